This design comes from an exercise in tuning for small area on the open sky130 flow, not from production work.
Only simulation tests tie the RTL to the original design; equivalence was not proved.
Order is by start time. A run may have started before the one above it ended, and the first run may already hold edits.
The series may have gaps, and a smaller design here may also do less where the tests do not look.
The clock port is modelled as an ideal driver; clocking choices that lean on that would not hold on a real chip.
No activity file was given, so power comes from the tool's default toggle rates.

File: flow/constraint.sdc
create_clock -name core_clock -period 12.5 [get_ports {clk}]
set_input_delay 2.5000 -clock core_clock [delete_from_list [all_inputs] [get_ports {clk}]]
set_output_delay 2.5000 -clock core_clock [all_outputs]
set_load 0.01 [all_outputs]
File: flow/config.mk
export PLATFORM = sky130hd
export DESIGN_NAME = DCalles_Lab7_7Segments
export DESIGN_NICKNAME = DCalles_Lab7_7Segments
export VERILOG_FILES = /design/flow/design.v
export SDC_FILE = /design/flow/constraint.sdc
export NUM_CORES = 4
export LEC_CHECK = 0
export CAP_MARGIN = 20
export CORE_MARGIN = 2
export CORE_UTILIZATION = 40
export SLEW_MARGIN = 20
File: flow/run.sh
#!/bin/bash
# synth_recipe.tcl (not shown) runs the flow's synth.tcl, then flattens the netlist and writes it again
# the make line also repeats each setting of config.mk as NAME=value (left out here)
make -C /OpenROAD-flow-scripts/flow DESIGN_CONFIG=/design/flow/config.mk WORK_HOME=/design/flow/orfs CLKGATE_MAP_FILE= SYNTH_SCRIPT=/design/flow/synth_recipe.tcl finish
File: flow/design.v
module SevenSegments(input [3:0] ones,
                     output reg[6:0] segments);
always@(ones)
begin
    case(ones)
        4'b0000 : segments = 7'b1000000;  
        4'b0001 : segments = 7'b1111001;  
        4'b0010 : segments = 7'b0100100;  
        4'b0011 : segments = 7'b0110000;  
        4'b0100 : segments = 7'b0011001;  
        4'b0101 : segments = 7'b0010010;  
        4'b0110 : segments = 7'b0000010;  
        4'b0111 : segments = 7'b1111000;  
        4'b1000 : segments = 7'b0000000;  
        4'b1001 : segments = 7'b0011000;  
        4'b1010 : segments = 7'b0001000;  
        4'b1011 : segments = 7'b0000011;  
        4'b1100 : segments = 7'b1000110;  
        4'b1101 : segments = 7'b0100001;  
        4'b1110 : segments = 7'b0000110;  
        4'b1111 : segments = 7'b0001110;  
        default : segments = 7'b0111111;  
    endcase
end
endmodule
module ModuleDivision( 
        input [15:0] number,
		  input [15:0] divider,
		  input [15:0] mod,
        output [3:0] result
    );
	assign result = (number / divider) % mod;
endmodule
module Counter16Bits(
		input clk,
		input reset,
		input enable,
		output [15:0] count
	);
	reg [15:0] countSignal;
	always@(posedge clk)
	begin
		if (!reset) 
			countSignal <= 16'h0000;
		else if (enable)
			countSignal <= countSignal + 16'h0001;	
	end
	assign count = countSignal;
endmodule
module FreqDivider(
		input clk,
		input reset,
		input [9:0] factor,
		output reg clk_out,
		output tick
);
	reg [31:0] countSignal;
	wire [31:0] clkFactorSignal;
	assign clkFactorSignal = {4'd0, factor, 18'd0};
	always@(posedge clk)
	begin
		if (!reset) begin
			countSignal <= 32'd0;
			clk_out <= 1'b0;
		end
		else begin
			if (countSignal < clkFactorSignal) begin 
				countSignal <= countSignal + 32'd1;
			end
			else begin
				countSignal <= 32'd0;
				clk_out <= ~clk_out;
			end
		end
	end
	assign tick = reset & ~(countSignal < clkFactorSignal) & ~clk_out;
endmodule
module DCalles_Lab7_7Segments(
		input clk,
		input reset,
		input [9:0] clkFactor,
		output [6:0] segment0,
		output [6:0] segment1,	
		output [6:0] segment2,
		output [6:0] segment3,	
		output [6:0] segment4
	);
	wire [6:0] segment0Signal;
	wire [6:0] segment1Signal;
	wire [6:0] segment2Signal;
	wire [6:0] segment3Signal;
	wire [6:0] segment4Signal;
	wire [3:0] digit0Signal;
	wire [3:0] digit1Signal;
	wire [3:0] digit2Signal;
	wire [3:0] digit3Signal;
	wire [3:0] digit4Signal;
	wire [15:0] countSignal;
	wire dividedclkSignal;
	wire tickSignal;
	SevenSegments SevenSegments0(
		digit0Signal, segment0Signal);
	SevenSegments SevenSegments1(
		digit1Signal, segment1Signal);
	SevenSegments SevenSegments2(
		digit2Signal, segment2Signal);
	SevenSegments SevenSegments3(
		digit3Signal, segment3Signal);
	SevenSegments SevenSegments4(
		digit4Signal, segment4Signal);
	Counter16Bits Counter16Bits0(
		clk, reset, tickSignal, countSignal);
	FreqDivider FreqDivider0(
		clk, reset, clkFactor, dividedclkSignal, tickSignal);
	ModuleDivision ModuleDivision0(
		countSignal, 16'h0001, 16'h000A, digit0Signal);
	ModuleDivision ModuleDivision1(
		countSignal, 16'h000A, 16'h000A, digit1Signal);
	ModuleDivision ModuleDivision2(
		countSignal, 16'h0064, 16'h000A, digit2Signal);
	ModuleDivision ModuleDivision3(
		countSignal, 16'h03E8, 16'h000A, digit3Signal);
	ModuleDivision ModuleDivision4(
		countSignal, 16'h2710, 16'h000A, digit4Signal);
	assign segment0 = segment0Signal;
	assign segment1 = segment1Signal;
	assign segment2 = segment2Signal;
	assign segment3 = segment3Signal;
	assign segment4 = segment4Signal;
endmodule
==> flow_metrics.env, run 1 <==
export IMPL_syn_avg_cell_area_um2=7.216
export IMPL_area_delta_synth_final_pct=9.853
export IMPL_synth_top_family_by_area="compound AO/OA/AOI/OAI gates"
export IMPL_h_tree_depth=2
export IMPL_worstSetupPathType="register to primary output"
export IMPL_grt_overflow_total=0
export IMPL_ys_flop_type="dfxtp_1"
export IMPL_syn_area_um2=9359
export IMPL_antennaDiodeCount=0
export IMPL_cts_tree="built"
export IMPL_coreArea_um2=22780
export IMPL_slew_headroom_pct=37.37
export IMPL_antenna_left=0
export IMPL_max_stage_delay_ns=0.57
export IMPL_die_area_um2=24640
export IMPL_arrival_ns=9.35
export IMPL_crit_slowest_cell="clkdlybuf4s50_1"
export IMPL_multiInputGateArea_um2=7820
export IMPL_required_ns=10.00
export IMPL_grt_max_degree=47
export IMPL_end_kind="primary output"
export IMPL_synth_cells=1297
export IMPL_layout_drive_gt1_share_pct=10.56
export IMPL_grt_antenna_before_repair=0
export IMPL_vias=9459
export IMPL_fmax_mhz=84.40
export IMPL_synth_top_area_share_pct=10.48
export IMPL_crit_path_start_kind="register"
export IMPL_final_seq_area_um2=993.5
export IMPL_layout_commonest_cell="nor2_1"
export IMPL_cts_buffer_depth=2
export IMPL_ys_seq_area_share_pct=10.48
export IMPL_dp_hpwl_um=18480
export IMPL_port_buffers=46
export IMPL_fillCellCount=2351
export IMPL_synth_area_leaders="dfxtp_1 10%, ha_1 7.2%, xnor2_1 6.0%, nor2_1 5.9%, nand2_1 4.1%"
export IMPL_power_density_nw_per_um2=33.36
export IMPL_track_usage_pct=19.76
export IMPL_die_y_um=157.0
export IMPL_cts_sinks=49
export IMPL_wl_per_cell_um=15.35
export IMPL_cts_root_buffer="clkbuf_16"
export IMPL_gp_congestion=0.8472
export IMPL_grt_pass1_vias=8616
export IMPL_synth_distinct_cells=122
export IMPL_skew_ns=0.007332
export IMPL_drv_cap=0
export IMPL_synthAdderAreaFrac_pct=8.610
export IMPL_hold_viol_final=0
export IMPL_status="finished clean"
export IMPL_hold_path_class="register to register"
export IMPL_drtIter0Drc=771
export IMPL_firstDrtPassIters=8
export IMPL_tightest_slew_ns=0.9372
export IMPL_synth_compound_area_share_pct=33.84
export IMPL_clk_pin_slew_worst_paths_ns=0.07
export IMPL_p_total_w=0.0003430
export IMPL_rows=55
export IMPL_synthMuxAreaShare_pct=5.374
export IMPL_initial_core_util_pct=41.09
export IMPL_clock_latency_ns=0.29
export IMPL_synthArstFlopShare_pct=0
export IMPL_postPlaceCellArea_um2=9966
export IMPL_io_pin_count=47
export IMPL_crit_fanout=25
export IMPL_routed_via_density=5.875
export IMPL_vdd_drop_max_mv=0.09302
export IMPL_totalWireLength_um=24720
export IMPL_total_leakage_power_nw=3.850
export IMPL_ys_warn_count=3
export IMPL_synth_edf_count=0
export IMPL_drv_slew=0
export IMPL_period_needed_ns=11.85
export IMPL_numCtsBuffers=5
export IMPL_drc=0
export IMPL_final_area_um2=10280
export IMPL_finalCritPeriodShare_pct=94.79
export IMPL_fin_nets=1362
export IMPL_synth_xor_area_share_pct=8.877
export IMPL_grt_pass1_wl_um=41500
export IMPL_synth_seq_cells=49
export IMPL_setup_violations=0
export IMPL_die_w_um=157.0
export IMPL_final_cell_mix="146 x nor2_1, 102 x nand2_1, 67 x a21oi_1, 62 x xnor2_1, 55 x inv_1"
export IMPL_synth_simple_area_share_pct=25.75
export IMPL_synth_top_cell_by_area="dfxtp_1"
[worst paths after layout]
path / start / to / slack (ns) / cells past startpoint
setup reg to reg: FreqDivider0.countSignal[19] / Counter16Bits0.countSignal[15] / 8.96 / 18
setup / recovery: Counter16Bits0.countSignal[15] / segment3[3] / 0.65 / 36
hold reg to reg: FreqDivider0.countSignal[0] / FreqDivider0.countSignal[0] / 0.46 / 1
hold / removal: FreqDivider0.countSignal[0] / FreqDivider0.countSignal[0] / 0.46 / 1
[through the flow]
stage / setup WS [ns] / setup TNS [ns] / util, % / hold WS, ns / instances
2_1_floorplan: 2.212 / 0 / - / 0.4281 / 1299
3_3_place_gp: 0.6901 / 0 / 43.75 / 0.4460 / 1593
3_5_place_dp: 0.4195 / 0 / 43.75 / 0.4500 / 1593
4_1_cts: 0.09192 / 0 / 44.38 / 0.4656 / 1601
5_1_grt: -0.02955 / -0.02955 / 45.14 / 0.4912 / 1610
6_report: 0.6514 / 0 / 45.14 / 0.4634 / 1610
[power by group]
part,leakage (nW),switching (W),internal [W]
registers,0.400,0.00000319,0.000158
logic,3.38,0.0000222,0.0000245
clock network,0.0712,0.0000607,0.0000748
[sequential cells by signal (all words and copies together) (netlist names)]
signal	count
Counter16Bits0.countSignal	16
FreqDivider0.clk_out	1
FreqDivider0.countSignal	32
[worst max-delay path, delay by kind of cell, from the launching register on]
| family | cells | cell delay (ns) |
|---|---|---|
| XOR/XNOR | 3 | 0.53 |
| multiplexers | 3 | 0.95 |
| AO/OA/AOI/OAI | 10 | 2.79 |
| AND/OR/NAND/NOR | 12 | 2.44 |
| adder cells (fa/ha/maj) | 2 | 0.54 |
| flip-flops | 1 | 0.39 |
| buffers and inverters | 6 | 1.35 |
[metal layers]
layer | wire length, µm | GRT usage [%] | part of all wire (%) | vias to the layer above
met5 | 0 | 0 | 0 | -
met4 | 348 | 4.063 | 1.4 | 0
met3 | 890 | 1.184 | 3.6 | 23
met2 | 11880 | 34.86 | 48 | 203
met1 | 11610 | 26.56 | 47 | 4462
li1 | - | - | - | 4771
[layout make-up]
class / instances / area share, %
Clock buffer: 6 / 1.254
Clock inverter: 2 / 0.1339
Inverter: 64 / 2.337
Multi-Input combinational cell: 1099 / 76.06
Sequential cell: 49 / 9.663
Tap cell: 313 / 3.809
Timing Repair Buffer: 77 / 6.742
[logic make-up (layout without fill, tap and decap cells)]
family                   after synthesis  in the layout
buffers and inverters                151            149
XOR/XNOR                              91             91
multiplexers                          47             47
flip-flops                            49             49
other                                  1              3
AO/OA/AOI/OAI                        406            406
adder cells (fa/ha/maj)               67             67
AND/OR/NAND/NOR                      485            485
[synth_stat cells (12+ instances only)]
master      n
nand4_1    13
o21ai_0    54
o22ai_1    15
a211oi_1   27
dfxtp_1    49
and2_1     35
a31oi_1    17
a21o_1     14
nor4_1     12
buf_2      28
and3_1     16
maj3_1     13
nand2b_1   21
nor2b_1    15
xor2_1     24
mux2i_1    33
inv_1      55
clkbuf_1   42
nor3_1     34
nand2_1   102
or3_1      15
nand3_1    37
o211ai_1   15
a21oi_1    67
xnor2_1    64
nor2_1    147
ha_1       54
[repair_timing]
| item | 4_1_cts | 5_1_grt |
|---|---|---|
| buffers inserted | 0 | 9 |
| endpoints found under the setup margin | 0 | 17 |
| resized for setup | 0 | 28 |
| hold buffers | 0 | 0 |
==> run 2, diff against run 1 <==
==> flow/design.v (replaced) <==
module SevenSegments(input [3:0] ones,
                     output [6:0] segments);
    assign segments =
        (ones == 4'd0) ? 7'b1000000 :
        (ones == 4'd1) ? 7'b1111001 :
        (ones == 4'd2) ? 7'b0100100 :
        (ones == 4'd3) ? 7'b0110000 :
        (ones == 4'd4) ? 7'b0011001 :
        (ones == 4'd5) ? 7'b0010010 :
        (ones == 4'd6) ? 7'b0000010 :
        (ones == 4'd7) ? 7'b1111000 :
        (ones == 4'd8) ? 7'b0000000 :
                         7'b0011000;
endmodule
module Counter16Bits(
		input clk,
		input reset,
		input enable,
		output reg [3:0] digit0,
		output reg [3:0] digit1,
		output reg [3:0] digit2,
		output reg [3:0] digit3,
		output reg [2:0] digit4
	);
	wire top = digit4[2] & digit4[1] & digit3[2] & digit3[0] & digit2[2] &
	           digit2[0] & digit1[1] & digit1[0] & digit0[2] & digit0[0];
	wire nine0 = digit0[3] & digit0[0];
	wire nine1 = digit1[3] & digit1[0];
	wire nine2 = digit2[3] & digit2[0];
	wire nine3 = digit3[3] & digit3[0];
	wire en1 = enable & nine0;
	wire en2 = en1 & nine1;
	wire en3 = en2 & nine2;
	wire en4 = en3 & nine3;
	always @(posedge clk) begin
		if (!reset || (enable && top)) begin
			digit0 <= 4'd0;
			digit1 <= 4'd0;
			digit2 <= 4'd0;
			digit3 <= 4'd0;
			digit4 <= 3'd0;
		end else begin
			if (enable) digit0 <= nine0 ? 4'd0 : digit0 + 4'd1;
			if (en1) digit1 <= nine1 ? 4'd0 : digit1 + 4'd1;
			if (en2) digit2 <= nine2 ? 4'd0 : digit2 + 4'd1;
			if (en3) digit3 <= nine3 ? 4'd0 : digit3 + 4'd1;
			if (en4) digit4 <= digit4 + 3'd1;
		end
	end
endmodule
module FreqDivider(
		input clk,
		input reset,
		input [9:0] factor,
		output tick
);
	localparam [18:0] LO_LAST = 19'h18544;
	localparam [18:0] LO_MASK = 19'h7dff3;
	reg [18:0] lo;
	reg [9:0] hi;
	reg clk_out;
	wire hit = ~(hi < factor);
	wire clr = ~reset | hit;
	wire lo_last = ((lo ^ LO_LAST) & LO_MASK) == 19'd0;
	always @(posedge clk) begin
		if (clr) begin
			lo <= 19'd0;
			hi <= 10'd0;
		end else if (lo_last) begin
			lo <= 19'd0;
			hi <= hi + 10'd1;
		end else
			lo <= {lo[17:0], ~(lo[18] ^ lo[5])};
		if (!reset)
			clk_out <= 1'b0;
		else if (hit)
			clk_out <= ~clk_out;
	end
	assign tick = reset & hit & ~clk_out;
endmodule
module DCalles_Lab7_7Segments(
		input clk,
		input reset,
		input [9:0] clkFactor,
		output [6:0] segment0,
		output [6:0] segment1,
		output [6:0] segment2,
		output [6:0] segment3,
		output [6:0] segment4
	);
	wire tickSignal;
	wire [3:0] digit0Signal, digit1Signal, digit2Signal, digit3Signal;
	wire [2:0] digit4Signal;
	FreqDivider FreqDivider0(
		.clk(clk), .reset(reset), .factor(clkFactor), .tick(tickSignal));
	Counter16Bits Counter16Bits0(
		.clk(clk), .reset(reset), .enable(tickSignal),
		.digit0(digit0Signal), .digit1(digit1Signal), .digit2(digit2Signal),
		.digit3(digit3Signal), .digit4(digit4Signal));
	SevenSegments SevenSegments0(digit0Signal, segment0);
	SevenSegments SevenSegments1(digit1Signal, segment1);
	SevenSegments SevenSegments2(digit2Signal, segment2);
	SevenSegments SevenSegments3(digit3Signal, segment3);
	SevenSegments SevenSegments4({1'b0, digit4Signal}, segment4);
endmodule
==> run 2 against run 1 <==
  * Via count fell by 72%
  * Synthesized area fell by 67%
  * Largest power group unchanged
  * Still clean on timing, DRC and antenna
  * Synthesized cell count fell by 70%
==> flow_metrics.env, run 2 <==
export IMPL_status="finished clean"
export IMPL_rows=32
export IMPL_synthArstFlopShare_pct=0
export IMPL_grt_overflow_total=0
export IMPL_synth_distinct_cells=50
export IMPL_setup_ws_ns=7.670
export IMPL_synth_area_leaders="dfxtp_1 31%, ha_1 13%, nor2_1 5.1%, a21oi_1 4.8%, and2_1 4.4%"
export IMPL_crit_fanout=10
export IMPL_synth_cells=392
export IMPL_numCtsBuffers=5
export IMPL_clkPwrFrac_pct=37.2
export IMPL_synthMostInstantiatedCell="dfxtp_1"
export IMPL_cts_sinks=49
export IMPL_reg_largest_list="FreqDivider0.lo: 19 flops, FreqDivider0.hi: 10 flops"
export IMPL_power_internal_w=0.0002033
export IMPL_finalCritPeriodShare_pct=38.64
export IMPL_p_comb_share_pct=3.6
export IMPL_drtIter0Drc=161
export IMPL_tightest_slew_ns=0.7580
export IMPL_vias=2687
export IMPL_top_register="FreqDivider0.lo"
export IMPL_syn_avg_cell_area_um2=7.954
export IMPL_end_kind="primary output"
export IMPL_hold_path_class="register to register"
export IMPL_antennaDiodeCount=0
export IMPL_rsz0062_at_grt="no"
export IMPL_totalWireLength_um=6002
export IMPL_required_ns=10.00
export IMPL_p_switching_w=0.00006187
export IMPL_die_w_um=92.29
export IMPL_synth_top_area_share_pct=31.46
export IMPL_wl_per_cell_um=11.41
export IMPL_crit_path_start_kind="register"
export IMPL_die_y_um=92.29
export IMPL_antenna_left=0
export IMPL_syn_area_um2=3118
export IMPL_area_delta_synth_final_pct=18.30
export IMPL_setup_tns_ns=0
export IMPL_grt_antenna_before_repair=0
export IMPL_cts_resized=0
export IMPL_fin_nets=467
export IMPL_cts_buffer_depth=2
export IMPL_slew_headroom_pct=49.46
export IMPL_power_density_nw_per_um2=71.89
export IMPL_grt_pass1_vias=2402
export IMPL_yosys_top_cells_count="49 x dfxtp_1, 42 x nor2_1, 32 x ha_1"
export IMPL_arrival_ns=2.33
export IMPL_total_leakage_power_nw=1.348
export IMPL_vdd_drop_max_mv=0.06160
export IMPL_largest_register_ffs=19
export IMPL_layout_drive_gt1_share_pct=4.245
export IMPL_cts_root_buffer="clkbuf_8"
export IMPL_r2r_cells=7
export IMPL_grt_max_degree=20
export IMPL_synth_seq_cells=49
export IMPL_skew_ns=0.004960
export IMPL_gp_congestion=0.8364
export IMPL_clock_latency_ns=0.30
export IMPL_worstSetupPathType="register to primary output"
export IMPL_dp_hpwl_um=4457
export IMPL_cts_setup_buffers=0
export IMPL_ys_flop_type="dfxtp_1"
export IMPL_track_usage_pct=14.29
export IMPL_synth_top_cell_by_area="dfxtp_1"
export IMPL_hold_viol_final=0
export IMPL_clk_pin_slew_worst_paths_ns=0.10
export IMPL_drv_slew=0
export IMPL_final_cell_mix="49 x dfxtp_1, 46 x clkdlybuf4s50_1, 42 x nor2_1, 32 x ha_1, 30 x a21oi_1"
export IMPL_initial_core_util_pct=40.77
export IMPL_p_total_w=0.0002652
export IMPL_drc=0
export IMPL_layout_commonest_cell="dfxtp_1"
export IMPL_whs_path_depth=1
export IMPL_ys_warn_count=2
export IMPL_grt_pass1_wl_um=10320
export IMPL_h_tree_depth=2
export IMPL_cts_tree="built"
export IMPL_coreArea_um2=7647
export IMPL_port_buffers=46
export IMPL_fmax_mhz=207.0
export IMPL_seqPwrFrac_pct=59.2
export IMPL_routed_via_density=5.108
export IMPL_drv_cap=0
export IMPL_cts_hold_buffers=0
export IMPL_setup_violations=0
export IMPL_die_area_um2=8517
export IMPL_firstDrtPassIters=4
export IMPL_ys_seq_area_share_pct=31.46
export IMPL_synth_edf_count=0
export IMPL_preCtsSetupSlack_ns=7.419
export IMPL_switching_share_pct=23.33
export IMPL_io_pin_count=47
export IMPL_period_needed_ns=4.830
-- run 2: changes by cell type in the layout (fill, tap and decap cells not counted), moves of 22 or more --
cell	previous run	this run
o21ai_0	53	23
ha_1	54	32
nor2_1	146	42
buf_4	31	0
a21oi_1	67	30
nand2_1	102	25
xnor2_1	62	9
inv_1	55	27
nand3_1	37	13
nor3_1	33	9
mux2i_1	32	2
-- run 2: final timing paths --
path	to	slack, ns	from
min reg2reg	FreqDivider0.lo[4]	0.44	FreqDivider0.lo[3]
min	FreqDivider0.lo[4]	0.44	FreqDivider0.lo[3]
max reg2reg	FreqDivider0.lo[1]	10.10	FreqDivider0.hi[7]
max	segment2[6]	7.67	Counter16Bits0.digit2[0]
-- run 2: kinds of logic (layout without fill, tap and decap cells) --
logic type | count (synthesis) | count (layout) | synth area share (%)
AO/OA/AOI/OAI | 81 | 81 | 15.33
XOR/XNOR | 14 | 14 | 3.933
adder cells (fa/ha/maj) | 32 | 32 | 12.84
buffers and inverters | 49 | 81 | 6.942
flip-flops | 49 | 49 | 31.46
multiplexers | 2 | 2 | 0.6421
AND/OR/NAND/NOR | 165 | 165 | 28.85
-- run 2: per-layer routing --
metal,GRT usage (%),part of all wire (%),up-vias
met4,3.856,0.87,0
li1,-,-,1420
met1,18.45,49,1217
met5,0,0,-
met2,24.88,47,46
met3,2.197,3.3,4
-- run 2: stage by stage --
stage	area, µm²	hold slack, ns	utilization (%)	cells
floorplan	3118	0.4057	-	392
global placement	3591	0.4104	46.96	518
detailed placement	3591	0.4144	46.96	518
CTS	3689	0.4394	48.23	526
global route	3689	0.4443	48.23	526
finish	3689	0.4356	48.23	526
-- run 2: layout make-up --
class                      instances  area [µm²]
fill                             758        3959
multi-input combinational        294        1921
sequential                        49       980.9
timing repair buffer              46       460.4
tap                              102       127.6
inverter                          27       101.3
clock buffer                       5       68.82
clock inverter                     3       28.78
-- run 2: power groups by stage --
stage	Combinational, W	Sequential, W	Clock [W]
finish	0.00000959	0.000157	0.0000986
global route	0.0000109	0.000157	0.000109
CTS	0.00000968	0.000157	0.000104
detailed placement	0.00000956	0.000161	0
global placement	0.00000944	0.000161	0
floorplan	0.00000569	0.000161	0
-- run 2: critical path, cell delays in order (launching register included) --
cell and delay, ns:
dfxtp_1 0.49, inv_1 0.13, ha_1 0.33, nor2_1 0.16, nand3_1 0.09, o22a_1 0.19, nor2_1 0.09, clkdlybuf4s50_1 0.54
==> run 3, diff against run 2 <==
--- a/flow/config.mk
+++ b/flow/config.mk
@@ -7,5 +7,5 @@
 export LEC_CHECK = 0
 export CAP_MARGIN = 20
 export CORE_MARGIN = 2
-export CORE_UTILIZATION = 40
+export CORE_UTILIZATION = 70
 export SLEW_MARGIN = 20
==> run 3 against run 2 <==
  * Via count grew 2.8%
  * Setup slack lost 0.038 ns
  * Clock power grew 4%
  * Critical endpoint unchanged
  * Highest routed layer unchanged
  * Sequential power is essentially flat
  * Final area shrank 1.7%
  * Fmax shrank 0.78%
  * Still clean
  * Cell count shrank 9.5%
  * Register-to-register slack lost 0.07 ns
  * Total power grew 1.7%
==> flow_metrics.env, run 3 <==
export IMPL_status="finished clean"
export IMPL_slew_headroom_pct=51.43
export IMPL_tightest_slew_ns=0.7284
export IMPL_dp_hpwl_um=4656
export IMPL_hold_path_class="register to register"
export IMPL_die_y_um=70.74
export IMPL_fin_nets=467
export IMPL_firstDrtPassIters=4
export IMPL_cts_resized=0
export IMPL_rrSetupSlack_ns=10.03
export IMPL_grt_pass1_vias=2636
export IMPL_cts_setup_buffers=0
export IMPL_crit_chain="inv_1, ha_1, nor2_1, nand3_1, o22a_1, nor2_1, clkdlybuf4s50_1"
export IMPL_rsz0062_at_grt="no"
export IMPL_rows=24
export IMPL_syn_avg_cell_area_um2=7.954
export IMPL_setup_tns_ns=0
export IMPL_crit_slowest_cell="clkdlybuf4s50_1"
export IMPL_reg_largest_list="FreqDivider0.lo: 19 flops, FreqDivider0.hi: 10 flops"
export IMPL_drv_slew=0
export IMPL_skew_ns=0.009032
export IMPL_top_register="FreqDivider0.lo"
export IMPL_period_needed_ns=4.868
export IMPL_synthMostInstantiatedCell="dfxtp_1"
export IMPL_ys_seq_area_share_pct=31.46
export IMPL_antenna_left=0
export IMPL_preCtsSetupSlack_ns=7.392
export IMPL_end_kind="primary output"
export IMPL_cp_common_cell="nor2_1"
export IMPL_required_ns=10.00
export IMPL_ys_warn_count=2
export IMPL_synth_cells=392
export IMPL_crit_family="buffers and inverters"
export IMPL_die_w_um=70.74
export IMPL_cts_root_buffer="clkbuf_8"
export IMPL_whs_path_depth=1
export IMPL_max_stage_delay_ns=0.53
export IMPL_clk_pin_slew_worst_paths_ns=0.10
export IMPL_drv_cap=0
export IMPL_synthArstFlopShare_pct=0
export IMPL_cts_buffer_depth=2
export IMPL_synth_distinct_cells=50
export IMPL_fmax_mhz=205.4
export IMPL_clock_latency_ns=0.32
export IMPL_ys_flop_type="dfxtp_1"
export IMPL_syn_area_um2=3118
export IMPL_routed_via_density=5.805
export IMPL_setup_ws_ns=7.632
export IMPL_layout_commonest_cell="dfxtp_1"
export IMPL_track_usage_pct=27.44
export IMPL_numCtsBuffers=5
export IMPL_grt_overflow_total=0
export IMPL_finalCritPeriodShare_pct=38.94
export IMPL_vias=2763
export IMPL_power_density_nw_per_um2=74.39
export IMPL_synth_top_cell_by_area="dfxtp_1"
export IMPL_wl_per_cell_um=13.51
export IMPL_critPathBufInv=2
export IMPL_area_delta_synth_final_pct=16.29
export IMPL_drc=0
export IMPL_setup_violations=0
export IMPL_port_buffers=46
export IMPL_total_leakage_power_nw=1.348
export IMPL_cts_sinks=49
export IMPL_grt_antenna_before_repair=0
export IMPL_p_total_w=0.0002697
export IMPL_cp_depth=7
export IMPL_worstSetupPathType="register to primary output"
export IMPL_hold_viol_final=0
export IMPL_grt_max_degree=20
export IMPL_gp_congestion=0.8238
export IMPL_arrival_ns=2.37
export IMPL_largest_register_ffs=19
export IMPL_synth_area_leaders="dfxtp_1 31%, ha_1 13%, nor2_1 5.1%, a21oi_1 4.8%, and2_1 4.4%"
export IMPL_cts_hold_buffers=0
export IMPL_final_cell_mix="49 x dfxtp_1, 46 x clkdlybuf4s50_1, 42 x nor2_1, 32 x ha_1, 30 x a21oi_1"
export IMPL_layout_drive_gt1_share_pct=4.245
export IMPL_grt_pass1_wl_um=11320
export IMPL_r2r_cells=7
export IMPL_cts_tree="built"
export IMPL_coreArea_um2=4324
export IMPL_io_pin_count=47
export IMPL_drtIter0Drc=151
export IMPL_whs_ns=0.4508
export IMPL_totalWireLength_um=6430
export IMPL_synth_top_area_share_pct=31.46
export IMPL_vdd_drop_max_mv=0.09361
export IMPL_antennaDiodeCount=0
export IMPL_crit_fanout=10
export IMPL_yosys_top_cells_count="49 x dfxtp_1, 42 x nor2_1, 32 x ha_1"
export IMPL_initial_core_util_pct=72.11
export IMPL_h_tree_depth=2
export IMPL_die_area_um2=5004
export IMPL_crit_path_start_kind="register"
export IMPL_synth_seq_cells=49
export IMPL_synth_edf_count=0
## run 3: routing by layer
metal,vias to the layer above,wire [µm],part of all wire (%),global-route usage (%)
li1,1424,-,-,-
met1,1271,2795,43,32.40
met2,51,3310,51,48.70
met3,17,168,2.6,5.271
met4,0,156,2.4,11.32
met5,-,0,0,0
## run 3: cell families after synthesis
group	Yosys count	synth area share (%)
compound gates	81	15.33
xor+xnor	14	3.933
fa+ha+maj	32	12.84
buf+inv	49	6.942
flops	49	31.46
mux	2	0.6421
simple gates	165	28.85
## run 3: worst reg2reg max path: cells and delay by family, from the launching register on
family | cells | cell delay (ns)
compound gates | 1 | 0.26
simple gates | 5 | 1.50
flops | 1 | 0.39
fa+ha+maj | 1 | 0.27
## run 3: path summary, 6_finish.rpt
| check | start | to |
|---|---|---|
| worst max register to register | FreqDivider0.hi[7] | FreqDivider0.lo[4] |
| worst max-delay path | Counter16Bits0.digit2[0] | segment2[6] |
| worst min register to register | FreqDivider0.lo[13] | FreqDivider0.lo[14] |
| worst min-delay path | FreqDivider0.lo[13] | FreqDivider0.lo[14] |
## run 3: power by group
part | internal, W | leakage [nW] | switching (W)
clock network | 0.0000419 | 0.0506 | 0.0000607
logic | 0.00000482 | 0.902 | 0.00000520
registers | 0.000157 | 0.395 | 0.000000396
## run 3: metrics by stage
stage	util [%]	cell area, µm²	std cells
after floorplan	-	3118	392
after global placement	81.60	3528	468
after detailed placement	81.60	3528	468
after CTS	83.85	3626	476
after global routing	83.85	3626	476
final	83.85	3626	476
## run 3: area by class of cell
type / count / area [µm²]
Multi-Input combinational cell: 294 / 1921
Sequential cell: 49 / 980.9
Fill cell: 276 / 698.2
Timing Repair Buffer: 46 / 460.4
Inverter: 27 / 101.3
Clock buffer: 5 / 68.82
Tap cell: 52 / 65.06
Clock inverter: 3 / 28.78
==> run 4, diff against run 3 <==
==> flow/design.v (replaced) <==
module SevenSegments(input [3:0] code,
                     output [6:0] segments);
	function lut4(input [15:0] t, input [3:0] i);
		lut4 = t[i];
	endfunction
	function lut3(input [7:0] t, input [2:0] i);
		lut3 = t[i];
	endfunction
	assign segments = {lut4(16'h8083, code),
		lut4(16'h888e, code),
		lut4(16'hbaba, code),
		lut4(16'hfa92, code),
		lut4(16'h0404, code),
		lut4(16'h6060, code),
		lut4(16'h0012, code)};
endmodule
module SevenSegments3(input [2:0] code,
                      output [6:0] segments);
	function lut4(input [15:0] t, input [3:0] i);
		lut4 = t[i];
	endfunction
	function lut3(input [7:0] t, input [2:0] i);
		lut3 = t[i];
	endfunction
	assign segments = {lut3(8'h03, code),
		lut3(8'h0e, code),
		lut3(8'h3a, code),
		lut3(8'h12, code),
		lut3(8'h04, code),
		lut3(8'he0, code),
		lut3(8'h12, code)};
endmodule
module Counter16Bits(
		input clk,
		input reset,
		input enable,
		output reg [3:0] digit0,
		output reg [3:0] digit1,
		output reg [3:0] digit2,
		output reg [3:0] digit3,
		output reg [2:0] digit4
	);
	function lut4(input [15:0] t, input [3:0] i);
		lut4 = t[i];
	endfunction
	function lut3(input [7:0] t, input [2:0] i);
		lut3 = t[i];
	endfunction
	function [3:0] step(input [3:0] d);
		step = {lut4(16'hd580, d), lut4(16'h7878, d), lut4(16'h0066, d), lut4(16'h5555, d)};
	endfunction
	function [2:0] step4(input [2:0] d);
		step4 = {lut3(8'hf8, d), lut3(8'h66, d), lut3(8'h55, d)};
	endfunction
	wire nine0 = lut4(16'h0a00, digit0);
	wire nine1 = lut4(16'h0a00, digit1);
	wire nine2 = lut4(16'h0a00, digit2);
	wire nine3 = lut4(16'h0a00, digit3);
	wire top = lut3(8'h40, digit4) & lut4(16'h00a0, digit3) & lut4(16'h00a0, digit2) &
	           lut4(16'h0088, digit1) & lut4(16'h00a0, digit0);
	wire en1 = enable & nine0;
	wire en2 = en1 & nine1;
	wire en3 = en2 & nine2;
	wire en4 = en3 & nine3;
	wire clr = ~reset | (enable & top);
	always @(posedge clk) begin
		if (clr) begin
			digit0 <= 4'd0;
			digit1 <= 4'd0;
			digit2 <= 4'd0;
			digit3 <= 4'd0;
			digit4 <= 3'd0;
		end else begin
			if (enable) digit0 <= step(digit0);
			if (en1) digit1 <= step(digit1);
			if (en2) digit2 <= step(digit2);
			if (en3) digit3 <= step(digit3);
			if (en4) digit4 <= step4(digit4);
		end
	end
endmodule
module FreqDivider(
		input clk,
		input reset,
		input [9:0] factor,
		output tick
);
	localparam [18:0] LO_LAST = 19'h18544;
	localparam [18:0] LO_MASK = 19'h7dff3;
	localparam [18:0] LO_INV  = 19'h2aaaa;
	reg [18:0] lo_q;
	reg [9:0] hi;
	reg clk_out;
	wire [18:0] lo = lo_q ^ LO_INV;
	wire [10:0] ge;
	assign ge[0] = 1'b1;
	genvar j;
	generate
		for (j = 0; j < 10; j = j + 1) begin : cmp
			assign ge[j+1] = (hi[j] & ~factor[j]) | ((hi[j] | ~factor[j]) & ge[j]);
		end
	endgenerate
	wire hit = ge[10];
	wire lo_last = ((lo ^ LO_LAST) & LO_MASK) == 19'd0;
	wire run_hi = reset & ~hit;
	wire run_lo = run_hi & ~lo_last;
	wire [10:0] c;
	assign c[0] = lo_last;
	generate
		for (j = 0; j < 10; j = j + 1) begin : inc
			assign c[j+1] = c[j] & hi[j];
		end
	endgenerate
	wire [18:0] lo_next = {19{run_lo}} & {lo[17:0], ~(lo[18] ^ lo[5])};
	always @(posedge clk) begin
		lo_q <= lo_next ^ LO_INV;
		hi <= {10{run_hi}} & (hi ^ c[9:0]);
		clk_out <= reset & (clk_out ^ hit);
	end
	assign tick = reset & hit & ~clk_out;
endmodule
module DCalles_Lab7_7Segments(
		input clk,
		input reset,
		input [9:0] clkFactor,
		output [6:0] segment0,
		output [6:0] segment1,
		output [6:0] segment2,
		output [6:0] segment3,
		output [6:0] segment4
	);
	wire tickSignal;
	wire [3:0] digit0Signal, digit1Signal, digit2Signal, digit3Signal;
	wire [2:0] digit4Signal;
	FreqDivider FreqDivider0(
		.clk(clk), .reset(reset), .factor(clkFactor), .tick(tickSignal));
	Counter16Bits Counter16Bits0(
		.clk(clk), .reset(reset), .enable(tickSignal),
		.digit0(digit0Signal), .digit1(digit1Signal), .digit2(digit2Signal),
		.digit3(digit3Signal), .digit4(digit4Signal));
	SevenSegments SevenSegments0(digit0Signal, segment0);
	SevenSegments SevenSegments1(digit1Signal, segment1);
	SevenSegments SevenSegments2(digit2Signal, segment2);
	SevenSegments SevenSegments3(digit3Signal, segment3);
	SevenSegments3 SevenSegments4(digit4Signal, segment4);
endmodule
==> flow/flow/run.sh (new file) <==
#!/bin/bash
# Layout flow: standard.sh (ORFS) with
# - synthesis through flow/synth.tcl (area-oriented abc script, no adder cells);
# - port buffers of the smallest buffer cell, sky130_fd_sc_hd__buf_1.
# Each tool's full output is in the ORFS logs under orfs/logs; make's
# output is in flow.log.
set -euo pipefail
here=$(pwd)
export FLOW_SYNTH_TCL=$here/synth_recipe.tcl
export FLOW_ABC_SCRIPT=$here/flow/area.abc
bash standard.sh SYNTH_SCRIPT=$here/flow/synth.tcl \
  "BUFFER_PORTS_ARGS=-buffer_cell sky130_fd_sc_hd__buf_1" finish > flow.log 2>&1
==> flow/flow/area.abc (new file) <==
strash; dch -f; amap; topo
==> flow/flow/synth.tcl (new file) <==
# The standard flow's synthesis (synth_recipe.tcl, which runs ORFS's synth.tcl) with
# two changes that affect only the combinational logic:
# - no extraction of half and full adder cells (ADDER_MAP_FILE unset);
# - abc maps with the area script in flow/area.abc, without the clock
#   period, instead of ORFS's speed script.
# The flip-flops are mapped by dfflibmap before abc, as in the standard flow's run.
if { [info exists ::env(ADDER_MAP_FILE)] } { unset ::env(ADDER_MAP_FILE) }
proc abc {args} {
  set i [lsearch $args -script]
  if {$i >= 0} { set args [lreplace $args $i [expr {$i+1}] -script $::env(FLOW_ABC_SCRIPT)] }
  set i [lsearch $args -D]
  if {$i >= 0} { set args [lreplace $args $i [expr {$i+1}]] }
  yosys abc {*}$args
}
source $::env(FLOW_SYNTH_TCL)
==> flow/standard.sh (new file) <==
#!/bin/bash
# synth_recipe.tcl (not shown) runs the flow's synth.tcl, then flattens the netlist and writes it again
# the make line also repeats each setting of config.mk as NAME=value (left out here)
make -C /OpenROAD-flow-scripts/flow DESIGN_CONFIG=/design/flow/config.mk WORK_HOME=/design/flow/orfs CLKGATE_MAP_FILE= SYNTH_SCRIPT=/design/flow/synth_recipe.tcl "${@:-finish}"
--- a/flow/config.mk
+++ b/flow/config.mk
@@ -7,5 +7,5 @@
 export LEC_CHECK = 0
 export CAP_MARGIN = 20
 export CORE_MARGIN = 2
-export CORE_UTILIZATION = 70
+export CORE_UTILIZATION = 40
 export SLEW_MARGIN = 20
removed: flow/run.sh
==> run 4 against run 3 <==
  * Count of clock-buffer cells in the layout is 1 higher
  * Critical path depth up 15
  * Setup slack got worse by 1.5 ns
  * Clock power rose by 13%
  * Flip-flop and latch count unchanged
  * Combinational power fell by 45%
  * Global-route usage fell by 14 points
  * Synthesized cell count decreased by 19%
  * Cell count fell by 14%
  * Fmax fell by 23%
  * Largest power group unchanged
==> flow_metrics.env, run 4 <==
export IMPL_initial_core_util_pct=41.73
export IMPL_ys_flop_type="dfxtp_1"
export IMPL_cts_root_buffer="clkbuf_8"
export IMPL_synth_seq_cells=49
export IMPL_final_cell_mix="73 x nor2_1, 49 x dfxtp_1, 46 x buf_1, 37 x clkinv_1, 29 x nand2_1"
export IMPL_total_leakage_power_nw=0.8130
export IMPL_fmax_mhz=157.8
export IMPL_synthArstFlopShare_pct=0
export IMPL_synth_edf_count=0
export IMPL_yosys_top_cells_count="73 x nor2_1, 49 x dfxtp_1, 37 x clkinv_1"
export IMPL_p_switching_w=0.00005474
export IMPL_dp_hpwl_um=3193
export IMPL_io_pin_count=47
export IMPL_fin_nets=350
export IMPL_cts_buffer_depth=2
export IMPL_cts_resized=0
export IMPL_port_buffers=46
export IMPL_cts_hold_buffers=0
export IMPL_syn_avg_cell_area_um2=7.291
export IMPL_gp_congestion=0.8099
export IMPL_crit_fanout=6
export IMPL_cts_sinks=49
export IMPL_ys_warn_count=4
export IMPL_worstSetupPathType="input pin to register"
export IMPL_grt_overflow_total=0
export IMPL_coreArea_um2=5574
export IMPL_totalWireLength_um=4165
export IMPL_cts_tree="built"
export IMPL_dp_cells=403
export IMPL_drv_slew=0
export IMPL_area_delta_synth_final_pct=5.810
export IMPL_synth_area_leaders="dfxtp_1 42%, nor2_1 12%, buf_4 11%, clkinv_1 6.0%, nand2_1 4.7%"
export IMPL_p_comb_share_pct=2.0
export IMPL_status="finished clean"
export IMPL_skew_ns=0.008759
export IMPL_drc=0
export IMPL_arrival_ns=6.55
export IMPL_crit_chain="buf_1, or2_0, a32oi_1, o21ai_0, a222oi_1, o21ai_0, o221ai_1, a21oi_1, a221oi_1, nor2_1, a21o_1, o21ai_0, nand3_1, nor2_1, nand3_1, nor2_1, nand3_1, clkinv_1, nand4_1, nor4_1, clkinv_1, a221oi_1"
export IMPL_largest_register_ffs=19
export IMPL_ys_seq_area_share_pct=42.17
export IMPL_synth_top_area_share_pct=42.17
export IMPL_numCtsBuffers=5
export IMPL_slew_headroom_pct=56.65
export IMPL_fillCellCount=575
export IMPL_die_w_um=80.26
export IMPL_final_seq_area_um2=980.9
export IMPL_vias=2004
export IMPL_rsz0062_at_grt="no"
export IMPL_firstDrtPassIters=5
export IMPL_cts_setup_buffers=0
export IMPL_clock_latency_ns=0.30
export IMPL_crit_path_start_kind="input pin"
export IMPL_synth_distinct_cells=24
export IMPL_setup_violations=0
export IMPL_grt_antenna_before_repair=0
export IMPL_layout_drive_gt1_share_pct=2.950
export IMPL_antennaDiodeCount=0
export IMPL_layout_commonest_cell="nor2_1"
export IMPL_multiInputGateArea_um2=950.9
export IMPL_p_total_w=0.0002782
export IMPL_r2r_cells=22
export IMPL_drtIter0Drc=115
export IMPL_h_tree_depth=2
export IMPL_finalCritPeriodShare_pct=50.69
export IMPL_required_ns=12.71
export IMPL_grt_max_degree=17
export IMPL_layout_cells_non_filler=411
export IMPL_end_kind="register"
export IMPL_top_register="FreqDivider0.lo_q"
export IMPL_final_area_um2=2461
export IMPL_synthMostInstantiatedCell="nor2_1"
export IMPL_die_area_um2=6441
export IMPL_postPlaceCellArea_um2=2341
export IMPL_setup_tns_ns=0
export IMPL_hold_path_class="register to register"
export IMPL_die_y_um=80.26
export IMPL_power_internal_w=0.0002235
export IMPL_syn_area_um2=2326
export IMPL_clkPwrFrac_pct=41.6
export IMPL_final_util_pct=44.15
export IMPL_whs_path_depth=1
export IMPL_crit_slowest_cell="nor4_1"
export IMPL_tightest_slew_ns=0.6479
export IMPL_switching_share_pct=19.68
export IMPL_seqPwrFrac_pct=56.4
export IMPL_period_needed_ns=6.336
export IMPL_power_density_nw_per_um2=113.0
export IMPL_rows=27
export IMPL_hold_viol_final=0
export IMPL_track_usage_pct=13.80
export IMPL_drv_cap=0
export IMPL_vdd_drop_max_mv=0.05421
export IMPL_max_stage_delay_ns=0.53
export IMPL_synth_top_cell_by_area="dfxtp_1"
export IMPL_grt_pass1_wl_um=7155
export IMPL_grt_pass1_vias=1685
export IMPL_reg_largest_list="FreqDivider0.lo_q: 19 flops, FreqDivider0.hi: 10 flops"
export IMPL_synth_cells=319
export IMPL_antenna_left=0
export IMPL_clk_pin_slew_worst_paths_ns=0.09
export IMPL_wl_per_cell_um=10.13
export IMPL_routed_via_density=4.876
## run 4: cell types whose count changed in the layout (fill, tap and decap cells not counted), moves of 7 or more
cell / previous run / this run
inv_1: 27 / 0
and2_1: 22 / 0
ha_1: 32 / 0
clkdlybuf4s50_1: 46 / 0
xnor2_1: 9 / 0
nor2_1: 42 / 73
o21ai_0: 23 / 16
clkinv_1: 0 / 37
nor4_1: 10 / 1
a21oi_1: 30 / 20
nor3_1: 9 / 20
buf_1: 0 / 46
## run 4: per-stage QoR
step / hold slack [ns] / worst slack, ns
after CTS: 0.3849 / 6.166
final: 0.3851 / 6.164
after detailed placement: 0.3555 / 5.840
after global routing: 0.4008 / 5.631
after floorplan: 0.3434 / 6.395
after global placement: 0.3618 / 5.989
## run 4: worst paths after layout
path,end,startpoint,slack (ns)
worst max-delay path,Counter16Bits0.digit4[0],clkFactor[1],6.16
worst min-delay path,FreqDivider0.lo_q[17],FreqDivider0.lo_q[16],0.39
worst max register to register,Counter16Bits0.digit4[0],FreqDivider0.hi[1],8.03
worst min register to register,FreqDivider0.lo_q[17],FreqDivider0.lo_q[16],0.39
## run 4: worst max-delay path, delay by kind of cell
family          cells  cell delay [ns]
simple gates        9             2.08
buf+inv             3             0.40
compound gates     10             1.57
## run 4: layout make-up
class                      instances  share of cell area (%)
clock buffer                       6                   3.355
clock inverter                     2                   1.525
inverter                          37                   5.643
multi-input combinational        198                   38.64
sequential                        49                   39.86
tap                               72                   3.660
timing repair buffer              47                   7.321
## run 4: routing by layer
metal	GRT usage, %	vias up	wire, µm
met4	4.068	0	23
li1	-	1078	-
met1	18.32	862	2080
met3	3.708	2	239
met5	0	-	0
met2	21.92	62	1821
## run 4: power groups by stage
stage           logic [W]  registers [W]  clock network (W)
4_1_cts        0.00000566       0.000157           0.000119
3_3_place_gp   0.00000557       0.000161                  0
2_1_floorplan  0.00000272       0.000161                  0
3_5_place_dp   0.00000569       0.000161                  0
5_1_grt        0.00000628       0.000157           0.000126
6_report       0.00000555       0.000157           0.000116
## run 4: cell families after synthesis
| family | Yosys count | share of synthesized area, % |
|---|---|---|
| flops | 49 | 42.17 |
| compound gates | 61 | 16.03 |
| buf+inv | 72 | 17.27 |
| simple gates | 137 | 24.53 |
==> run 5, diff against run 4 <==
==> flow/flow/run.sh (replaced) <==
#!/bin/bash
# Layout flow: standard.sh (ORFS) with
# - synthesis through flow/synth.tcl (area-oriented abc script, no adder cells);
# - port buffers of the smallest buffer cell, sky130_fd_sc_hd__buf_1;
# - clock tree synthesis with the arguments below: one level of clock
#   buffers from flow/cts_buf, and no dummy loads.
# Each tool's full output is in the ORFS logs under orfs/logs; make's
# output is in flow.log.
set -euo pipefail
here=$(pwd)
export FLOW_SYNTH_TCL=$here/synth_recipe.tcl
export FLOW_ABC_SCRIPT=$here/flow/area.abc
bash standard.sh SYNTH_SCRIPT=$here/flow/synth.tcl \
  "BUFFER_PORTS_ARGS=-buffer_cell sky130_fd_sc_hd__buf_1" \
  "CTS_ARGS=$(cat $here/flow/cts_args)" finish > flow.log 2>&1
==> flow/flow/cts_args (new file) <==
-sink_clustering_enable -repair_clock_nets -dont_use_dummy_load -sink_clustering_size 50 -sink_clustering_max_diameter 500 -buf_list sky130_fd_sc_hd__clkbuf_8
==> run 5 against run 4 <==
  * Critical path depth unchanged
  * Combinational power barely moved
  * Die area is the same
  * Setup slack worse by 0.0028 ns
  * Via count down 0.45%
  * Sequential share of layout area up 0.85 points
  * Largest cell class unchanged
  * Highest routed layer unchanged
==> flow_metrics.env, run 5 <==
export IMPL_rows=27
export IMPL_status="finished clean"
export IMPL_dp_hpwl_um=3193
export IMPL_synth_simple_area_share_pct=24.53
export IMPL_fmax_mhz=157.8
export IMPL_required_ns=12.71
export IMPL_layout_cells_non_filler=408
export IMPL_cts_hold_buffers=0
export IMPL_h_tree_depth=2
export IMPL_hold_viol_final=0
export IMPL_reg_largest_list="FreqDivider0.lo_q: 19 flops, FreqDivider0.hi: 10 flops"
export IMPL_cts_root_buffer="clkbuf_8"
export IMPL_p_total_w=0.0002440
export IMPL_setup_violations=0
export IMPL_clk_pin_slew_worst_paths_ns=0.09
export IMPL_area_delta_synth_final_pct=3.604
export IMPL_hold_path_class="register to register"
export IMPL_cts_sinks=49
export IMPL_synth_xor_area_share_pct=0
export IMPL_synth_seq_cells=49
export IMPL_gp_congestion=0.8099
export IMPL_synthArstFlopShare_pct=0
export IMPL_antenna_left=0
export IMPL_cts_buffer_depth=2
export IMPL_synth_compound_area_share_pct=16.03
export IMPL_syn_avg_cell_area_um2=7.291
export IMPL_dp_cells=403
export IMPL_top_register="FreqDivider0.lo_q"
export IMPL_cts_setup_buffers=0
export IMPL_drv_slew=0
export IMPL_crit_path_start_kind="input pin"
export IMPL_end_kind="register"
export IMPL_yosys_top_cells_count="73 x nor2_1, 49 x dfxtp_1, 37 x clkinv_1"
export IMPL_skew_ns=0.02031
export IMPL_drv_cap=0
export IMPL_tightest_slew_ns=0.6495
export IMPL_fin_nets=350
export IMPL_synth_area_leaders="dfxtp_1 42%, nor2_1 12%, buf_4 11%, clkinv_1 6.0%, nand2_1 4.7%"
export IMPL_synthAdderAreaFrac_pct=0
export IMPL_drtIter0Drc=119
export IMPL_io_pin_count=47
export IMPL_total_leakage_power_nw=0.7915
export IMPL_firstDrtPassIters=4
export IMPL_setup_tns_ns=0
export IMPL_grt_pass1_vias=1675
export IMPL_clock_latency_ns=0.30
export IMPL_rsz0062_at_grt="no"
export IMPL_antennaDiodeCount=0
export IMPL_synth_cells=319
export IMPL_synthMuxAreaShare_pct=0
export IMPL_synth_top_area_share_pct=42.17
export IMPL_cts_resized=0
export IMPL_ys_seq_area_share_pct=42.17
export IMPL_synth_top_family_by_area="simple AND/OR/NAND/NOR gates"
export IMPL_grt_max_degree=17
export IMPL_ys_warn_count=4
export IMPL_finalCritPeriodShare_pct=50.71
export IMPL_synth_edf_count=0
export IMPL_port_buffers=46
export IMPL_routed_via_density=4.890
export IMPL_crit_chain="buf_1, or2_0, a32oi_1, o21ai_0, a222oi_1, o21ai_0, o221ai_1, a21oi_1, a221oi_1, nor2_1, a21o_1, o21ai_0, nand3_1, nor2_1, nand3_1, nor2_1, nand3_1, clkinv_1, nand4_1, nor4_1, clkinv_1, a221oi_1"
export IMPL_crit_fanout=6
export IMPL_wl_per_cell_um=10.10
export IMPL_die_area_um2=6441
export IMPL_drc=0
export IMPL_worstSetupPathType="input pin to register"
export IMPL_numCtsBuffers=5
export IMPL_initial_core_util_pct=41.73
export IMPL_layout_commonest_cell="nor2_1"
export IMPL_track_usage_pct=13.73
export IMPL_vias=1995
export IMPL_max_stage_delay_ns=0.53
export IMPL_coreArea_um2=5574
export IMPL_ys_flop_type="dfxtp_1"
export IMPL_grt_pass1_wl_um=7100
export IMPL_crit_slowest_cell="nor4_1"
export IMPL_synth_top_cell_by_area="dfxtp_1"
export IMPL_die_y_um=80.26
export IMPL_totalWireLength_um=4120
export IMPL_cts_tree="built"
export IMPL_final_util_pct=43.23
export IMPL_largest_register_ffs=19
export IMPL_synthMostInstantiatedCell="nor2_1"
export IMPL_slew_headroom_pct=56.54
export IMPL_final_cell_mix="73 x nor2_1, 49 x dfxtp_1, 46 x buf_1, 37 x clkinv_1, 29 x nand2_1"
export IMPL_vdd_drop_max_mv=0.05234
export IMPL_layout_drive_gt1_share_pct=2.083
export IMPL_grt_antenna_before_repair=0
export IMPL_synth_distinct_cells=24
export IMPL_period_needed_ns=6.339
export IMPL_grt_overflow_total=0
export IMPL_syn_area_um2=2326
export IMPL_power_density_nw_per_um2=101.2
export IMPL_die_w_um=80.26
export IMPL_arrival_ns=6.55
## run 5: cell families after synthesis
| logic type | count (synthesis) |
|---|---|
| flops | 49 |
| compound gates | 61 |
| simple gates | 137 |
| buf+inv | 72 |
## run 5: routing by layer
layer	vias up	global-route usage (%)	wire (µm)
met2	50	21.83	1775
met3	6	3.708	220
li1	1080	-	-
met4	0	4.068	50
met1	859	18.17	2074
met5	-	0	0
## run 5: cell type report
type	instances	area (µm²)
clock buffers	5	68.82
fillers	582	3164
inverters	37	138.9
multi-input cells	198	950.9
flip-flops and latches	49	980.9
well taps	72	90.09
repair buffers	47	180.2
## run 5: report_power, final
part | total, W | internal (W) | leakage (nW) | switching, W
clock network | 0.0000814 | 0.0000361 | 0.0359 | 0.0000453
registers | 0.000157 | 0.000157 | 0.396 | 0.000000325
logic | 0.00000556 | 0.00000178 | 0.360 | 0.00000379
## run 5: critical path, delay by kind of cell
kind	cells	cell delay, ns
and+or+nand+nor	9	2.08
buffers and inverters	3	0.40
AOI/OAI and AO/OA	10	1.57
## run 5: through the flow
stage          setup slack, ns  instance area (µm²)  hold slack (ns)
6_report                 6.161                 2410           0.3810
5_1_grt                  5.632                 2410           0.3955
4_1_cts                  6.167                 2410           0.3763
3_5_place_dp             5.840                 2341           0.3555
3_3_place_gp             5.989                 2341           0.3618
2_1_floorplan            6.395                 2326           0.3434
## run 5: final timing paths
check | slack, ns | end | cells after the start | startpoint
worst max-delay path | 6.16 | Counter16Bits0.digit4[0] | 22 | clkFactor[1]
worst min register to register | 0.38 | FreqDivider0.lo_q[17] | 1 | FreqDivider0.lo_q[16]
worst max register to register | 8.04 | Counter16Bits0.digit4[0] | 22 | FreqDivider0.hi[1]
worst min-delay path | 0.38 | FreqDivider0.lo_q[17] | 1 | FreqDivider0.lo_q[16]
==> run 6, diff against run 5 <==
==> flow/flow/cts_args (replaced) <==
-sink_clustering_enable -repair_clock_nets -dont_use_dummy_load -sink_clustering_size 50 -sink_clustering_max_diameter 500 -buf_list sky130_fd_sc_hd__clkbuf_16
==> run 6 against run 5 <==
  * Critical endpoint unchanged
  * Fmax shrank 0.20%
  * Clock skew decreased by 0.0077 ns
  * Die area unchanged
  * Still clean on timing, DRC and antenna
==> flow_metrics.env, run 6 <==
export IMPL_status="finished clean"
export IMPL_crit_chain="buf_1, or2_0, a32oi_1, o21ai_0, a222oi_1, o21ai_0, o221ai_1, a21oi_1, a221oi_1, nor2_1, a21o_1, o21ai_0, nand3_1, nor2_1, nand3_1, nor2_1, nand3_1, clkinv_1, nand4_1, nor4_1, clkinv_1, a221oi_1"
export IMPL_syn_avg_cell_area_um2=7.291
export IMPL_firstDrtPassIters=5
export IMPL_end_kind="register"
export IMPL_crit_slowest_cell="nor4_1"
export IMPL_grt_antenna_before_repair=0
export IMPL_dp_hpwl_um=3193
export IMPL_hold_viol_final=0
export IMPL_period_needed_ns=6.352
export IMPL_cts_resized=0
export IMPL_hold_path_class="register to register"
export IMPL_synthArstFlopShare_pct=0
export IMPL_setup_tns_ns=0
export IMPL_max_stage_delay_ns=0.53
export IMPL_cts_buffer_depth=2
export IMPL_cts_setup_buffers=0
export IMPL_fillCellCount=572
export IMPL_crit_fanout=6
export IMPL_power_density_nw_per_um2=114.9
export IMPL_setup_violations=0
export IMPL_drv_cap=0
export IMPL_worstSetupPathType="input pin to register"
export IMPL_rows=27
export IMPL_numCtsBuffers=5
export IMPL_reg_largest_list="FreqDivider0.lo_q: 19 flops, FreqDivider0.hi: 10 flops"
export IMPL_cts_sinks=49
export IMPL_synth_seq_cells=49
export IMPL_slew_headroom_pct=56.59
export IMPL_busiest_layer="met2"
export IMPL_antennaDiodeCount=0
export IMPL_setup_ws_ns=6.148
export IMPL_grt_max_degree=17
export IMPL_largest_register_ffs=19
export IMPL_die_area_um2=6441
export IMPL_final_seq_area_um2=980.9
export IMPL_synth_area_leaders="dfxtp_1 42%, nor2_1 12%, buf_4 11%, clkinv_1 6.0%, nand2_1 4.7%"
export IMPL_synth_top_cell_by_area="dfxtp_1"
export IMPL_crit_path_start_kind="input pin"
export IMPL_cts_hold_buffers=0
export IMPL_preCtsSetupSlack_ns=5.840
export IMPL_io_pin_count=47
export IMPL_vdd_drop_max_mv=0.05847
export IMPL_gp_congestion=0.8099
export IMPL_area_delta_synth_final_pct=6.025
export IMPL_total_leakage_power_nw=0.8172
export IMPL_grt_pass1_wl_um=7162
export IMPL_fmax_mhz=157.4
export IMPL_required_ns=12.69
export IMPL_grt_overflow_total=0
export IMPL_drc=0
export IMPL_vias=2007
export IMPL_antenna_left=0
export IMPL_cts_root_buffer="clkbuf_16"
export IMPL_initial_core_util_pct=41.73
export IMPL_synthMostInstantiatedCell="nor2_1"
export IMPL_port_buffers=46
export IMPL_final_cell_mix="73 x nor2_1, 49 x dfxtp_1, 46 x buf_1, 37 x clkinv_1, 29 x nand2_1"
export IMPL_fin_nets=350
export IMPL_synth_distinct_cells=24
export IMPL_ys_warn_count=4
export IMPL_synth_top_area_share_pct=42.17
export IMPL_skew_ns=0.01258
export IMPL_arrival_ns=6.54
export IMPL_rsz0062_at_grt="no"
export IMPL_use_met3_pct=3.708
export IMPL_h_tree_depth=2
export IMPL_die_w_um=80.26
export IMPL_top_register="FreqDivider0.lo_q"
export IMPL_clk_pin_slew_worst_paths_ns=0.06
export IMPL_synth_edf_count=0
export IMPL_layout_drive_gt1_share_pct=2.083
export IMPL_clock_latency_ns=0.28
export IMPL_finalCritPeriodShare_pct=50.82
export IMPL_drtIter0Drc=97
export IMPL_wl_per_cell_um=10.23
export IMPL_track_usage_pct=13.90
export IMPL_grt_use_met1_pct=18.40
export IMPL_cts_tree="built"
export IMPL_synth_cells=319
export IMPL_drv_slew=0
export IMPL_routed_via_density=4.919
export IMPL_die_y_um=80.26
export IMPL_layout_commonest_cell="nor2_1"
export IMPL_tightest_slew_ns=0.6488
export IMPL_syn_area_um2=2326
export IMPL_totalWireLength_um=4175
export IMPL_ys_seq_area_share_pct=42.17
export IMPL_multiInputGateArea_um2=950.9
export IMPL_coreArea_um2=5574
export IMPL_ys_flop_type="dfxtp_1"
export IMPL_grt_pass1_vias=1676
export IMPL_use_met2_pct=22.17
export IMPL_yosys_top_cells_count="73 x nor2_1, 49 x dfxtp_1, 37 x clkinv_1"
==> run 6: cell counts after synthesis <==
Identical to the previous run, type by type.
==> run 6: per-layer routing <==
layer,vias up,share of wire [%]
li1,1076,-
met1,862,49
met2,62,43
met3,7,6.1
met4,0,1.2
met5,-,0
==> run 6: final timing paths <==
| check | startpoint | endpoint | slack, ns | depth (start not counted) |
|---|---|---|---|---|
| setup reg to reg | FreqDivider0.hi[1] | Counter16Bits0.digit4[0] | 8.05 | 22 |
| hold / removal | FreqDivider0.lo_q[16] | FreqDivider0.lo_q[17] | 0.37 | 1 |
| hold reg to reg | FreqDivider0.lo_q[16] | FreqDivider0.lo_q[17] | 0.37 | 1 |
| setup / recovery | clkFactor[1] | Counter16Bits0.digit4[0] | 6.15 | 22 |
==> run 6: final cells by class <==
| cell class | count | area share, % |
|---|---|---|
| sequential | 49 | 39.78 |
| clock buffer | 5 | 5.074 |
| timing repair buffer | 47 | 7.306 |
| multi-input combinational | 198 | 38.56 |
| inverter | 37 | 5.632 |
| tap | 72 | 3.653 |
==> run 6: where the power goes <==
part	switching, W	total [W]	internal, W
Sequential	0.000000325	0.000157	0.000157
Clock	0.0000498	0.000121	0.0000707
Combinational	0.00000380	0.00000558	0.00000178
Total	0.0000540	0.000283	0.000229
==> run 6: logic make-up (layout without fill, tap and decap cells) <==
kind of cell | count (synthesis) | after routing | synth area share [%]
AND/OR/NAND/NOR | 137 | 137 | 24.53
buffers and inverters | 72 | 89 | 17.27
flip-flops | 49 | 49 | 42.17
AO/OA/AOI/OAI | 61 | 61 | 16.03
==> run 6: through the flow <==
stage	instances	hold slack, ns	power [W]	utilization (%)	area (µm²)
after floorplan	319	0.3434	0.0001633	-	2326
after global placement	403	0.3618	0.0001662	42.00	2341
after detailed placement	403	0.3555	0.0001663	42.00	2341
after CTS	408	0.3752	0.0002867	44.24	2466
after global routing	408	0.3908	0.0002943	44.24	2466
final	408	0.3745	0.0002833	44.24	2466
==> run 6: critical path, delay by kind of cell <==
family / cells / cell delay [ns]
buffers and inverters: 3 / 0.40
AOI/OAI and AO/OA: 10 / 1.57
and+or+nand+nor: 9 / 2.08
==> run 7, diff against run 6 <==
==> flow/flow/cts_args (replaced) <==
-repair_clock_nets -dont_use_dummy_load -buf_list sky130_fd_sc_hd__clkbuf_8 -sink_buffer_max_cap_derate 1.0
==> run 7 against run 6 <==
  * Highest routed layer unchanged
  * First-iteration DRC count rose by 23%
  * Flip-flop and latch count did not move
  * Fmax increased by 0.20%
  * Still clean on timing, DRC and antenna
  * Via count down 0.60%
  * Largest cell class unchanged
==> flow_metrics.env, run 7 <==
export IMPL_area_delta_synth_final_pct=3.604
export IMPL_die_y_um=80.26
export IMPL_hold_path_class="register to register"
export IMPL_synth_cells=319
export IMPL_largest_register_ffs=19
export IMPL_cts_sinks=49
export IMPL_die_area_um2=6441
export IMPL_fin_nets=350
export IMPL_wl_per_cell_um=10.10
export IMPL_port_buffers=46
export IMPL_coreArea_um2=5574
export IMPL_antennaDiodeCount=0
export IMPL_synth_compound_area_share_pct=16.03
export IMPL_synth_xor_area_share_pct=0
export IMPL_top_register="FreqDivider0.lo_q"
export IMPL_finalCritPeriodShare_pct=50.71
export IMPL_vdd_drop_max_mv=0.05234
export IMPL_switching_share_pct=20.23
export IMPL_tightest_slew_ns=0.6495
export IMPL_dp_hpwl_um=3193
export IMPL_skew_ns=0.02031
export IMPL_syn_avg_cell_area_um2=7.291
export IMPL_rows=27
export IMPL_fmax_mhz=157.8
export IMPL_layout_drive_gt1_share_pct=2.083
export IMPL_yosys_top_cells_count="73 x nor2_1, 49 x dfxtp_1, 37 x clkinv_1"
export IMPL_vias=1995
export IMPL_critPathBufInv=3
export IMPL_fillCellCount=582
export IMPL_synthArstFlopShare_pct=0
export IMPL_p_switching_w=0.00004937
export IMPL_ys_flop_type="dfxtp_1"
export IMPL_synth_top_area_share_pct=42.17
export IMPL_h_tree_depth=2
export IMPL_synth_seq_cells=49
export IMPL_total_leakage_power_nw=0.7915
export IMPL_synth_simple_area_share_pct=24.53
export IMPL_grt_overflow_total=0
export IMPL_cts_root_buffer="clkbuf_8"
export IMPL_power_density_nw_per_um2=101.2
export IMPL_totalWireLength_um=4120
export IMPL_grt_max_degree=17
export IMPL_setup_violations=0
export IMPL_synthAdderAreaFrac_pct=0
export IMPL_synth_edf_count=0
export IMPL_grt_pass1_vias=1675
export IMPL_synth_top_family_by_area="simple AND/OR/NAND/NOR gates"
export IMPL_layout_cells_non_filler=408
export IMPL_seqPwrFrac_pct=64.4
export IMPL_clk_pin_slew_worst_paths_ns=0.09
export IMPL_setup_tns_ns=0
export IMPL_routed_via_density=4.890
export IMPL_layout_commonest_cell="nor2_1"
export IMPL_crit_slowest_cell="nor4_1"
export IMPL_period_needed_ns=6.339
export IMPL_synth_distinct_cells=24
export IMPL_grt_antenna_before_repair=0
export IMPL_synth_top_cell_by_area="dfxtp_1"
export IMPL_end_kind="register"
export IMPL_rsz0062_at_grt="no"
export IMPL_drv_slew=0
export IMPL_crit_path_start_kind="input pin"
export IMPL_synth_area_leaders="dfxtp_1 42%, nor2_1 12%, buf_4 11%, clkinv_1 6.0%, nand2_1 4.7%"
export IMPL_ys_warn_count=4
export IMPL_synthMostInstantiatedCell="nor2_1"
export IMPL_cts_hold_buffers=0
export IMPL_status="finished clean"
export IMPL_cts_setup_buffers=0
export IMPL_initial_core_util_pct=41.73
export IMPL_reg_largest_list="FreqDivider0.lo_q: 19 flops, FreqDivider0.hi: 10 flops"
export IMPL_drv_cap=0
export IMPL_grt_pass1_wl_um=7100
export IMPL_cts_resized=0
export IMPL_gp_congestion=0.8099
export IMPL_crit_family="simple AND/OR/NAND/NOR gates"
export IMPL_numCtsBuffers=5
export IMPL_slew_headroom_pct=56.54
export IMPL_final_util_pct=43.23
export IMPL_io_pin_count=47
export IMPL_final_cell_mix="73 x nor2_1, 49 x dfxtp_1, 46 x buf_1, 37 x clkinv_1, 29 x nand2_1"
export IMPL_arrival_ns=6.55
export IMPL_required_ns=12.71
export IMPL_power_internal_w=0.0001946
export IMPL_cts_tree="built"
export IMPL_antenna_left=0
export IMPL_clkPwrFrac_pct=33.4
export IMPL_ys_seq_area_share_pct=42.17
export IMPL_max_stage_delay_ns=0.53
export IMPL_dp_cells=403
export IMPL_die_w_um=80.26
export IMPL_track_usage_pct=13.73
export IMPL_cts_buffer_depth=2
export IMPL_p_comb_share_pct=2.3
export IMPL_drc=0
export IMPL_worstSetupPathType="input pin to register"
export IMPL_syn_area_um2=2326
export IMPL_hold_viol_final=0
export IMPL_synthMuxAreaShare_pct=0
export IMPL_clock_latency_ns=0.30
export IMPL_crit_chain="buf_1, or2_0, a32oi_1, o21ai_0, a222oi_1, o21ai_0, o221ai_1, a21oi_1, a221oi_1, nor2_1, a21o_1, o21ai_0, nand3_1, nor2_1, nand3_1, nor2_1, nand3_1, clkinv_1, nand4_1, nor4_1, clkinv_1, a221oi_1"
export IMPL_drtIter0Drc=119
export IMPL_firstDrtPassIters=4
export IMPL_crit_fanout=6
[run 7: cell counts after synthesis]
Identical to the previous run, type by type.
[run 7: per-stage QoR]
| step | total power, W | hold slack (ns) | setup slack [ns] | cell area [µm²] |
|---|---|---|---|---|
| final | 0.0002440 | 0.3810 | 6.161 | 2410 |
| after global routing | 0.0002548 | 0.3955 | 5.632 | 2410 |
| after CTS | 0.0002480 | 0.3763 | 6.167 | 2410 |
| after detailed placement | 0.0001663 | 0.3555 | 5.840 | 2341 |
| after global placement | 0.0001662 | 0.3618 | 5.989 | 2341 |
| after floorplan | 0.0001633 | 0.3434 | 6.395 | 2326 |
[run 7: kinds of logic after synthesis]
| group | count (synthesis) |
|---|---|
| buf+inv | 72 |
| simple gates | 137 |
| flops | 49 |
| compound gates | 61 |
[run 7: final cells by class]
| type | count | area [µm²] | area share, % |
|---|---|---|---|
| clock buffers | 5 | 68.82 | 2.856 |
| well taps | 72 | 90.09 | 3.738 |
| flip-flops and latches | 49 | 980.9 | 40.71 |
| multi-input cells | 198 | 950.9 | 39.46 |
| inverters | 37 | 138.9 | 5.763 |
| repair buffers | 47 | 180.2 | 7.477 |
[run 7: worst paths after layout]
| path | to | from | slack (ns) | depth (start not counted) |
|---|---|---|---|---|
| setup / recovery | Counter16Bits0.digit4[0] | clkFactor[1] | 6.16 | 22 |
| setup reg to reg | Counter16Bits0.digit4[0] | FreqDivider0.hi[1] | 8.04 | 22 |
| hold / removal | FreqDivider0.lo_q[17] | FreqDivider0.lo_q[16] | 0.38 | 1 |
| hold reg to reg | FreqDivider0.lo_q[17] | FreqDivider0.lo_q[16] | 0.38 | 1 |
[run 7: power by group through the flow]
stage          Clock [W]  Combinational (W)  Sequential (W)
2_1_floorplan          0         0.00000272        0.000161
3_3_place_gp           0         0.00000557        0.000161
3_5_place_dp           0         0.00000569        0.000161
4_1_cts        0.0000853         0.00000566        0.000157
5_1_grt        0.0000914         0.00000629        0.000157
6_report       0.0000814         0.00000556        0.000157
[run 7: per-layer routing]
layer / share of wire (%) / up-vias / wire (µm) / global-route usage, %
met1: 50 / 859 / 2074 / 18.17
met5: 0 / - / 0 / 0
li1: - / 1080 / - / -
met4: 1.2 / 0 / 50 / 4.068
met2: 43 / 50 / 1775 / 21.83
met3: 5.3 / 6 / 220 / 3.708
==> run 8, diff against run 7 <==
==> flow/design.v (replaced) <==
module SevenSegments(input [3:0] code,
                     output [6:0] segments);
	localparam [15:0] T4_0012 = 16'h0012;
	localparam [15:0] T4_0404 = 16'h0404;
	localparam [15:0] T4_6060 = 16'h6060;
	localparam [15:0] T4_8083 = 16'h8083;
	localparam [15:0] T4_888E = 16'h888e;
	localparam [15:0] T4_BABA = 16'hbaba;
	localparam [15:0] T4_FA92 = 16'hfa92;
	assign segments = {T4_8083[code],
		T4_888E[code],
		T4_BABA[code],
		T4_FA92[code],
		T4_0404[code],
		T4_6060[code],
		T4_0012[code]};
endmodule
module SevenSegments3(input [2:0] code,
                      output [6:0] segments);
	localparam [7:0] T3_03 = 8'h03;
	localparam [7:0] T3_04 = 8'h04;
	localparam [7:0] T3_0E = 8'h0e;
	localparam [7:0] T3_12 = 8'h12;
	localparam [7:0] T3_3A = 8'h3a;
	localparam [7:0] T3_E0 = 8'he0;
	assign segments = {T3_03[code],
		T3_0E[code],
		T3_3A[code],
		T3_12[code],
		T3_04[code],
		T3_E0[code],
		T3_12[code]};
endmodule
module Counter16Bits(
		input clk,
		input reset,
		input enable,
		output reg [3:0] digit0,
		output reg [3:0] digit1,
		output reg [3:0] digit2,
		output reg [3:0] digit3,
		output reg [2:0] digit4
	);
	localparam [7:0] T3_40 = 8'h40;
	localparam [7:0] T3_55 = 8'h55;
	localparam [7:0] T3_66 = 8'h66;
	localparam [7:0] T3_F8 = 8'hf8;
	localparam [15:0] T4_0066 = 16'h0066;
	localparam [15:0] T4_0088 = 16'h0088;
	localparam [15:0] T4_00A0 = 16'h00a0;
	localparam [15:0] T4_0A00 = 16'h0a00;
	localparam [15:0] T4_5555 = 16'h5555;
	localparam [15:0] T4_7878 = 16'h7878;
	localparam [15:0] T4_D580 = 16'hd580;
	wire [3:0] next0 = {T4_D580[digit0], T4_7878[digit0], T4_0066[digit0], T4_5555[digit0]};
	wire [3:0] next1 = {T4_D580[digit1], T4_7878[digit1], T4_0066[digit1], T4_5555[digit1]};
	wire [3:0] next2 = {T4_D580[digit2], T4_7878[digit2], T4_0066[digit2], T4_5555[digit2]};
	wire [3:0] next3 = {T4_D580[digit3], T4_7878[digit3], T4_0066[digit3], T4_5555[digit3]};
	wire [2:0] next4 = {T3_F8[digit4], T3_66[digit4], T3_55[digit4]};
	wire nine0 = T4_0A00[digit0];
	wire nine1 = T4_0A00[digit1];
	wire nine2 = T4_0A00[digit2];
	wire nine3 = T4_0A00[digit3];
	wire top = T3_40[digit4] & T4_00A0[digit3] & T4_00A0[digit2] &
	           T4_0088[digit1] & T4_00A0[digit0];
	wire en1 = enable & nine0;
	wire en2 = en1 & nine1;
	wire en3 = en2 & nine2;
	wire en4 = en3 & nine3;
	wire clr = ~reset | (enable & top);
	always @(posedge clk) begin
		if (clr) begin
			digit0 <= 4'd0;
			digit1 <= 4'd0;
			digit2 <= 4'd0;
			digit3 <= 4'd0;
			digit4 <= 3'd0;
		end else begin
			if (enable) digit0 <= next0;
			if (en1) digit1 <= next1;
			if (en2) digit2 <= next2;
			if (en3) digit3 <= next3;
			if (en4) digit4 <= next4;
		end
	end
endmodule
module FreqDivider(
		input clk,
		input reset,
		input [9:0] factor,
		output tick
);
	localparam [18:0] LO_LAST = 19'h18544;
	localparam [18:0] LO_MASK = 19'h7dff3;
	localparam [18:0] LO_INV  = 19'h2aaaa;
	localparam [9:0] HI_INV = 10'h1fd;
	reg [18:0] lo_q;
	reg [9:0] hi_q;
	wire [9:0] hi = hi_q ^ HI_INV;
	reg clk_out;
	wire [18:0] lo = lo_q ^ LO_INV;
	wire [10:0] ge;
	assign ge[0] = 1'b1;
	genvar j;
	generate
		for (j = 0; j < 10; j = j + 1) begin : cmp
			assign ge[j+1] = (hi[j] & ~factor[j]) | ((hi[j] | ~factor[j]) & ge[j]);
		end
	endgenerate
	wire hit = ge[10];
	wire lo_last = ((lo ^ LO_LAST) & LO_MASK) == 19'd0;
	wire run_hi = reset & ~hit;
	wire run_lo = run_hi & ~lo_last;
	wire [10:0] c;
	assign c[0] = lo_last;
	generate
		for (j = 0; j < 10; j = j + 1) begin : inc
			assign c[j+1] = c[j] & hi[j];
		end
	endgenerate
	wire [18:0] lo_next = {19{run_lo}} & {lo[17:0], ~(lo[18] ^ lo[5])};
	always @(posedge clk) begin
		lo_q <= lo_next ^ LO_INV;
		hi_q <= ({10{run_hi}} & (hi ^ c[9:0])) ^ HI_INV;
		clk_out <= reset & (clk_out ^ hit);
	end
	assign tick = reset & hit & ~clk_out;
endmodule
module DCalles_Lab7_7Segments(
		input clk,
		input reset,
		input [9:0] clkFactor,
		output [6:0] segment0,
		output [6:0] segment1,
		output [6:0] segment2,
		output [6:0] segment3,
		output [6:0] segment4
	);
	wire tickSignal;
	wire [3:0] digit0Signal, digit1Signal, digit2Signal, digit3Signal;
	wire [2:0] digit4Signal;
	FreqDivider FreqDivider0(
		.clk(clk), .reset(reset), .factor(clkFactor), .tick(tickSignal));
	Counter16Bits Counter16Bits0(
		.clk(clk), .reset(reset), .enable(tickSignal),
		.digit0(digit0Signal), .digit1(digit1Signal), .digit2(digit2Signal),
		.digit3(digit3Signal), .digit4(digit4Signal));
	SevenSegments SevenSegments0(digit0Signal, segment0);
	SevenSegments SevenSegments1(digit1Signal, segment1);
	SevenSegments SevenSegments2(digit2Signal, segment2);
	SevenSegments SevenSegments3(digit3Signal, segment3);
	SevenSegments3 SevenSegments4(digit4Signal, segment4);
endmodule
==> flow/flow/run.sh (replaced) <==
#!/bin/bash
# Layout flow: standard.sh (ORFS) with
# - synthesis through flow/synth.tcl (area-oriented abc script, adder cells
#   turned back into logic before abc);
# - port buffers of the smallest buffer cell, sky130_fd_sc_hd__buf_1;
# - clock tree synthesis with the arguments in flow/cts_args: clkbuf_8
#   buffers and no dummy loads.
# Each tool's full output is in the ORFS logs under orfs/logs; make's
# output is in flow.log.
set -euo pipefail
here=$(pwd)
export FLOW_SYNTH_TCL=$here/synth_recipe.tcl
export FLOW_DIR=$here/flow
bash standard.sh SYNTH_SCRIPT=$here/flow/synth.tcl \
  "BUFFER_PORTS_ARGS=-buffer_cell sky130_fd_sc_hd__buf_1" \
  "CTS_ARGS=$(cat $here/flow/cts_args)" finish > flow.log 2>&1
==> flow/flow/area.abc (replaced) <==
strash; dc2; balance; rewrite -z; refactor -z; rewrite -z; dch -f; amap -m -F 4 -A 10; topo
==> flow/flow/cts_args (replaced) <==
-sink_clustering_enable -repair_clock_nets -dont_use_dummy_load -sink_clustering_size 50 -sink_clustering_max_diameter 500 -buf_list sky130_fd_sc_hd__clkbuf_8
==> flow/flow/synth.tcl (replaced) <==
# The standard flow's synthesis (synth_recipe.tcl, which runs ORFS's synth.tcl) with
# one change, at its abc step, which comes after the flip-flops are mapped
# and so changes only the combinational logic:
# - the half and full adder cells that the adder step placed are turned
#   back into plain logic (flow/unmap_adders.v);
# - abc maps with the area script in flow/area.abc, without the clock
#   period, instead of ORFS's speed script.
# Every pass before abc is the standard flow's own, so the registers keep their names.
proc abc {args} {
  yosys techmap -map $::env(FLOW_DIR)/unmap_adders.v t:sky130_fd_sc_hd__ha_1 t:sky130_fd_sc_hd__fa_1
  yosys techmap
  yosys opt -fast
  set i [lsearch $args -script]
  if {$i >= 0} { set args [lreplace $args $i [expr {$i+1}] -script $::env(FLOW_DIR)/area.abc] }
  set i [lsearch $args -D]
  if {$i >= 0} { set args [lreplace $args $i [expr {$i+1}]] }
  yosys abc {*}$args
}
source $::env(FLOW_SYNTH_TCL)
==> flow/flow/unmap_adders.v (new file) <==
// The adder cells that synthesis's adder step places, as plain logic, so
// that abc maps them together with the rest of the logic.
module sky130_fd_sc_hd__ha_1(input A, input B, output COUT, output SUM);
  assign COUT = A & B;
  assign SUM = A ^ B;
endmodule

module sky130_fd_sc_hd__fa_1(input A, input B, input CIN, output COUT, output SUM);
  assign COUT = (A & B) | (A & CIN) | (B & CIN);
  assign SUM = A ^ B ^ CIN;
endmodule
==> run 8 against run 7 <==
  * Critical endpoint is now Counter16Bits0.digit4[2]
  * Sequential power about the same
  * Global-route usage up 2.4 points
  * Flip-flop and latch count unchanged
  * Synthesized cell count down 13%
  * Via count down 3.2%
  * Utilization up 4.5 points
  * Clock skew up 0.0014 ns
  * Non-clock buffer count unchanged
  * Still clean on timing, DRC and antenna
  * Die area down 10%
  * Cell count down 2.7%
  * Setup slack better by 0.44 ns
==> flow_metrics.env, run 8 <==
export IMPL_port_buffers=46
export IMPL_synth_top_cell_by_area="dfxtp_1"
export IMPL_grt_pass1_vias=1826
export IMPL_setup_violations=0
export IMPL_period_needed_ns=5.900
export IMPL_initial_core_util_pct=41.07
export IMPL_tightest_slew_ns=0.7301
export IMPL_top_register="FreqDivider0.lo_q"
export IMPL_fin_nets=341
export IMPL_syn_avg_cell_area_um2=7.503
export IMPL_layout_commonest_cell="nor2_1"
export IMPL_wl_per_cell_um=10.51
export IMPL_cts_sinks=49
export IMPL_p_comb_share_pct=2.6
export IMPL_cts_hold_buffers=0
export IMPL_grt_pass1_wl_um=7755
export IMPL_required_ns=12.73
export IMPL_coreArea_um2=5042
export IMPL_hold_path_class="register to register"
export IMPL_grt_max_degree=17
export IMPL_synth_top_area_share_pct=47.37
export IMPL_layout_drive_gt1_share_pct=2.141
export IMPL_total_leakage_power_nw=0.7758
export IMPL_io_pin_count=47
export IMPL_synth_seq_cells=49
export IMPL_dp_cells=392
export IMPL_clkPwrFrac_pct=33.1
export IMPL_fillCellCount=525
export IMPL_clock_latency_ns=0.30
export IMPL_switching_share_pct=20.09
export IMPL_skew_ns=0.02172
export IMPL_ys_warn_count=2
export IMPL_cts_setup_buffers=0
export IMPL_track_usage_pct=16.08
export IMPL_clk_pin_slew_worst_paths_ns=0.09
export IMPL_synth_distinct_cells=26
export IMPL_ys_flop_type="dfxtp_1"
export IMPL_firstDrtPassIters=4
export IMPL_die_w_um=75.95
export IMPL_crit_path_start_kind="input pin"
export IMPL_vias=1931
export IMPL_p_switching_w=0.00004907
export IMPL_antennaDiodeCount=0
export IMPL_die_area_um2=5768
export IMPL_die_y_um=75.95
export IMPL_final_seq_area_um2=980.9
export IMPL_worstSetupPathType="input pin to register"
export IMPL_drc=0
export IMPL_fmax_mhz=169.5
export IMPL_setup_tns_ns=0
export IMPL_dp_hpwl_um=3184
export IMPL_power_density_nw_per_um2=101.4
export IMPL_drtIter0Drc=86
export IMPL_crit_fanout=5
export IMPL_cts_resized=0
export IMPL_slew_headroom_pct=51.23
export IMPL_numCtsBuffers=5
export IMPL_status="finished clean"
export IMPL_grt_overflow_total=0
export IMPL_vdd_drop_max_mv=0.06697
export IMPL_drv_slew=0
export IMPL_power_internal_w=0.0001951
export IMPL_synth_area_leaders="dfxtp_1 47%, nor2_1 11%, clkinv_1 7.1%, a21oi_1 6.0%, nand2_1 3.8%"
export IMPL_seqPwrFrac_pct=64.3
export IMPL_hold_viol_final=0
export IMPL_antenna_left=0
export IMPL_syn_area_um2=2071
export IMPL_layout_cells_non_filler=397
export IMPL_gp_congestion=0.8223
export IMPL_drv_cap=0
export IMPL_finalCritPeriodShare_pct=47.20
export IMPL_totalWireLength_um=4172
export IMPL_largest_register_ffs=19
export IMPL_rsz0062_at_grt="no"
export IMPL_end_kind="register"
export IMPL_routed_via_density=4.864
export IMPL_synthArstFlopShare_pct=0
export IMPL_h_tree_depth=2
export IMPL_synth_cells=276
export IMPL_cts_tree="built"
export IMPL_grt_antenna_before_repair=0
export IMPL_reg_largest_list="FreqDivider0.lo_q: 19 flops, FreqDivider0.hi_q: 10 flops"
export IMPL_final_cell_mix="63 x nor2_1, 49 x dfxtp_1, 46 x buf_1, 39 x clkinv_1, 25 x a21oi_1"
export IMPL_synth_edf_count=0
export IMPL_cts_buffer_depth=2
export IMPL_rows=26
export IMPL_synthMostInstantiatedCell="nor2_1"
export IMPL_whs_ns=0.3747
export IMPL_yosys_top_cells_count="63 x nor2_1, 49 x dfxtp_1, 39 x clkinv_1"
export IMPL_ys_seq_area_share_pct=47.37
export IMPL_area_delta_synth_final_pct=16.25
export IMPL_arrival_ns=6.13
export IMPL_cts_root_buffer="clkbuf_8"
export IMPL_multiInputGateArea_um2=943.4
## run 8: cell types whose count changed after synthesis, moves of 5 or more
| cell | before | now |
|---|---|---|
| buf_4 | 35 | 1 |
| nor2_1 | 73 | 63 |
| nand2_1 | 29 | 21 |
| o22ai_1 | 1 | 9 |
| nor3_1 | 20 | 14 |
| a21oi_1 | 20 | 25 |
| o211ai_1 | 0 | 5 |
## run 8: final cells by class
type	instances	share of cell area (%)
inverter	39	6.081
tap	70	3.638
sequential	49	40.75
multi-input combinational	187	39.19
timing repair buffer	47	7.484
clock buffer	5	2.859
## run 8: metrics by stage
stage	power (W)	instance area (µm²)	setup slack, ns	util, %
after floorplan	0.0001639	2071	6.592	-
after global placement	0.0001671	2338	6.479	46.38
after global routing	0.0002550	2407	5.968	47.74
after detailed placement	0.0001672	2338	6.342	46.38
after CTS	0.0002486	2407	6.653	47.74
final	0.0002442	2407	6.600	47.74
## run 8: final timing paths
check                       startpoint                        to  slack, ns  cells after the start
hold / removal    FreqDivider0.lo_q[2]      FreqDivider0.lo_q[3]       0.37                      1
setup / recovery          clkFactor[1]  Counter16Bits0.digit4[2]       6.60                     21
setup reg to reg  FreqDivider0.hi_q[1]  Counter16Bits0.digit4[2]       8.47                     21
hold reg to reg   FreqDivider0.lo_q[2]      FreqDivider0.lo_q[3]       0.37                      1
## run 8: power groups by stage
stage	clock (W)	sequential [W]	combinational [W]
global placement	0	0.000161	0.00000652
detailed placement	0	0.000161	0.00000654
global route	0.0000906	0.000157	0.00000741
finish	0.0000808	0.000157	0.00000646
CTS	0.0000850	0.000157	0.00000655
floorplan	0	0.000161	0.00000337
## run 8: cells by family (layout without fill, tap and decap cells)
| kind of cell | Yosys count | in the layout | share of synthesized area (%) |
|---|---|---|---|
| AND/OR/NAND/NOR | 113 | 113 | 23.02 |
| AO/OA/AOI/OAI | 74 | 74 | 22.18 |
| flip-flops | 49 | 49 | 47.37 |
| buffers and inverters | 40 | 91 | 7.432 |
## run 8: critical path, cell delays in order
cell	delay [ns]
buf_1	0.08
a22o_1	0.22
a222oi_1	0.22
nor2_1	0.07
a21oi_1	0.10
o21ai_0	0.11
o21ai_0	0.08
a21oi_1	0.08
o22ai_1	0.17
nand3_1	0.16
nor2_1	0.20
nand3_1	0.16
nor2_1	0.26
nand3_1	0.17
nor2_1	0.20
clkinv_1	0.13
nor3_1	0.35
nand2_1	0.19
nor3_1	0.38
nand3_1	0.14
a21oi_1	0.14
## run 8: per-layer routing
metal	global-route usage, %	routed length, µm	vias up	share of wire, %
li1	-	-	1055	-
met1	20.91	2102	831	50
met2	25.89	1826	36	44
met3	3.929	161	9	3.9
met4	6.182	80	0	1.9
met5	0	0	-	0
==> run 9, diff against run 8 <==
--- a/flow/design.v
+++ b/flow/design.v
@@ -1,34 +1,34 @@
 module SevenSegments(input [3:0] code,
                      output [6:0] segments);
-	localparam [15:0] T4_0012 = 16'h0012;
-	localparam [15:0] T4_0404 = 16'h0404;
-	localparam [15:0] T4_6060 = 16'h6060;
-	localparam [15:0] T4_8083 = 16'h8083;
-	localparam [15:0] T4_888E = 16'h888e;
-	localparam [15:0] T4_BABA = 16'hbaba;
-	localparam [15:0] T4_FA92 = 16'hfa92;
-	assign segments = {T4_8083[code],
-		T4_888E[code],
-		T4_BABA[code],
-		T4_FA92[code],
-		T4_0404[code],
-		T4_6060[code],
-		T4_0012[code]};
+	localparam [15:0] T4_00AA = 16'h00aa;
+	localparam [15:0] T4_0303 = 16'h0303;
+	localparam [15:0] T4_0F0F = 16'h0f0f;
+	localparam [15:0] T4_1111 = 16'h1111;
+	localparam [15:0] T4_115B = 16'h115b;
+	localparam [15:0] T4_4E4E = 16'h4e4e;
+	localparam [15:0] T4_C000 = 16'hc000;
+	assign segments = {T4_00AA[code],
+		T4_115B[code],
+		T4_4E4E[code],
+		T4_0F0F[code],
+		T4_1111[code],
+		T4_C000[code],
+		T4_0303[code]};
 endmodule
 module SevenSegments3(input [2:0] code,
                       output [6:0] segments);
-	localparam [7:0] T3_03 = 8'h03;
-	localparam [7:0] T3_04 = 8'h04;
-	localparam [7:0] T3_0E = 8'h0e;
+	localparam [7:0] T3_07 = 8'h07;
+	localparam [7:0] T3_0A = 8'h0a;
 	localparam [7:0] T3_12 = 8'h12;
-	localparam [7:0] T3_3A = 8'h3a;
-	localparam [7:0] T3_E0 = 8'he0;
-	assign segments = {T3_03[code],
-		T3_0E[code],
-		T3_3A[code],
+	localparam [7:0] T3_33 = 8'h33;
+	localparam [7:0] T3_44 = 8'h44;
+	localparam [7:0] T3_A0 = 8'ha0;
+	assign segments = {T3_0A[code],
+		T3_07[code],
+		T3_33[code],
 		T3_12[code],
-		T3_04[code],
-		T3_E0[code],
+		T3_44[code],
+		T3_A0[code],
 		T3_12[code]};
 endmodule
 module Counter16Bits(
@@ -41,28 +41,28 @@
 		output reg [3:0] digit3,
 		output reg [2:0] digit4
 	);
-	localparam [7:0] T3_40 = 8'h40;
-	localparam [7:0] T3_55 = 8'h55;
-	localparam [7:0] T3_66 = 8'h66;
+	localparam [7:0] T3_22 = 8'h22;
+	localparam [7:0] T3_80 = 8'h80;
+	localparam [7:0] T3_F1 = 8'hf1;
 	localparam [7:0] T3_F8 = 8'hf8;
-	localparam [15:0] T4_0066 = 16'h0066;
-	localparam [15:0] T4_0088 = 16'h0088;
-	localparam [15:0] T4_00A0 = 16'h00a0;
-	localparam [15:0] T4_0A00 = 16'h0a00;
-	localparam [15:0] T4_5555 = 16'h5555;
-	localparam [15:0] T4_7878 = 16'h7878;
-	localparam [15:0] T4_D580 = 16'hd580;
-	wire [3:0] next0 = {T4_D580[digit0], T4_7878[digit0], T4_0066[digit0], T4_5555[digit0]};
-	wire [3:0] next1 = {T4_D580[digit1], T4_7878[digit1], T4_0066[digit1], T4_5555[digit1]};
-	wire [3:0] next2 = {T4_D580[digit2], T4_7878[digit2], T4_0066[digit2], T4_5555[digit2]};
-	wire [3:0] next3 = {T4_D580[digit3], T4_7878[digit3], T4_0066[digit3], T4_5555[digit3]};
-	wire [2:0] next4 = {T3_F8[digit4], T3_66[digit4], T3_55[digit4]};
-	wire nine0 = T4_0A00[digit0];
-	wire nine1 = T4_0A00[digit1];
-	wire nine2 = T4_0A00[digit2];
-	wire nine3 = T4_0A00[digit3];
-	wire top = T3_40[digit4] & T4_00A0[digit3] & T4_00A0[digit2] &
-	           T4_0088[digit1] & T4_00A0[digit0];
+	localparam [15:0] T4_0055 = 16'h0055;
+	localparam [15:0] T4_0505 = 16'h0505;
+	localparam [15:0] T4_4400 = 16'h4400;
+	localparam [15:0] T4_4A4A = 16'h4a4a;
+	localparam [15:0] T4_5F0F = 16'h5f0f;
+	localparam [15:0] T4_CCCC = 16'hcccc;
+	localparam [15:0] T4_FF05 = 16'hff05;
+	wire [3:0] next0 = {T4_4A4A[digit0], T4_5F0F[digit0], T4_FF05[digit0], T4_CCCC[digit0]};
+	wire [3:0] next1 = {T4_4A4A[digit1], T4_5F0F[digit1], T4_FF05[digit1], T4_CCCC[digit1]};
+	wire [3:0] next2 = {T4_4A4A[digit2], T4_5F0F[digit2], T4_FF05[digit2], T4_CCCC[digit2]};
+	wire [3:0] next3 = {T4_4A4A[digit3], T4_5F0F[digit3], T4_FF05[digit3], T4_CCCC[digit3]};
+	wire [2:0] next4 = {T3_F1[digit4], T3_22[digit4], T3_F8[digit4]};
+	wire nine0 = T4_0505[digit0];
+	wire nine1 = T4_0505[digit1];
+	wire nine2 = T4_0505[digit2];
+	wire nine3 = T4_0505[digit3];
+	wire top = T3_80[digit4] & T4_4400[digit3] & T4_4400[digit2] &
+	           T4_0055[digit1] & T4_4400[digit0];
 	wire en1 = enable & nine0;
 	wire en2 = en1 & nine1;
 	wire en3 = en2 & nine2;
@@ -70,11 +70,11 @@
 	wire clr = ~reset | (enable & top);
 	always @(posedge clk) begin
 		if (clr) begin
-			digit0 <= 4'd0;
-			digit1 <= 4'd0;
-			digit2 <= 4'd0;
-			digit3 <= 4'd0;
-			digit4 <= 3'd0;
+			digit0 <= 4'd7;
+			digit1 <= 4'd7;
+			digit2 <= 4'd7;
+			digit3 <= 4'd7;
+			digit4 <= 3'd3;
 		end else begin
 			if (enable) digit0 <= next0;
 			if (en1) digit1 <= next1;
==> run 9 against run 8 <==
  * Still clean
  * Routed wire length is 6.8% lower
  * Sequential share of layout area grew 3.6 points
  * Sequential power barely moved
  * Clock skew is 0.0030 ns lower
  * Flip-flop and latch count unchanged
  * Non-clock buffer count unchanged
  * Die area fell by 7.7%
  * Critical path type unchanged
==> flow_metrics.env, run 9 <==
export IMPL_fin_nets=304
export IMPL_end_kind="register"
export IMPL_rsz0062_at_grt="no"
export IMPL_wl_per_cell_um=11.31
export IMPL_cts_hold_buffers=0
export IMPL_synth_top_area_share_pct=51.58
export IMPL_syn_avg_cell_area_um2=7.957
export IMPL_cts_setup_buffers=0
export IMPL_final_util_pct=47.44
export IMPL_clk_pin_slew_worst_paths_ns=0.09
export IMPL_slew_headroom_pct=56.57
export IMPL_layout_drive_gt1_share_pct=2.069
export IMPL_dp_hpwl_um=2994
export IMPL_cts_sinks=49
export IMPL_die_y_um=72.96
export IMPL_die_area_um2=5322
export IMPL_synth_area_leaders="dfxtp_1 52%, nor2_1 9.7%, clkinv_1 7.1%, a21oi_1 5.5%, o221ai_1 5.1%"
export IMPL_status="finished clean"
export IMPL_routed_via_density=5.015
export IMPL_cts_resized=0
export IMPL_skew_ns=0.01877
export IMPL_power_density_nw_per_um2=110.5
export IMPL_setup_tns_ns=0
export IMPL_period_needed_ns=6.246
export IMPL_gp_congestion=0.8024
export IMPL_area_delta_synth_final_pct=16.25
export IMPL_grt_pass1_vias=1513
export IMPL_finalCritPeriodShare_pct=49.97
export IMPL_grt_max_degree=16
export IMPL_vias=1725
export IMPL_synth_seq_cells=49
export IMPL_hold_viol_final=0
export IMPL_ys_seq_area_share_pct=51.58
export IMPL_yosys_top_cells_count="49 x dfxtp_1, 49 x nor2_1, 36 x clkinv_1"
export IMPL_cts_root_buffer="clkbuf_8"
export IMPL_grt_antenna_before_repair=0
export IMPL_synth_top_cell_by_area="dfxtp_1"
export IMPL_ys_warn_count=2
export IMPL_fmax_mhz=160.1
export IMPL_worstSetupPathType="input pin to register"
export IMPL_drtIter0Drc=123
export IMPL_hold_path_class="register to register"
export IMPL_tightest_slew_ns=0.6500
export IMPL_coreArea_um2=4661
export IMPL_total_leakage_power_nw=0.7497
export IMPL_cts_tree="built"
export IMPL_h_tree_depth=2
export IMPL_drc=0
export IMPL_crit_fanout=6
export IMPL_antennaDiodeCount=0
export IMPL_grt_overflow_total=0
export IMPL_setup_violations=0
export IMPL_track_usage_pct=15.33
export IMPL_postPlaceCellArea_um2=2142
export IMPL_rows=25
export IMPL_cts_buffer_depth=2
export IMPL_numCtsBuffers=5
export IMPL_drv_cap=0
export IMPL_die_w_um=72.96
export IMPL_syn_area_um2=1902
export IMPL_synth_distinct_cells=21
export IMPL_p_total_w=0.0002443
export IMPL_clock_latency_ns=0.29
export IMPL_antenna_left=0
export IMPL_use_met2_pct=25.15
export IMPL_final_cell_mix="49 x dfxtp_1, 49 x nor2_1, 46 x buf_1, 36 x clkinv_1, 25 x nand2_1"
export IMPL_synthArstFlopShare_pct=0
export IMPL_whs_ns=0.3682
export IMPL_vdd_drop_max_mv=0.07907
export IMPL_crit_path_start_kind="input pin"
export IMPL_port_buffers=46
export IMPL_ys_flop_type="dfxtp_1"
export IMPL_drv_slew=0
export IMPL_arrival_ns=6.44
export IMPL_largest_register_ffs=19
export IMPL_grt_pass1_wl_um=6306
export IMPL_grt_use_met1_pct=19.24
export IMPL_synth_cells=239
export IMPL_firstDrtPassIters=4
export IMPL_totalWireLength_um=3889
export IMPL_io_pin_count=47
export IMPL_busiest_layer="met2"
export IMPL_synth_edf_count=0
export IMPL_final_area_um2=2211
export IMPL_top_register="FreqDivider0.lo_q"
export IMPL_required_ns=12.69
export IMPL_reg_largest_list="FreqDivider0.lo_q: 19 flops, FreqDivider0.hi_q: 10 flops"
export IMPL_use_met3_pct=4.282
export IMPL_initial_core_util_pct=40.81
==> run 9: cell types whose count changed after synthesis, sizes merged, moves of 4 or more <==
| cell | before | now |
|---|---|---|
| o221ai | 0 | 11 |
| nor2 | 63 | 49 |
| o21a | 4 | 0 |
| o21ai | 15 | 9 |
| a21oi | 25 | 21 |
| o22ai | 9 | 4 |
| nor3 | 14 | 9 |
| nand2 | 21 | 25 |
==> run 9: stage by stage <==
stage               cells  setup slack [ns]
floorplan             239             6.666
global placement      339             6.167
detailed placement    339             5.993
CTS                   344             6.305
global route          344             5.718
finish                344             6.254
==> run 9: worst paths after layout <==
kind                             start                       end  slack, ns  cells after the start
hold / removal    FreqDivider0.lo_q[2]      FreqDivider0.lo_q[3]       0.37                      1
hold reg to reg   FreqDivider0.lo_q[2]      FreqDivider0.lo_q[3]       0.37                      1
setup / recovery          clkFactor[1]  Counter16Bits0.digit4[1]       6.25                     20
setup reg to reg  FreqDivider0.hi_q[1]  Counter16Bits0.digit4[1]       8.13                     20
==> run 9: worst max-delay path, stage by stage <==
cell,delay [ns]
buf_1,0.08
a22oi_1,0.17
o21ai_0,0.10
o21ai_0,0.08
nand2_1,0.06
o221ai_1,0.06
o21ai_0,0.11
o21ai_0,0.08
a21oi_1,0.08
a221oi_1,0.21
nor2_1,0.09
nor3b_1,0.57
nand2_1,0.24
clkinv_1,0.17
nand2_1,0.14
nor3_1,0.51
clkinv_1,0.29
nor3_1,0.35
clkinv_1,0.18
a221o_1,0.36
==> run 9: power by group <==
group | internal [W] | switching, W
clock | 0.0000361 | 0.0000447
sequential | 0.000157 | 0.000000302
combinational | 0.00000219 | 0.00000427
total | 0.000195 | 0.0000493
==> run 9: cell type report <==
cell class                 instances  area (µm²)
inverter                          36       135.1
timing repair buffer              47       180.2
clock buffer                       5       68.82
multi-input combinational        153       778.2
tap                               54       67.56
sequential                        49       980.9
fill                             495        2450
==> run 9: cell families after synthesis <==
family	share of synthesized area, %
and+or+nand+nor	20.39
AOI/OAI and AO/OA	20.53
DFF	51.58
buffers and inverters	7.500
==> run 9: per-layer routing <==
layer	routed length [µm]	share of wire [%]
met1	1916	49
met2	1768	45
met3	151	3.9
met4	53	1.4
met5	0	0
==> run 10, diff against run 9 <==
==> flow/flow/area.abc (replaced) <==
strash; dc2; balance; rewrite -z; refactor -z; rewrite -z; dch -f; amap -m -F 4 -A 10; topo; strash; dch -f; amap -m -F 4 -A 10; topo
==> run 10 against run 9 <==
  * Combinational power is 4.5% lower
  * Clock power rose by 1%
  * Routed wire length down 2.5%
  * Count of clock-buffer cells in the layout is the same
  * Sequential power is essentially flat
  * Clock skew fell by 0.012 ns
  * Largest power group unchanged
  * Utilization shrank 0.30 points
  * Cell count decreased by 0.87%
  * Critical endpoint unchanged
  * Setup slack worse by 0.76 ns
  * Die area fell by 0.31%
  * Critical path type unchanged
==> flow_metrics.env, run 10 <==
export IMPL_status="finished clean"
export IMPL_power_internal_w=0.0001947
export IMPL_grt_use_met1_pct=20.78
export IMPL_top_register="FreqDivider0.lo_q"
export IMPL_setup_violations=0
export IMPL_cts_root_buffer="clkbuf_8"
export IMPL_drv_slew=0
export IMPL_coreArea_um2=4661
export IMPL_final_area_um2=2197
export IMPL_clk_pin_slew_worst_paths_ns=0.08
export IMPL_postPlaceCellArea_um2=2128
export IMPL_drv_cap=0
export IMPL_p_comb_share_pct=2.5
export IMPL_setup_tns_ns=0
export IMPL_synth_distinct_cells=20
export IMPL_h_tree_depth=2
export IMPL_io_pin_count=47
export IMPL_end_kind="register"
export IMPL_total_leakage_power_nw=0.7336
export IMPL_track_usage_pct=14.86
export IMPL_synth_area_leaders="dfxtp_1 52%, nor2_1 8.5%, clkinv_1 7.1%, a21oi_1 6.1%, o221ai_1 6.0%"
export IMPL_cts_hold_buffers=0
export IMPL_vdd_drop_max_mv=0.04920
export IMPL_cts_setup_buffers=0
export IMPL_routed_via_density=5.106
export IMPL_cts_tree="built"
export IMPL_rsz0062_at_grt="no"
export IMPL_power_density_nw_per_um2=111.5
export IMPL_layout_drive_gt1_share_pct=1.742
export IMPL_vias=1741
export IMPL_reg_largest_list="FreqDivider0.lo_q: 19 flops, FreqDivider0.hi_q: 10 flops"
export IMPL_antennaDiodeCount=0
export IMPL_dp_hpwl_um=2863
export IMPL_ys_warn_count=2
export IMPL_slew_headroom_pct=50.62
export IMPL_crit_path_start_kind="input pin"
export IMPL_crit_fanout=7
export IMPL_arrival_ns=7.20
export IMPL_wl_per_cell_um=11.11
export IMPL_synth_edf_count=0
export IMPL_synth_cells=237
export IMPL_busiest_layer="met2"
export IMPL_use_met3_pct=4.972
export IMPL_firstDrtPassIters=4
export IMPL_required_ns=12.69
export IMPL_initial_core_util_pct=40.67
export IMPL_final_cell_mix="49 x dfxtp_1, 46 x buf_1, 43 x nor2_1, 36 x clkinv_1, 24 x nand2_1"
export IMPL_die_w_um=72.84
export IMPL_cts_resized=0
export IMPL_synth_top_area_share_pct=51.75
export IMPL_synth_top_cell_by_area="dfxtp_1"
export IMPL_rows=25
export IMPL_tightest_slew_ns=0.7351
export IMPL_use_met2_pct=21.52
export IMPL_grt_antenna_before_repair=0
export IMPL_grt_pass1_wl_um=6210
export IMPL_port_buffers=46
export IMPL_p_switching_w=0.00005033
export IMPL_synthArstFlopShare_pct=0
export IMPL_drtIter0Drc=119
export IMPL_gp_congestion=0.8258
export IMPL_skew_ns=0.006650
export IMPL_whs_ns=0.3793
export IMPL_totalWireLength_um=3790
export IMPL_hold_viol_final=0
export IMPL_fmax_mhz=142.7
export IMPL_syn_avg_cell_area_um2=7.998
export IMPL_finalCritPeriodShare_pct=56.07
export IMPL_fin_nets=301
export IMPL_period_needed_ns=7.008
export IMPL_final_util_pct=47.14
export IMPL_seqPwrFrac_pct=64.1
export IMPL_cts_sinks=49
export IMPL_grt_pass1_vias=1451
export IMPL_antenna_left=0
export IMPL_hold_path_class="register to register"
export IMPL_area_delta_synth_final_pct=15.91
export IMPL_layout_commonest_cell="dfxtp_1"
export IMPL_yosys_top_cells_count="49 x dfxtp_1, 43 x nor2_1, 36 x clkinv_1"
export IMPL_largest_register_ffs=19
export IMPL_ys_seq_area_share_pct=51.75
export IMPL_die_area_um2=5306
export IMPL_cts_buffer_depth=2
export IMPL_clock_latency_ns=0.29
export IMPL_syn_area_um2=1896
export IMPL_numCtsBuffers=5
export IMPL_die_y_um=72.84
export IMPL_ys_flop_type="dfxtp_1"
export IMPL_worstSetupPathType="input pin to register"
export IMPL_grt_max_degree=15
export IMPL_drc=0
export IMPL_synthMostInstantiatedCell="dfxtp_1"
export IMPL_grt_overflow_total=0
export IMPL_clkPwrFrac_pct=33.4
export IMPL_synth_seq_cells=49
export IMPL_switching_share_pct=20.54
run 10: cell count changes in the layout (fill, tap and decap cells not counted), moves of 2 or more:
cell / previous run / this run
nor2_1: 49 / 43
nor3_1: 9 / 15
nor4_1: 3 / 0
o21ai_0: 9 / 6
a2111oi_0: 2 / 0
a21oi_1: 21 / 23
nand3_1: 3 / 1
nand4_1: 2 / 4
o221ai_1: 11 / 13
o22ai_1: 4 / 6
run 10: final timing paths:
path,depth (start not counted),endpoint,startpoint,slack (ns)
worst max-delay path,22,Counter16Bits0.digit4[1],clkFactor[1],5.49
worst min-delay path,1,FreqDivider0.lo_q[3],FreqDivider0.lo_q[2],0.38
worst max register to register,22,Counter16Bits0.digit4[1],FreqDivider0.hi_q[1],7.34
worst min register to register,1,FreqDivider0.lo_q[3],FreqDivider0.lo_q[2],0.38
run 10: cell type report:
| class | count | area (µm²) |
|---|---|---|
| Tap cell | 54 | 67.56 |
| Inverter | 36 | 135.1 |
| Fill cell | 490 | 2464 |
| Clock buffer | 5 | 68.82 |
| Timing Repair Buffer | 46 | 172.7 |
| Sequential cell | 49 | 980.9 |
| Multi-Input combinational cell | 151 | 772.0 |
run 10: critical path: stages:
cell and delay, ns:
buf_1 0.08, a22oi_1 0.17, o21ai_0 0.10, o21ai_0 0.08
nand2_1 0.07, o221ai_1 0.06, o21ai_0 0.10, o21ai_0 0.09
a21oi_1 0.08, a221oi_1 0.20, nor2_1 0.09, nor2_1 0.09
nand2_1 0.14, nor3_1 0.49, clkinv_1 0.28, nor3_1 0.63
clkinv_1 0.27, nor3_1 0.52, clkinv_1 0.28, nor3_1 0.36
clkinv_1 0.18, a221o_1 0.34
run 10: power groups by stage:
stage | sequential [W] | combinational (W) | clock (W)
after floorplan | 0.000161 | 0.00000328 | 0
after global placement | 0.000161 | 0.00000617 | 0
after detailed placement | 0.000161 | 0.00000617 | 0
after CTS | 0.000157 | 0.00000620 | 0.0000853
after global routing | 0.000157 | 0.00000709 | 0.0000910
final | 0.000157 | 0.00000617 | 0.0000818
run 10: cell families after synthesis:
group / count (synthesis) / share of synthesized area (%)
and+or+nand+nor: 89 / 19.54
buffers and inverters: 37 / 7.525
AOI/OAI and AO/OA: 62 / 21.19
DFF: 49 / 51.75
run 10: per-stage QoR:
stage                     power [W]  cells  worst slack, ns
final                     0.0002450    341            5.492
after floorplan           0.0001639    237            6.061
after CTS                 0.0002485    341            5.539
after detailed placement  0.0001669    336            5.212
after global placement    0.0001669    336            5.511
after global routing      0.0002552    341            4.833
run 10: metal layers:
layer	wire length, µm	up-vias
met2	1560	40
li1	-	924
met5	0	-
met4	48	0
met3	184	6
met1	1997	771
==> run 11, diff against run 10 <==
--- a/flow/design.v
+++ b/flow/design.v
@@ -90,15 +90,13 @@
 		input [9:0] factor,
 		output tick
 );
-	localparam [18:0] LO_LAST = 19'h18544;
-	localparam [18:0] LO_MASK = 19'h7dff3;
-	localparam [18:0] LO_INV  = 19'h2aaaa;
-	localparam [9:0] HI_INV = 10'h1fd;
-	reg [18:0] lo_q;
+	localparam [17:0] LO_INV  = 18'h15555;
+	localparam [9:0] HI_INV = 10'h3ff;
+	reg [17:0] lo_q;
 	reg [9:0] hi_q;
 	wire [9:0] hi = hi_q ^ HI_INV;
 	reg clk_out;
-	wire [18:0] lo = lo_q ^ LO_INV;
+	wire [17:0] lo = lo_q ^ LO_INV;
 	wire [10:0] ge;
 	assign ge[0] = 1'b1;
 	genvar j;
@@ -108,9 +106,9 @@
 		end
 	endgenerate
 	wire hit = ge[10];
-	wire lo_last = ((lo ^ LO_LAST) & LO_MASK) == 19'd0;
+	wire lo_zero = lo[16:0] == 17'd0;
+	wire lo_last = lo[17] & lo_zero;
 	wire run_hi = reset & ~hit;
-	wire run_lo = run_hi & ~lo_last;
 	wire [10:0] c;
 	assign c[0] = lo_last;
 	generate
@@ -118,7 +116,7 @@
 			assign c[j+1] = c[j] & hi[j];
 		end
 	endgenerate
-	wire [18:0] lo_next = {19{run_lo}} & {lo[17:0], ~(lo[18] ^ lo[5])};
+	wire [17:0] lo_next = {18{run_hi}} & {lo[16:0], lo[17] ^ lo[10] ^ lo_zero};
 	always @(posedge clk) begin
 		lo_q <= lo_next ^ LO_INV;
 		hi_q <= ({10{run_hi}} & (hi ^ c[9:0])) ^ HI_INV;
==> run 11 against run 10 <==
  * Still clean
  * Non-clock buffer count did not move
  * Count of clock-buffer cells in the layout is the same
  * Worst hold slack got worse by 0.0066 ns
  * Clock skew is 0.0055 ns higher
  * Flip-flop and latch count fell by 1
  * Sequential power is essentially flat
  * Critical endpoint unchanged
  * Largest power group unchanged
==> flow_metrics.env, run 11 <==
export IMPL_track_usage_pct=15.95
export IMPL_cts_hold_buffers=0
export IMPL_setup_ws_ns=5.878
export IMPL_crit_fanout=7
export IMPL_die_w_um=72.77
export IMPL_io_pin_count=47
export IMPL_drv_slew=0
export IMPL_numCtsBuffers=5
export IMPL_synth_edf_count=0
export IMPL_power_internal_w=0.0001928
export IMPL_antenna_left=0
export IMPL_top_register="FreqDivider0.lo_q"
export IMPL_ys_warn_count=2
export IMPL_crit_family="simple AND/OR/NAND/NOR gates"
export IMPL_antennaDiodeCount=0
export IMPL_totalWireLength_um=3943
export IMPL_clock_latency_ns=0.29
export IMPL_wl_met2_um=1697
export IMPL_hold_path_class="register to register"
export IMPL_grt_pass1_vias=1572
export IMPL_synth_seq_cells=48
export IMPL_period_needed_ns=6.622
export IMPL_p_total_w=0.0002430
export IMPL_multiInputGateArea_um2=795.8
export IMPL_drtIter0Drc=132
export IMPL_syn_avg_cell_area_um2=7.916
export IMPL_critPathBufInv=5
export IMPL_initial_core_util_pct=40.86
export IMPL_total_leakage_power_nw=0.7539
export IMPL_crit_chain="buf_1, nand2_1, o21ai_0, o22ai_1, o21ai_0, a222oi_1, nor3_1, a221o_1, a222oi_1, nor2_1, nor2_1, nand2_1, clkinv_1, nand2_1, nor3_1, clkinv_1, nor3_1, clkinv_1, nor3_1, clkinv_1, a221o_1"
export IMPL_final_seq_area_um2=960.9
export IMPL_crit_slowest_cell="nor3_1"
export IMPL_synth_simple_area_share_pct=22.49
export IMPL_cts_buffer_depth=2
export IMPL_cts_sinks=48
export IMPL_synthMuxAreaShare_pct=0
export IMPL_area_delta_synth_final_pct=15.94
export IMPL_fin_nets=303
export IMPL_synth_distinct_cells=22
export IMPL_routed_top_layer="met4"
export IMPL_layout_drive_gt1_share_pct=1.730
export IMPL_reg_largest_list="FreqDivider0.lo_q: 18 flops, FreqDivider0.hi_q: 10 flops"
export IMPL_slew_headroom_pct=34.42
export IMPL_layout_commonest_cell="dfxtp_1"
export IMPL_finalCritPeriodShare_pct=52.97
export IMPL_vdd_drop_max_mv=0.06181
export IMPL_die_area_um2=5295
export IMPL_cts_tree="built"
export IMPL_synth_cells=239
export IMPL_p_switching_w=0.00005020
export IMPL_worstSetupPathType="input pin to register"
export IMPL_drc=0
export IMPL_h_tree_depth=2
export IMPL_clkPwrFrac_pct=33.2
export IMPL_fmax_mhz=151.0
export IMPL_grt_antenna_before_repair=0
export IMPL_status="finished clean"
export IMPL_end_kind="register"
export IMPL_wl_per_cell_um=11.50
export IMPL_setup_tns_ns=0
export IMPL_clk_pin_slew_worst_paths_ns=0.08
export IMPL_met1_length_um=1954
export IMPL_ys_flop_type="dfxtp_1"
export IMPL_final_area_um2=2193
export IMPL_fillCellCount=487
export IMPL_yosys_top_cells_count="48 x dfxtp_1, 45 x nor2_1, 34 x clkinv_1"
export IMPL_rsz0062_at_grt="no"
export IMPL_coreArea_um2=4629
export IMPL_synthMostInstantiatedCell="dfxtp_1"
export IMPL_max_stage_delay_ns=0.58
export IMPL_postPlaceCellArea_um2=2125
export IMPL_synthArstFlopShare_pct=0
export IMPL_synth_area_leaders="dfxtp_1 51%, nor2_1 8.9%, clkinv_1 6.7%, a21oi_1 5.8%, nand2_1 5.4%"
export IMPL_rows=25
export IMPL_preCtsSetupSlack_ns=5.599
export IMPL_drv_cap=0
export IMPL_syn_area_um2=1892
export IMPL_synth_top_cell_by_area="dfxtp_1"
export IMPL_hold_viol_final=0
export IMPL_skew_ns=0.01212
export IMPL_final_cell_mix="48 x dfxtp_1, 46 x buf_1, 45 x nor2_1, 34 x clkinv_1, 27 x nand2_1"
export IMPL_vias=1741
export IMPL_grt_overflow_total=0
export IMPL_port_buffers=46
export IMPL_synth_compound_area_share_pct=19.58
export IMPL_setup_violations=0
export IMPL_switching_share_pct=20.66
export IMPL_cts_resized=0
export IMPL_dp_hpwl_um=3010
export IMPL_tightest_slew_ns=0.9734
export IMPL_largest_register_ffs=18
export IMPL_firstDrtPassIters=4
export IMPL_gp_congestion=0.9058
export IMPL_synth_top_family_by_area="simple AND/OR/NAND/NOR gates"
export IMPL_cts_root_buffer="clkbuf_8"
export IMPL_p_comb_share_pct=3.2
export IMPL_synth_xor_area_share_pct=0
export IMPL_grt_max_degree=20
export IMPL_grt_pass1_wl_um=6658
export IMPL_cts_setup_buffers=0
export IMPL_synth_top_area_share_pct=50.79
export IMPL_power_density_nw_per_um2=110.8
export IMPL_seqPwrFrac_pct=63.5
export IMPL_ys_seq_area_share_pct=50.79
export IMPL_arrival_ns=6.80
export IMPL_die_y_um=72.77
export IMPL_routed_wl_met3_um=221
export IMPL_synthAdderAreaFrac_pct=0
export IMPL_required_ns=12.68
export IMPL_crit_path_start_kind="input pin"
export IMPL_routed_via_density=5.076
## run 11: layer usage
layer | vias up | global-route usage (%)
li1 | 936 | -
met3 | 8 | 4.420
met4 | 0 | 6.790
met2 | 44 | 25.15
met5 | - | 0
met1 | 753 | 20.48
## run 11: cell type report
cell class                      count  share of cell area [%]
Sequential cell                    48                   43.81
Tap cell                           54                   3.080
Inverter                           34                   5.819
Multi-Input combinational cell    156                   36.28
Clock buffer                        5                   3.137
Timing Repair Buffer               46                   7.872
## run 11: kinds of logic (layout without fill, tap and decap cells)
| group | Yosys count | after routing |
|---|---|---|
| AOI/OAI and AO/OA | 57 | 57 |
| DFF | 48 | 48 |
| and+or+nand+nor | 99 | 99 |
| buffers and inverters | 35 | 85 |
## run 11: worst paths after layout
kind | from | end | slack, ns | cells after the start
setup / recovery | clkFactor[2] | Counter16Bits0.digit4[1] | 5.88 | 21
setup reg to reg | FreqDivider0.hi_q[2] | Counter16Bits0.digit4[1] | 7.79 | 20
hold / removal | FreqDivider0.lo_q[13] | FreqDivider0.lo_q[14] | 0.37 | 1
hold reg to reg | FreqDivider0.lo_q[13] | FreqDivider0.lo_q[14] | 0.37 | 1
## run 11: power groups by stage
stage	Clock (W)	Combinational, W	Sequential [W]
2_1_floorplan	0	0.00000483	0.000158
3_3_place_gp	0	0.00000780	0.000158
4_1_cts	0.0000836	0.00000797	0.000154
6_report	0.0000808	0.00000789	0.000154
5_1_grt	0.0000897	0.00000914	0.000155
3_5_place_dp	0	0.00000793	0.000158
## run 11: metrics by stage
stage | instances | util, % | hold slack, ns
after floorplan | 239 | - | 0.3529
after global placement | 338 | 45.89 | 0.3610
after detailed placement | 338 | 45.89 | 0.3691
after CTS | 343 | 47.38 | 0.3727
after global routing | 343 | 47.38 | 0.3927
final | 343 | 47.38 | 0.3727
==> run 12, diff against run 11 <==
==> flow/flow/run.sh (replaced) <==
#!/bin/bash
# Layout flow: standard.sh (ORFS) with
# - synthesis through flow/synth.tcl (area-oriented abc script, adder cells
#   turned back into logic before abc);
# - port buffers of the smallest buffer cell, sky130_fd_sc_hd__buf_1;
# - clock tree synthesis with the arguments in flow/cts_args: clkbuf_8
#   buffers and no dummy loads; then flow/resize_clock.tcl makes the
#   buffers that drive few pins clkbuf_4.
# Each tool's full output is in the ORFS logs under orfs/logs; make's
# output is in flow.log.
set -euo pipefail
here=$(pwd)
export FLOW_SYNTH_TCL=$here/synth_recipe.tcl
export FLOW_DIR=$here/flow
export CLOCK_SMALL_FANOUT=13
bash standard.sh SYNTH_SCRIPT=$here/flow/synth.tcl \
  "BUFFER_PORTS_ARGS=-buffer_cell sky130_fd_sc_hd__buf_1" \
  "CTS_ARGS=$(cat $here/flow/cts_args)" POST_CTS_TCL=$here/flow/resize_clock.tcl finish > flow.log 2>&1
==> flow/flow/resize_clock.tcl (new file) <==
# Runs at the end of ORFS's CTS step (POST_CTS_TCL). Clock buffers that
# drive other clock buffers, or at most CLOCK_SMALL_FANOUT flip-flops, are
# made sky130_fd_sc_hd__clkbuf_4 instead of clkbuf_8. The tree's shape and
# placement stay as CTS made them; the smaller cell fits the same site.
foreach inst [[ord::get_db_block] getInsts] {
  if { [[$inst getMaster] getName] ne "sky130_fd_sc_hd__clkbuf_8" } { continue }
  set onet "NULL"
  foreach it [$inst getITerms] {
    if { [$it isOutputSignal] } { set onet [$it getNet] }
  }
  if { $onet eq "NULL" } { continue }
  set nsinks 0
  set nbufs 0
  foreach it [$onet getITerms] {
    if { [$it isInputSignal] } {
      incr nsinks
      if { [string match "*clkbuf*" [[[$it getInst] getMaster] getName]] } { incr nbufs }
    }
  }
  if { $nbufs > 0 || $nsinks <= $::env(CLOCK_SMALL_FANOUT) } {
    puts "resize_clock: [$inst getName] drives $nsinks pins, made clkbuf_4"
    replace_cell [$inst getName] sky130_fd_sc_hd__clkbuf_4
  } else {
    puts "resize_clock: [$inst getName] drives $nsinks pins, kept clkbuf_8"
  }
}
estimate_parasitics -placement
report_check_types -max_slew -max_capacitance -violators
==> run 12 against run 11 <==
  * Clock power fell by about 20%
  * Clock skew rose by 0.021 ns
  * Critical path depth did not move
  * Fmax rose by 0.91%
  * First-iteration DRC count fell by 6.8%
  * Utilization fell by 0.54 points
  * Flip-flop and latch count did not move
  * Sequential power barely moved
  * Global-route usage rose by 0.12 points
  * Worst hold slack improved by 0.0042 ns
  * Critical path type unchanged
  * Critical endpoint unchanged
==> flow_metrics.env, run 12 <==
export IMPL_top_register="FreqDivider0.lo_q"
export IMPL_synth_cells=239
export IMPL_drv_slew=0
export IMPL_skew_ns=0.03336
export IMPL_clk_pin_slew_worst_paths_ns=0.12
export IMPL_initial_core_util_pct=40.86
export IMPL_dp_hpwl_um=3010
export IMPL_fin_nets=303
export IMPL_hold_path_class="register to register"
export IMPL_crit_family="simple AND/OR/NAND/NOR gates"
export IMPL_drv_cap=0
export IMPL_grt_max_degree=20
export IMPL_critPathBufInv=5
export IMPL_dp_cells=338
export IMPL_track_usage_pct=16.06
export IMPL_final_util_pct=46.84
export IMPL_max_stage_delay_ns=0.57
export IMPL_crit_chain="buf_1, nand2_1, o21ai_0, o22ai_1, o21ai_0, a222oi_1, nor3_1, a221o_1, a222oi_1, nor2_1, nor2_1, nand2_1, clkinv_1, nand2_1, nor3_1, clkinv_1, nor3_1, clkinv_1, nor3_1, clkinv_1, a221o_1"
export IMPL_die_y_um=72.77
export IMPL_port_buffers=46
export IMPL_synth_seq_cells=48
export IMPL_reg_largest_list="FreqDivider0.lo_q: 18 flops, FreqDivider0.hi_q: 10 flops"
export IMPL_grt_overflow_total=0
export IMPL_ys_warn_count=2
export IMPL_power_density_nw_per_um2=104.8
export IMPL_crit_fanout=7
export IMPL_whs_ns=0.3769
export IMPL_largest_register_ffs=18
export IMPL_coreArea_um2=4629
export IMPL_cts_sinks=48
export IMPL_status="finished clean"
export IMPL_gp_congestion=0.9058
export IMPL_worstSetupPathType="input pin to register"
export IMPL_die_w_um=72.77
export IMPL_vdd_drop_max_mv=0.05235
export IMPL_cts_tree="built"
export IMPL_slew_headroom_pct=34.30
export IMPL_synth_top_area_share_pct=50.79
export IMPL_crit_path_start_kind="input pin"
export IMPL_layout_commonest_cell="dfxtp_1"
export IMPL_setup_violations=0
export IMPL_layout_cells_non_filler=343
export IMPL_wl_per_cell_um=11.48
export IMPL_yosys_top_cells_count="48 x dfxtp_1, 45 x nor2_1, 34 x clkinv_1"
export IMPL_firstDrtPassIters=4
export IMPL_clock_latency_ns=0.34
export IMPL_setup_tns_ns=0
export IMPL_hold_viol_final=0
export IMPL_rows=25
export IMPL_ys_seq_area_share_pct=50.79
export IMPL_antennaDiodeCount=0
export IMPL_syn_area_um2=1892
export IMPL_routed_via_density=5.058
export IMPL_tightest_slew_ns=0.9752
export IMPL_crit_slowest_cell="nor3_1"
export IMPL_die_area_um2=5295
export IMPL_end_kind="register"
export IMPL_required_ns=12.74
export IMPL_synth_distinct_cells=22
export IMPL_io_pin_count=47
export IMPL_synthArstFlopShare_pct=0
export IMPL_ys_flop_type="dfxtp_1"
export IMPL_layout_drive_gt1_share_pct=1.730
export IMPL_final_cell_mix="48 x dfxtp_1, 46 x buf_1, 45 x nor2_1, 34 x clkinv_1, 27 x nand2_1"
export IMPL_arrival_ns=6.80
export IMPL_synth_area_leaders="dfxtp_1 51%, nor2_1 8.9%, clkinv_1 6.7%, a21oi_1 5.8%, nand2_1 5.4%"
export IMPL_total_leakage_power_nw=0.7435
export IMPL_grt_pass1_vias=1568
export IMPL_area_delta_synth_final_pct=14.62
export IMPL_drc=0
export IMPL_period_needed_ns=6.562
export IMPL_totalWireLength_um=3937
export IMPL_vias=1735
export IMPL_rsz0062_at_grt="no"
export IMPL_syn_avg_cell_area_um2=7.916
export IMPL_drtIter0Drc=123
export IMPL_synthMostInstantiatedCell="dfxtp_1"
export IMPL_grt_pass1_wl_um=6672
export IMPL_fmax_mhz=152.4
export IMPL_grt_antenna_before_repair=0
export IMPL_antenna_left=0
export IMPL_synth_edf_count=0
export IMPL_finalCritPeriodShare_pct=52.49
export IMPL_synth_top_cell_by_area="dfxtp_1"
-- run 12: cell counts after synthesis --
Identical to the previous run, type by type.
-- run 12: metal layers --
metal,up-vias,GRT usage [%],part of all wire (%)
met5,-,0,0
met4,0,6.790,1.8
met3,8,4.834,5.4
met2,44,25.25,43
met1,746,20.48,50
li1,937,-,-
-- run 12: cells by family (layout without fill, tap and decap cells) --
group	count (synthesis)	in the layout	synth area share [%]
buffers and inverters	35	85	7.143
AND/OR/NAND/NOR	99	99	22.49
flip-flops	48	48	50.79
AO/OA/AOI/OAI	57	57	19.58
-- run 12: report_power, final --
group / internal (W) / leakage (nW) / total [W] / switching (W)
Clock: 0.0000223 / 0.0256 / 0.0000648 / 0.0000425
Combinational: 0.00000283 / 0.329 / 0.00000789 / 0.00000505
Sequential: 0.000154 / 0.389 / 0.000154 / 0.000000506
Total: 0.000179 / 0.744 / 0.000227 / 0.0000480
-- run 12: cell type report --
class	instances	area [µm²]
multi-input combinational	156	795.8
clock buffer	5	43.79
sequential	48	960.9
inverter	34	127.6
fill	493	2461
timing repair buffer	46	172.7
tap	54	67.56
-- run 12: path summary, 6_finish.rpt --
check / startpoint / to / slack (ns) / cells past startpoint
max: clkFactor[2] / Counter16Bits0.digit4[1] / 5.94 / 21
max reg2reg: FreqDivider0.hi_q[2] / Counter16Bits0.digit4[1] / 7.78 / 20
min reg2reg: FreqDivider0.lo_q[3] / FreqDivider0.lo_q[4] / 0.38 / 1
min: FreqDivider0.lo_q[3] / FreqDivider0.lo_q[4] / 0.38 / 1
-- run 12: per-stage QoR --
stage               area [µm²]  worst slack, ns  power [W]
finish                    2168            5.938  0.0002272
floorplan                 1892            6.334  0.0001626
global placement          2125            5.839  0.0001658
global route              2168            5.316  0.0002389
detailed placement        2125            5.599  0.0001659
-- run 12: worst register-to-register path: cells and delay by family (launching register included) --
family,cells,cell delay (ns)
AOI/OAI and AO/OA,7,1.33
buffers and inverters,4,0.87
DFF,1,0.37
and+or+nand+nor,9,2.06
==> run 13, diff against run 12 <==
--- a/flow/design.v
+++ b/flow/design.v
@@ -102,7 +102,7 @@
 	genvar j;
 	generate
 		for (j = 0; j < 10; j = j + 1) begin : cmp
-			assign ge[j+1] = (hi[j] & ~factor[j]) | ((hi[j] | ~factor[j]) & ge[j]);
+			assign ge[j+1] = (hi[j] ^ factor[j]) ? hi[j] : ge[j];
 		end
 	endgenerate
 	wire hit = ge[10];
==> run 13 against run 12 <==
  * Synthesized area fell by 0.60%
  * Cell count fell by 1.5%
  * Final area barely moved
  * Total power rose by 0.58%
  * Worst hold slack got worse by 0.020 ns
  * First-iteration DRC count fell by 25%
  * Critical endpoint unchanged
  * Highest routed layer unchanged
==> flow_metrics.env, run 13 <==
export IMPL_coreArea_um2=4444
export IMPL_whs_path_depth=1
export IMPL_vdd_drop_max_mv=0.08982
export IMPL_final_cell_mix="48 x dfxtp_1, 46 x buf_1, 44 x nor2_1, 30 x clkinv_1, 24 x nand2_1"
export IMPL_clkPwrFrac_pct=28.7
export IMPL_r2r_end="Counter16Bits0.digit4[1]"
export IMPL_gp_congestion=0.8139
export IMPL_die_y_um=72.57
export IMPL_io_pin_count=47
export IMPL_track_usage_pct=15.17
export IMPL_grt_max_degree=20
export IMPL_r2r_start="FreqDivider0.hi_q[1]"
export IMPL_skew_ns=0.03234
export IMPL_setup_ws_ns=5.747
export IMPL_hold_path_startpoint="FreqDivider0.lo_q[1]"
export IMPL_die_area_um2=5266
export IMPL_syn_avg_cell_area_um2=8.037
export IMPL_grt_antenna_before_repair=0
export IMPL_synth_seq_cells=48
export IMPL_reg_largest_list="FreqDivider0.lo_q: 18 flops, FreqDivider0.hi_q: 10 flops"
export IMPL_whs_endpoint="FreqDivider0.lo_q[2]"
export IMPL_arrival_ns=6.99
export IMPL_drtIter0Drc=92
export IMPL_finalCritPeriodShare_pct=54.03
export IMPL_firstDrtPassIters=4
export IMPL_clk_pin_slew_worst_paths_ns=0.12
export IMPL_initial_core_util_pct=42.31
export IMPL_fin_nets=300
export IMPL_synth_edf_count=0
export IMPL_crit_fanout=7
export IMPL_synth_top_cell_by_area="dfxtp_1"
export IMPL_switching_share_pct=21.42
export IMPL_seqPwrFrac_pct=67.6
export IMPL_ys_warn_count=2
export IMPL_wl_per_cell_um=11.46
export IMPL_hold_viol_final=0
export IMPL_totalWireLength_um=3874
export IMPL_synth_cells=234
export IMPL_syn_area_um2=1881
export IMPL_rows=24
export IMPL_layout_drive_gt1_share_pct=2.448
export IMPL_total_leakage_power_nw=0.7682
export IMPL_largest_register_ffs=18
export IMPL_dp_hpwl_um=2890
export IMPL_period_needed_ns=6.753
export IMPL_worstSetupPathType="input pin to register"
export IMPL_power_internal_w=0.0001795
export IMPL_cts_tree="built"
export IMPL_yosys_top_cells_count="48 x dfxtp_1, 44 x nor2_1, 30 x clkinv_1"
export IMPL_synth_distinct_cells=25
export IMPL_synth_top_area_share_pct=51.10
export IMPL_slew_headroom_pct=56.71
export IMPL_port_buffers=46
export IMPL_grt_pass1_vias=1472
export IMPL_grt_pass1_wl_um=6272
export IMPL_antennaDiodeCount=0
export IMPL_ys_flop_type="dfxtp_1"
export IMPL_fillCellCount=461
export IMPL_crit_path_start_kind="input pin"
export IMPL_power_density_nw_per_um2=105.3
export IMPL_area_delta_synth_final_pct=15.37
export IMPL_rsz0062_at_grt="no"
export IMPL_p_switching_w=0.00004893
export IMPL_fmax_mhz=148.1
export IMPL_drv_slew=0
export IMPL_p_comb_share_pct=3.6
export IMPL_synth_area_leaders="dfxtp_1 51%, nor2_1 8.8%, clkinv_1 6.0%, o221ai_1 5.6%, a21oi_1 5.1%"
export IMPL_synthArstFlopShare_pct=0
export IMPL_tightest_slew_ns=0.6444
export IMPL_ys_seq_area_share_pct=51.10
export IMPL_required_ns=12.74
export IMPL_end_kind="register"
export IMPL_die_w_um=72.57
export IMPL_drv_cap=0
export IMPL_antenna_left=0
export IMPL_grt_overflow_total=0
export IMPL_routed_via_density=5.272
export IMPL_top_register="FreqDivider0.lo_q"
export IMPL_synthMostInstantiatedCell="dfxtp_1"
export IMPL_vias=1782
export IMPL_drc=0
export IMPL_rrSetupSlack_ns=7.63
export IMPL_cts_sinks=48
export IMPL_status="finished clean"
export IMPL_layout_commonest_cell="dfxtp_1"
export IMPL_hold_path_class="register to register"
export IMPL_preCtsSetupSlack_ns=5.356
export IMPL_r2r_cells=19
export IMPL_clock_latency_ns=0.35
export IMPL_setup_violations=0
export IMPL_setup_tns_ns=0
-- run 13: changes by cell type after synthesis, sizes merged, moves of 2 or more --
cell | before | now
a21oi | 22 | 19
o221ai | 10 | 12
clkinv | 34 | 30
or2 | 0 | 2
nand2 | 27 | 24
o211ai | 5 | 3
and3 | 0 | 2
nand3 | 0 | 6
-- run 13: critical path, cell delays in order --
cell	delay, ns
buf_1	0.08
a22o_1	0.22
a222oi_1	0.21
nor3_1	0.08
a221o_1	0.26
a222oi_1	0.22
nor3_1	0.07
a221o_1	0.25
o21ai_0	0.10
nand3_1	0.25
clkinv_1	0.17
nand2_1	0.17
nor3_1	0.54
clkinv_1	0.27
nor3_1	0.52
clkinv_1	0.28
nor3_1	0.49
o21ai_0	0.16
o21ai_0	0.10
nand2_1	0.06
-- run 13: how the worst max path moves through the flow --
stage	startpoint	endpoint	cells after the start
after floorplan	clkFactor[1]	Counter16Bits0.digit4[1]	19
after global routing	clkFactor[1]	Counter16Bits0.digit4[1]	20
after detailed placement	clkFactor[1]	Counter16Bits0.digit4[1]	20
after global placement	clkFactor[1]	Counter16Bits0.digit4[1]	20
final	clkFactor[1]	Counter16Bits0.digit4[1]	20
-- run 13: kinds of logic (layout without fill, tap and decap cells) --
kind of cell	Yosys count	in the layout	synth area share, %
flip-flops	48	48	51.10
AND/OR/NAND/NOR	100	100	22.89
AO/OA/AOI/OAI	55	55	19.63
buffers and inverters	31	83	6.387
-- run 13: power by group through the flow --
stage | clock (W) | combinational (W) | sequential, W
after floorplan | 0 | 0.00000481 | 0.000158
after global placement | 0 | 0.00000833 | 0.000158
after detailed placement | 0 | 0.00000842 | 0.000158
after global routing | 0.0000742 | 0.00000948 | 0.000155
final | 0.0000656 | 0.00000831 | 0.000155
-- run 13: area by class of cell --
| class | count | area [µm²] | share of cell area [%] |
|---|---|---|---|
| multi-input combinational | 155 | 799.5 | 36.85 |
| inverter | 30 | 112.6 | 5.190 |
| tap | 52 | 65.06 | 2.999 |
| sequential | 48 | 960.9 | 44.29 |
| timing repair buffer | 48 | 187.7 | 8.651 |
| clock buffer | 5 | 43.79 | 2.018 |
-- run 13: layer usage --
layer | track usage [%] | share of wire, % | wire [µm]
met1 | 19.36 | 48 | 1864
met2 | 25.05 | 46 | 1776
met3 | 3.472 | 4.8 | 187
met4 | 5.556 | 1.2 | 45
met5 | 0 | 0 | 0
-- run 13: metrics by stage --
stage	instance area, µm²	utilization [%]	instances	total power [W]	hold WS (ns)
2_1_floorplan	1881	-	234	0.0001627	0.3576
3_3_place_gp	2126	47.83	333	0.0001664	0.3639
3_5_place_dp	2126	47.83	333	0.0001664	0.3652
5_1_grt	2170	48.82	338	0.0002385	0.3801
6_report	2170	48.82	338	0.0002285	0.3572

re-timing with driven ports:
Ports are ideal in the flow. The routed layouts listed here were re-timed in OpenROAD.
Step 1 assumes that a clkbuf_16 drives the clock port and a buf_2 every other input.
Step 2 adds t to the input delays and takes it off the output delays; t is the mean of the earliest and latest rising clock arrival at the registers after step 1. Input paths then give back, and output paths get back, about the clock's delay inside the block.
Three values: no drivers, after step 1, after step 2; two values: the first two.
| run | t (ns) | slack for setup (ns) | latest minus earliest clock arrival (ns) | worst slew at a driven data input, ns | cell pins on the clock port's net |
|---|---|---|---|---|---|
| run 1 | 0.323 | 0.651 / 0.615 / 0.938 | 0.007 / 0.008 | 0.03 | 1 |
| run 2 | 0.326 | 7.670 / 7.642 / 7.433 | 0.005 / 0.005 | 0.03 | 1 |
| run 3 | 0.343 | 7.632 / 7.603 / 7.355 | 0.009 / 0.009 | 0.03 | 1 |
| run 4 | 0.323 | 6.164 / 6.172 / 5.849 | 0.009 / 0.009 | 0.03 | 1 |
| run 5 | 0.316 | 6.161 / 6.169 / 5.853 | 0.021 / 0.020 | 0.03 | 1 |
| run 6 | 0.308 | 6.148 / 6.160 / 5.852 | 0.012 / 0.013 | 0.03 | 1 |
| run 7 | 0.316 | 6.161 / 6.169 / 5.853 | 0.021 / 0.020 | 0.03 | 1 |
| run 8 | 0.313 | 6.600 / 6.605 / 6.292 | 0.022 / 0.022 | 0.03 | 1 |
| run 9 | 0.309 | 6.254 / 6.262 / 5.953 | 0.018 / 0.019 | 0.03 | 1 |
| run 10 | 0.315 | 5.492 / 5.494 / 5.179 | 0.007 / 0.006 | 0.03 | 1 |
| run 11 | 0.310 | 5.878 / 5.884 / 5.574 | 0.012 / 0.012 | 0.04 | 1 |
| run 12 | 0.349 | 5.938 / 5.941 / 5.593 | 0.034 / 0.033 | 0.04 | 1 |
| run 13 | 0.357 | 5.747 / 5.749 / 5.392 | 0.032 / 0.032 | 0.03 | 1 |
After both steps setup and hold are still met in every run listed. For run 13, which loses most, drivers alone change the setup slack by +0.002 ns; drivers and shift together by -0.355 ns.
